Background: an optimization exercise with open tools, aiming at small area and a short achievable clock period. Do not read the settings as production practice.
Only simulation tests tie the RTL to the original design; equivalence was not proved.
Order is by start time. A run may have started before the one above it ended, and the first run may already hold edits.
Not every run is shown, and edits may drop behaviour that the tests do not exercise.
Power and IR drop assume default switching activity.

<file path="flow/run.sh">
#!/bin/bash
# synth_recipe.tcl (not shown) runs the flow's synth.tcl, then flattens the netlist and writes it again
# the make line also repeats each setting of config.mk as NAME=value (left out here)
make -C /OpenROAD-flow-scripts/flow DESIGN_CONFIG=/design/flow/config.mk WORK_HOME=/design/flow/orfs CLKGATE_MAP_FILE= SYNTH_SCRIPT=/design/flow/synth_recipe.tcl finish
</file>
<file path="flow/config.mk">
export PLATFORM = sky130hd
export DESIGN_NAME = processing_unit
export DESIGN_NICKNAME = processing_unit
export VERILOG_FILES = /design/flow/design.v
export SDC_FILE = /design/flow/constraint.sdc
export NUM_CORES = 4
export LEC_CHECK = 0
export CAP_MARGIN = 20
export CORE_MARGIN = 2
export CORE_UTILIZATION = 40
export SLEW_MARGIN = 20
</file>
<file path="flow/constraint.sdc">
create_clock -name core_clock -period 33.0 [get_ports {clock}]
set_input_delay 6.6000 -clock core_clock [delete_from_list [all_inputs] [get_ports {clock}]]
set_output_delay 6.6000 -clock core_clock [all_outputs]
set_load 0.01 [all_outputs]
</file>
<file path="flow/design.v">
module bin_to_7seg(binary, display);
  input [3:0] binary;
  reg [6:0] aux;
  output wire [6:0] display;
  always @ (*)
  begin
    case(binary)
	   4'B0000:
		  aux = 7'B1000000;
		4'B0001:
		  aux = 7'B1111001;
		4'B0010:
		  aux = 7'B0100100;
		4'B0011:
		  aux = 7'B0110000;
		4'B0100:
		  aux = 7'B0011001;
		4'B0101:
		  aux = 7'B0010010;
		4'B0110:
		  aux = 7'B0000010;
		4'B0111:
		  aux = 7'B1111000;
		4'B1000:
		  aux = 7'B0000000;
		4'B1001:
		  aux = 7'B0010000;
		default:
		  aux = 7'B0111111;
	 endcase
  end
  assign display = aux;
endmodule
module add3(d, q);
  input [3:0] d;
  output reg [3:0] q;
  always @(*) begin
    case (d)
      4'd5: q = 4'd8;
      4'd6: q = 4'd9;
      4'd7: q = 4'd10;
      4'd8: q = 4'd11;
      4'd9: q = 4'd12;
      4'd10: q = 4'd13;
      4'd11: q = 4'd14;
      4'd12: q = 4'd15;
      4'd13: q = 4'd0;
      4'd14: q = 4'd1;
      4'd15: q = 4'd2;
      default: q = d;
    endcase
  end
endmodule
module bin_to_dec(binary, ten_0, ten_1, ten_2);
  input [11:0] binary;
  output [3:0] ten_0, ten_1, ten_2;
  wire [3:0] d0 [0:12];
  wire [3:0] d1 [0:12];
  wire [3:0] d2 [0:12];
  assign d0[0] = 4'd0;
  assign d1[0] = 4'd0;
  assign d2[0] = 4'd0;
  genvar i;
  generate
    for (i = 0; i < 12; i = i + 1) begin : g_step
      wire [3:0] a0, a1, a2;
      add3 u0(.d(d0[i]), .q(a0));
      add3 u1(.d(d1[i]), .q(a1));
      add3 u2(.d(d2[i]), .q(a2));
      assign d2[i+1] = {a2[2:0], a1[3]};
      assign d1[i+1] = {a1[2:0], a0[3]};
      assign d0[i+1] = {a0[2:0], binary[11-i]};
    end
  endgenerate
  assign ten_0 = d0[12];
  assign ten_1 = d1[12];
  assign ten_2 = d2[12];
endmodule
module bin_to_dec2(binary, ten_0, ten_1);
  input [9:0] binary;
  output [3:0] ten_0, ten_1;
  wire [3:0] d0 [0:10];
  wire [3:0] d1 [0:10];
  assign d0[0] = 4'd0;
  assign d1[0] = 4'd0;
  genvar i;
  generate
    for (i = 0; i < 10; i = i + 1) begin : g_step
      wire [3:0] a0, a1;
      add3 u0(.d(d0[i]), .q(a0));
      add3 u1(.d(d1[i]), .q(a1));
      assign d1[i+1] = {a1[2:0], a0[3]};
      assign d0[i+1] = {a0[2:0], binary[9-i]};
    end
  endgenerate
  assign ten_0 = d0[10];
  assign ten_1 = d1[10];
endmodule
module op_display(op, ones, tens);
  input [4:0] op;
  output reg [6:0] ones, tens;
  always @(*) begin
    case (op)
      5'd0, 5'd10, 5'd20, 5'd30: ones = 7'b1000000;
      5'd1, 5'd11, 5'd21, 5'd31: ones = 7'b1111001;
      5'd2, 5'd12, 5'd22: ones = 7'b0100100;
      5'd3, 5'd13, 5'd23: ones = 7'b0110000;
      5'd4, 5'd14, 5'd24: ones = 7'b0011001;
      5'd5, 5'd15, 5'd25: ones = 7'b0010010;
      5'd6, 5'd16, 5'd26: ones = 7'b0000010;
      5'd7, 5'd17, 5'd27: ones = 7'b1111000;
      5'd8, 5'd18, 5'd28: ones = 7'b0000000;
      default: ones = 7'b0010000;
    endcase
    if (op >= 5'd30) tens = 7'b0110000;
    else if (op >= 5'd20) tens = 7'b0100100;
    else if (op >= 5'd10) tens = 7'b1111001;
    else tens = 7'b1000000;
  end
endmodule
module fold125(u, s);
  input [31:0] u;
  output [11:0] s;
  wire w1 = u[3] ^ u[17] ^ ~u[23];
  wire w2 = (u[3] & u[17]) | (u[3] & ~u[23]) | (u[17] & ~u[23]);
  wire w3 = u[4] ^ u[18] ^ ~u[24];
  wire w4 = (u[4] & u[18]) | (u[4] & ~u[24]) | (u[18] & ~u[24]);
  wire w5 = ~u[27] ^ 1'b1;
  wire w6 = ~u[27] & 1'b1;
  wire w7 = u[5] ^ u[12] ^ u[19];
  wire w8 = (u[5] & u[12]) | (u[5] & u[19]) | (u[12] & u[19]);
  wire w9 = ~u[25] ^ ~u[28] ^ ~u[31];
  wire w10 = (~u[25] & ~u[28]) | (~u[25] & ~u[31]) | (~u[28] & ~u[31]);
  wire w11 = u[6] ^ u[12] ^ u[13];
  wire w12 = (u[6] & u[12]) | (u[6] & u[13]) | (u[12] & u[13]);
  wire w13 = u[17] ^ u[20] ^ ~u[29];
  wire w14 = (u[17] & u[20]) | (u[17] & ~u[29]) | (u[20] & ~u[29]);
  wire w15 = u[7] ^ u[13] ^ u[14];
  wire w16 = (u[7] & u[13]) | (u[7] & u[14]) | (u[13] & u[14]);
  wire w17 = u[18] ^ u[21] ^ ~u[23];
  wire w18 = (u[18] & u[21]) | (u[18] & ~u[23]) | (u[21] & ~u[23]);
  wire w19 = ~u[26] ^ ~u[30] ^ 1'b1;
  wire w20 = (~u[26] & ~u[30]) | (~u[26] & 1'b1) | (~u[30] & 1'b1);
  wire w21 = u[8] ^ u[14] ^ u[15];
  wire w22 = (u[8] & u[14]) | (u[8] & u[15]) | (u[14] & u[15]);
  wire w23 = u[19] ^ u[22] ^ ~u[23];
  wire w24 = (u[19] & u[22]) | (u[19] & ~u[23]) | (u[22] & ~u[23]);
  wire w25 = ~u[24] ^ ~u[27] ^ ~u[31];
  wire w26 = (~u[24] & ~u[27]) | (~u[24] & ~u[31]) | (~u[27] & ~u[31]);
  wire w27 = u[9] ^ u[15] ^ u[16];
  wire w28 = (u[9] & u[15]) | (u[9] & u[16]) | (u[15] & u[16]);
  wire w29 = u[20] ^ ~u[24] ^ ~u[25];
  wire w30 = (u[20] & ~u[24]) | (u[20] & ~u[25]) | (~u[24] & ~u[25]);
  wire w31 = ~u[28] ^ 1'b1;
  wire w32 = ~u[28] & 1'b1;
  wire w33 = u[10] ^ u[16] ^ u[21];
  wire w34 = (u[10] & u[16]) | (u[10] & u[21]) | (u[16] & u[21]);
  wire w35 = ~u[25] ^ ~u[29];
  wire w36 = ~u[25] & ~u[29];
  wire w37 = u[11] ^ u[22] ^ ~u[30];
  wire w38 = (u[11] & u[22]) | (u[11] & ~u[30]) | (u[22] & ~u[30]);
  wire w39 = w2 ^ w3 ^ w5;
  wire w40 = (w2 & w3) | (w2 & w5) | (w3 & w5);
  wire w41 = w4 ^ w6 ^ w7;
  wire w42 = (w4 & w6) | (w4 & w7) | (w6 & w7);
  wire w43 = w9 ^ 1'b1;
  wire w44 = w9 & 1'b1;
  wire w45 = w8 ^ w10 ^ w11;
  wire w46 = (w8 & w10) | (w8 & w11) | (w10 & w11);
  wire w47 = w13 ^ ~u[31];
  wire w48 = w13 & ~u[31];
  wire w49 = w12 ^ w14 ^ w15;
  wire w50 = (w12 & w14) | (w12 & w15) | (w14 & w15);
  wire w51 = w17 ^ w19;
  wire w52 = w17 & w19;
  wire w53 = w16 ^ w18 ^ w20;
  wire w54 = (w16 & w18) | (w16 & w20) | (w18 & w20);
  wire w55 = w21 ^ w23 ^ w25;
  wire w56 = (w21 & w23) | (w21 & w25) | (w23 & w25);
  wire w57 = w22 ^ w24 ^ w26;
  wire w58 = (w22 & w24) | (w22 & w26) | (w24 & w26);
  wire w59 = w27 ^ w29 ^ w31;
  wire w60 = (w27 & w29) | (w27 & w31) | (w29 & w31);
  wire w61 = w28 ^ w30 ^ w32;
  wire w62 = (w28 & w30) | (w28 & w32) | (w30 & w32);
  wire w63 = w33 ^ w35;
  wire w64 = w33 & w35;
  wire w65 = w34 ^ w36 ^ w37;
  wire w66 = (w34 & w36) | (w34 & w37) | (w36 & w37);
  wire w67 = w40 ^ w41 ^ w43;
  wire w68 = (w40 & w41) | (w40 & w43) | (w41 & w43);
  wire w69 = w42 ^ w44 ^ w45;
  wire w70 = (w42 & w44) | (w42 & w45) | (w44 & w45);
  wire w71 = w46 ^ w48 ^ w49;
  wire w72 = (w46 & w48) | (w46 & w49) | (w48 & w49);
  wire w73 = w50 ^ w52 ^ w53;
  wire w74 = (w50 & w52) | (w50 & w53) | (w52 & w53);
  wire w75 = w54 ^ w56 ^ w57;
  wire w76 = (w54 & w56) | (w54 & w57) | (w56 & w57);
  wire w77 = w58 ^ w60 ^ w61;
  wire w78 = (w58 & w60) | (w58 & w61) | (w60 & w61);
  wire w79 = w62 ^ w64 ^ w65;
  wire w80 = (w62 & w64) | (w62 & w65) | (w64 & w65);
  wire w81 = w68 ^ w69 ^ w47;
  wire w82 = (w68 & w69) | (w68 & w47) | (w69 & w47);
  wire w83 = w70 ^ w71 ^ w51;
  wire w84 = (w70 & w71) | (w70 & w51) | (w71 & w51);
  wire w85 = w72 ^ w73 ^ w55;
  wire w86 = (w72 & w73) | (w72 & w55) | (w73 & w55);
  wire w87 = w74 ^ w75 ^ w59;
  wire w88 = (w74 & w75) | (w74 & w59) | (w75 & w59);
  wire w89 = w76 ^ w77 ^ w63;
  wire w90 = (w76 & w77) | (w76 & w63) | (w77 & w63);
  wire w91 = w80 ^ w66 ^ w38;
  wire w92 = (w80 & w66) | (w80 & w38) | (w66 & w38);
  wire w93 = w90 ^ w78 ^ w79;
  wire w94 = (w90 & w78) | (w90 & w79) | (w78 & w79);
  wire [11:0] r0 = {1'b0, w92, w94, w93, w88, w86, w84, w82, w81, w67, w39, w1};
  wire [11:0] r1 = {1'b0, 1'b0, w91, 1'b0, w89, w87, w85, w83, 1'b0, 1'b0, 1'b0, ~u[26]};
  assign s = r0 + r1;
endmodule
module fold100(pc, s);
  input [16:0] pc;
  output [9:0] s;
  wire w1 = pc[2] ^ pc[9] ^ ~pc[12];
  wire w2 = (pc[2] & pc[9]) | (pc[2] & ~pc[12]) | (pc[9] & ~pc[12]);
  wire w3 = pc[3] ^ pc[9] ^ pc[10];
  wire w4 = (pc[3] & pc[9]) | (pc[3] & pc[10]) | (pc[9] & pc[10]);
  wire w5 = ~pc[13] ^ 1'b1;
  wire w6 = ~pc[13] & 1'b1;
  wire w7 = pc[4] ^ pc[10] ^ pc[11];
  wire w8 = (pc[4] & pc[10]) | (pc[4] & pc[11]) | (pc[10] & pc[11]);
  wire w9 = pc[5] ^ pc[11] ^ ~pc[15];
  wire w10 = (pc[5] & pc[11]) | (pc[5] & ~pc[15]) | (pc[11] & ~pc[15]);
  wire w11 = pc[6] ^ ~pc[16] ^ 1'b1;
  wire w12 = (pc[6] & ~pc[16]) | (pc[6] & 1'b1) | (~pc[16] & 1'b1);
  wire w13 = w2 ^ w3 ^ w5;
  wire w14 = (w2 & w3) | (w2 & w5) | (w3 & w5);
  wire w15 = w4 ^ w6 ^ w7;
  wire w16 = (w4 & w6) | (w4 & w7) | (w6 & w7);
  wire w17 = w14 ^ w15 ^ ~pc[14];
  wire w18 = (w14 & w15) | (w14 & ~pc[14]) | (w15 & ~pc[14]);
  wire w19 = w16 ^ w8 ^ w9;
  wire w20 = (w16 & w8) | (w16 & w9) | (w8 & w9);
  wire w21 = w20 ^ w10 ^ w11;
  wire w22 = (w20 & w10) | (w20 & w11) | (w10 & w11);
  wire w23 = w22 ^ w12 ^ pc[7];
  wire w24 = (w22 & w12) | (w22 & pc[7]) | (w12 & pc[7]);
  wire [9:0] r0 = {1'b0, w24, w23, w21, w18, w17, w13, w1, pc[1], pc[0]};
  wire [9:0] r1 = {1'b0, pc[8], 1'b0, 1'b0, w19, 1'b0, 1'b0, 1'b1, 1'b0, 1'b0};
  assign s = r0 + r1;
endmodule
module alu(a, b, sub_mode, logic_tt, shamt, sel_srl, sum, carry, zero, logic_out, shl_out, shr_out);
  input [31:0] a, b;
  input sub_mode, sel_srl;
  input [3:0] logic_tt;
  input [4:0] shamt;
  output [31:0] sum, logic_out, shl_out, shr_out;
  output carry, zero;
  wire [31:0] bx = b ^ {32{sub_mode}};
  assign {carry, sum} = {1'b0, a} + {1'b0, bx} + {32'd0, sub_mode};
  assign zero = (sum == 32'd0);
  genvar i;
  generate
    for (i = 0; i < 32; i = i + 1) begin : g_bit
      assign logic_out[i] = logic_tt[{a[i], b[i]}];
    end
  endgenerate
  function [31:0] rev(input [31:0] x);
    integer k;
    for (k = 0; k < 32; k = k + 1) rev[k] = x[31-k];
  endfunction
  wire [31:0] sh_in = sel_srl ? rev(a) : a;
  wire [31:0] sh = sh_in << shamt;
  assign shl_out = sh;
  assign shr_out = rev(sh);
endmodule
module extender(immediate, extended);
  input [16:0] immediate;
  output reg [31:0] extended;
  always @ (*)
  begin
    extended = {14'h0000, immediate};
  end
endmodule
module mux_2(selector, in1, in2, out);
  input selector;
  input [31:0] in1, in2;
  output reg [31:0] out;
  always @ (*) begin
    if(selector == 0)
      out = in1;
    else
      out = in2;
  end
endmodule
module mux_4(selector, in1, in2, in3, in4, out);
  input [31:0] in1, in2, in3, in4;
  input [1:0] selector;
  output reg [31:0] out;
  always @ (*)
  begin
    case(selector[1:0])
      2'b00: out = in1;
      2'b01: out = in2;
      2'b10: out = in3;
      2'b11: out = in4;
    endcase
  end
endmodule
module control_unit(opcode, hold, use_imm, sub_mode, reg_write, dest_rd,
  sel_sum, sel_slt, sel_logic, sel_sll, sel_srl, sel_mem, sel_in,
  mem_write, out_write, is_jump, is_beq, is_bne, halt, logic_tt);
  input [4:0] opcode;
  input hold;
  output reg use_imm, sub_mode, reg_write, dest_rd;
  output reg sel_sum, sel_slt, sel_logic, sel_sll, sel_srl, sel_mem, sel_in;
  output reg mem_write, out_write, is_jump, is_beq, is_bne;
  output halt;
  output reg [3:0] logic_tt;  
  assign halt = hold & ((opcode == 5'd5) | (opcode == 5'd12));
  always @(*) begin
    use_imm = 1'b0; sub_mode = 1'b0; reg_write = 1'b0; dest_rd = 1'b0;
    sel_sum = 1'b0; sel_slt = 1'b0; sel_logic = 1'b0; sel_sll = 1'b0;
    sel_srl = 1'b0; sel_mem = 1'b0; sel_in = 1'b0;
    mem_write = 1'b0; out_write = 1'b0; is_jump = 1'b0; is_beq = 1'b0; is_bne = 1'b0;
    logic_tt = 4'b0000;
    case (opcode)
      5'd0:  begin reg_write = 1'b1; dest_rd = 1'b1; sel_sum = 1'b1; end                        
      5'd1:  begin reg_write = 1'b1; use_imm = 1'b1; sel_sum = 1'b1; end                        
      5'd2:  begin reg_write = 1'b1; dest_rd = 1'b1; sub_mode = 1'b1; sel_sum = 1'b1; end       
      5'd3:  begin reg_write = 1'b1; use_imm = 1'b1; sub_mode = 1'b1; sel_sum = 1'b1; end       
      5'd6:  begin is_jump = 1'b1; end                                                         
      5'd7:  begin sub_mode = 1'b1; is_beq = 1'b1; end                                         
      5'd8:  begin sub_mode = 1'b1; is_bne = 1'b1; end                                         
      5'd9:  begin reg_write = 1'b1; dest_rd = 1'b1; sub_mode = 1'b1; sel_slt = 1'b1; end       
      5'd10: begin reg_write = 1'b1; use_imm = 1'b1; sel_mem = 1'b1; end                        
      5'd11: begin reg_write = 1'b1; use_imm = 1'b1; sel_logic = 1'b1; logic_tt = 4'b1010; end  
      5'd12: begin reg_write = 1'b1; sel_in = 1'b1; end                                         
      5'd13: begin out_write = 1'b1; end                                                       
      5'd14: begin use_imm = 1'b1; mem_write = 1'b1; end                                       
      5'd15: begin reg_write = 1'b1; dest_rd = 1'b1; sel_logic = 1'b1; logic_tt = 4'b1000; end  
      5'd16: begin reg_write = 1'b1; use_imm = 1'b1; sel_logic = 1'b1; logic_tt = 4'b1000; end  
      5'd17: begin reg_write = 1'b1; dest_rd = 1'b1; sel_logic = 1'b1; logic_tt = 4'b1110; end  
      5'd18: begin reg_write = 1'b1; use_imm = 1'b1; sel_logic = 1'b1; logic_tt = 4'b1110; end  
      5'd19: begin reg_write = 1'b1; dest_rd = 1'b1; sel_logic = 1'b1; logic_tt = 4'b0011; end  
      5'd20: begin reg_write = 1'b1; dest_rd = 1'b1; sel_logic = 1'b1; logic_tt = 4'b0110; end  
      5'd21: begin reg_write = 1'b1; use_imm = 1'b1; sel_logic = 1'b1; logic_tt = 4'b0110; end  
      5'd22: begin reg_write = 1'b1; dest_rd = 1'b1; sel_sll = 1'b1; end                        
      5'd23: begin reg_write = 1'b1; dest_rd = 1'b1; sel_srl = 1'b1; end                        
      default: ;                                                                               
    endcase
  end
endmodule
module program_counter(clock, reset, halt, take, target, pc);
  input clock, reset, halt, take;
  input [16:0] target;
  output reg [16:0] pc;
  always @(posedge clock)
    if (reset) pc <= 17'd0;
    else if (!halt) pc <= take ? target : pc + 17'd1;
endmodule
module register_base(clock, rs1, rs2, wa, we, wd, out1, out2);
  input clock, we;
  input [4:0] rs1, rs2, wa;
  input [31:0] wd;
  output [31:0] out1, out2;
  wire [31*32-1:0] regs;
  wire [31:1] sel1, sel2;
  genvar i;
  generate
    for (i = 1; i < 32; i = i + 1) begin : g_reg
      reg [31:0] r;
      always @(posedge clock)
        if (we && wa == i) r <= wd;
      assign regs[(i-1)*32 +: 32] = r;
      assign sel1[i] = (rs1 == i);
      assign sel2[i] = (rs2 == i);
    end
  endgenerate
  register_read md_read1(.sel(sel1), .regs(regs), .out(out1));
  register_read md_read2(.sel(sel2), .regs(regs), .out(out2));
endmodule
module register_read(sel, regs, out);
  input [31:1] sel;
  input [31*32-1:0] regs;
  output [31:0] out;
  wire [32*32-1:0] acc;
  assign acc[31:0] = 32'd0;
  genvar i;
  generate
    for (i = 1; i < 32; i = i + 1) begin : g_or
      assign acc[i*32 +: 32] = acc[(i-1)*32 +: 32] | ({32{sel[i]}} & regs[(i-1)*32 +: 32]);
    end
  endgenerate
  assign out = acc[31*32 +: 32];
endmodule
module memory_data(clock, base, imm, we, wd, rd);
  input clock, we;
  input [31:0] base;
  input [16:0] imm;
  input [31:0] wd;
  output [31:0] rd;
  wire [31:0] b = {15'd0, imm};
  wire [4:0] low = {1'b0, base[3:0]} + {1'b0, b[3:0]};
  wire [31:4] ok;
  assign ok[4] = (base[4] ^ b[4]) == low[4];
  genvar k;
  generate
    for (k = 5; k < 32; k = k + 1) begin : g_ok
      assign ok[k] = (base[k] ^ b[k]) == (base[k-1] | b[k-1]);
    end
  endgenerate
  wire in_range = (&ok) && (low[3:0] < 4'd11);
  wire [12*32-1:0] acc;
  assign acc[31:0] = 32'd0;
  genvar i;
  generate
    for (i = 0; i < 11; i = i + 1) begin : g_word
      reg [31:0] m;
      wire hit = in_range && low[3:0] == i;
      always @(posedge clock)
        if (we && hit) m <= wd;
      assign acc[(i+1)*32 +: 32] = acc[i*32 +: 32] | ({32{hit}} & m);
    end
  endgenerate
  assign rd = acc[11*32 +: 32];
endmodule
module output_data(clock, reset, data_in, write_enabled, display_0, display_1, display_2, display_3);
  input clock, reset, write_enabled;
  input [31:0] data_in;
  output [6:0] display_0, display_1, display_2, display_3;
  wire [11:0] s1;
  fold125 md_fold(.u(data_in), .s(s1));
  wire [7:0] x0 = {1'b0, s1[6:0]};
  wire [7:0] x1 = {3'd0, s1[11:7]};
  wire [7:0] x2 = {2'd0, s1[11:7], 1'b0};
  wire [7:0] cs_s = x0 ^ x1 ^ x2;
  wire [7:0] cs_c = ((x0 & x1) | (x0 & x2) | (x1 & x2)) << 1;
  wire [7:0] s2_in = cs_s + cs_c;
  reg [7:0] s2;
  reg [2:0] lo;
  reg neg;
  always @(posedge clock) begin
    if (reset) begin
      s2 <= 8'd0; lo <= 3'd0; neg <= 1'b0;
    end else if (write_enabled) begin
      s2 <= s2_in; lo <= data_in[2:0]; neg <= data_in[31];
    end
  end
  wire borrow = (lo != 3'd0);
  wire [8:0] v = neg ? 9'd287 - {1'b0, s2} - {8'd0, borrow} : {1'b0, s2};
  wire [2:0] lo_abs = neg ? 3'd0 - lo : lo;
  wire [3:0] ten_0, ten_1, ten_2;
  bin_to_dec md_conversor(.binary({v, lo_abs}), .ten_0(ten_0), .ten_1(ten_1), .ten_2(ten_2));
  bin_to_7seg md_hex_0(.binary(ten_0), .display(display_0));
  bin_to_7seg md_hex_1(.binary(ten_1), .display(display_1));
  bin_to_7seg md_hex_2(.binary(ten_2), .display(display_2));
  assign display_3 = neg ? 7'b0111111 : 7'b1000000;
endmodule
module processing_unit(clock, rst, hold, switches, instr_addr, instr_data,
  display_0, display_1, display_2, display_3, display_4,
  display_5, display_6, display_7, flag_write);
  input clock, rst, hold;
  input [17:0] switches;
  input [31:0] instr_data;
  output wire [16:0] instr_addr;
  output wire [6:0] display_0, display_1, display_2, display_3, display_4, display_5, display_6, display_7;
  output wire flag_write;
  wire [4:0] opcode = instr_data[31:27];
  wire [4:0] rt = instr_data[26:22];
  wire [4:0] rs = instr_data[21:17];
  wire [4:0] rd = instr_data[16:12];
  wire [4:0] shamt = instr_data[11:7];
  wire [31:0] imm = {15'd0, instr_data[16:0]};
  wire use_imm, sub_mode, reg_write, dest_rd;
  wire sel_sum, sel_slt, sel_logic, sel_sll, sel_srl, sel_mem, sel_in;
  wire mem_write, out_write, is_jump, is_beq, is_bne, halt;
  wire [3:0] logic_tt;
  control_unit md_control_unit(
    .opcode(opcode), .hold(hold), .use_imm(use_imm), .sub_mode(sub_mode),
    .reg_write(reg_write), .dest_rd(dest_rd), .sel_sum(sel_sum), .sel_slt(sel_slt),
    .sel_logic(sel_logic), .sel_sll(sel_sll), .sel_srl(sel_srl), .sel_mem(sel_mem),
    .sel_in(sel_in), .mem_write(mem_write), .out_write(out_write), .is_jump(is_jump),
    .is_beq(is_beq), .is_bne(is_bne), .halt(halt), .logic_tt(logic_tt));
  assign flag_write = halt;
  wire [31:0] ra, rb, wd;
  register_base md_register_base(
    .clock(clock), .rs1(rs), .rs2(rt), .wa(dest_rd ? rd : rt), .we(reg_write),
    .wd(wd), .out1(ra), .out2(rb));
  wire [31:0] bop = use_imm ? imm : rb;
  wire [31:0] sum, logic_out, shl_out, shr_out;
  wire carry, zero;
  alu md_alu(
    .a(ra), .b(bop), .sub_mode(sub_mode), .logic_tt(logic_tt), .shamt(shamt),
    .sel_srl(sel_srl), .sum(sum), .carry(carry), .zero(zero), .logic_out(logic_out),
    .shl_out(shl_out), .shr_out(shr_out));
  wire [31:0] mem_out;
  memory_data md_memory_data(
    .clock(clock), .base(ra), .imm(instr_data[16:0]), .we(mem_write), .wd(rb), .rd(mem_out));
  assign wd = ({32{sel_sum}} & sum)
            | ({32{sel_logic}} & logic_out)
            | ({32{sel_sll}} & shl_out)
            | ({32{sel_srl}} & shr_out)
            | ({32{sel_mem}} & mem_out)
            | ({32{sel_in}} & {15'd0, switches[16:0]})
            | {31'd0, sel_slt & ~carry};
  wire take = is_jump | (is_beq & zero) | (is_bne & ~zero);
  wire [16:0] pc;
  program_counter md_pc(
    .clock(clock), .reset(rst), .halt(halt), .take(take), .target(instr_data[16:0]), .pc(pc));
  assign instr_addr = pc;
  output_data md_output_data(
    .clock(clock), .reset(rst), .data_in(rb), .write_enabled(out_write),
    .display_0(display_0), .display_1(display_1), .display_2(display_2), .display_3(display_3));
  op_display md_op_display(.op(opcode), .ones(display_4), .tens(display_5));
  wire [9:0] pc_sum;
  wire [3:0] pc_ones, pc_tens;
  fold100 md_pc_fold(.pc(pc), .s(pc_sum));
  bin_to_dec2 md_pc_converter(.binary(pc_sum), .ten_0(pc_ones), .ten_1(pc_tens));
  bin_to_7seg md_pc_presenter(.binary(pc_ones), .display(display_6));
  bin_to_7seg md_pc_presenter_1(.binary(pc_tens), .display(display_7));
endmodule
</file>
==> results of run 1 <==
-- cell usage in the layout, fill, tap and decap left out, types with 43 or more instances in the layout --
cell and instances:
mux2i_1 222, o21ai_0 183, clkbuf_16 140, nand4_1 108
nor2_4 90, fa_1 56, edfxtp_1 1344, a22oi_1 633
a22o_1 146, a221oi_1 167, ha_1 115, a211oi_1 43
clkdlybuf4s50_1 124, a222oi_1 73, a21oi_1 173, nand3_1 157
nor3_1 88, nand2_1 399, or3_1 43, xnor2_1 61
nor2_1 257, inv_1 194, buf_4 228
-- critical path: cells and delay by family --
family	cells	cell delay [ps]
mux	1	310
buf+inv	4	2350
simple gates	10	4480
xor+xnor	1	160
compound gates	12	3910
fa+ha+maj	1	400
-- flip-flops by register name, summed over array words and instances (netlist names) --
| signal | flops |
|---|---|
| md_register_base.g.r | 992 |
| md_memory_data.g_word.m | 352 |
| md_pc.pc | 17 |
| md_output_data.s2 | 8 |
| md_output_data.lo | 3 |
| md_output_data.neg | 1 |
-- path summary, 6_finish.rpt --
check	startpoint	end	slack [ps]	cells past startpoint
worst min register to register	md_output_data.s2[5]$_SDFFE_PP0P_	md_output_data.s2[5]$_SDFFE_PP0P_	470	2
worst min-delay path	md_output_data.s2[5]$_SDFFE_PP0P_	md_output_data.s2[5]$_SDFFE_PP0P_	470	2
worst max register to register	md_register_base.g_reg[30].r[0]$_DFFE_PP_	md_pc.pc[16]$_SDFFE_PP0N_	23680	25
worst max-delay path	instr_data[23]	md_pc.pc[16]$_SDFFE_PP0N_	15460	29
-- per-layer routing --
layer,vias to the layer above,global-route usage [%],share of wire [%]
li1,23126,-,-
met1,29002,44.9,35
met4,10,21.7,8.4
met2,5693,48.1,40
met3,1595,13.0,16
met5,-,0.349,0.040
-- power by group --
part,switching (mW),internal [mW]
Combinational,1.52,0.988
Sequential,0.0150,2.05
Clock,0.720,0.899
-- logic make-up (layout without fill, tap and decap cells) --
family / Yosys count / after routing
DFF: 1373 / 1373
and+or+nand+nor: 1395 / 1395
adders and majority gates: 178 / 178
AOI/OAI and AO/OA: 1792 / 1792
other: 1 / 14
xor gates and xnor gates: 93 / 93
muxes: 292 / 292
buffers and inverters: 591 / 798
-- area by class of cell --
type / count / area share [%]
sequential: 1373 / 51.1
multi-input combinational: 3751 / 34.9
clock buffer: 165 / 4.49
timing repair buffer: 353 / 3.69
tap: 2325 / 3.63
clock inverter: 76 / 1.18
inverter: 204 / 0.956
antenna: 13 / 0.0406
==> results.tsv, run 1 <==
metric	value	unit
outcome	complete, no violations	
ys.flop_type	edfxtp_1	
seq_area_frac_synth	58.3	%
rsz0062_at_grt	no	
register_area	40900	sq um
nFillCells	15537	
clk_latency	850	ps
synth_seq_cells	1373	
routabilityCongestion	1.02	
numClockSinks	1373	
wire_per_inst	38.6	um
syn_area	70200	sq um
finalClockSkew	55.7	ps
finalCritPeriodShare	53.2	%
worst-path-max-fanout	42	
cap_violations	0	
p_leak	27.1	nW
synthSimpleGateAreaFrac	9.58	%
fin_util	46.0	%
syn_to_final_growth	14.0	%
syn-instance-count	5715	
fin_hold_ws	468	ps
antenna_found_initial	16	
place_area	75500	sq um
dr_total_vias	59426	
synthAdderAreaFrac	3.77	%
fp.dieArea	179000	sq um
ir_drop	0.266	mV
ant_nets	0	
portBuffers	124	
multiInputGateArea	27900	sq um
cts_hold_buffers	0	
firstDrtPassIters	14	
synth_edf_count	1344	
synth.most_common_cell	edfxtp_1	
cts_resized	0	
dpl.hpwl	195	mm
finalHoldViolations	0	
cp_common_cell	o21ai_0	
slew_headroom	16.7	%
synth.distinct_cells	118	
endpoint_kind	flop	
avgSynthCellArea	12.3	sq um
place_ws	15110	ps
grt_pass1_vias	55097	
cp-start-kind	primary input	
synth_mux_area_share	4.83	%
setup_tns	0	ps
initial_core_util	40.3	%
drt-total-wl	318	mm
layout.nets	6048	
grt_max_degree	48	
yosys_warnings	11	
cts-root-buf	clkbuf_16	
htreeDepth	4	
clockBufferDepth	3	
die_w	423	um
drc	0	
cts_buffers	139	
core	174000	sq um
io_pins	127	
synthXorXnorAreaFrac	1.16	%
fin_area	80100	sq um
synth_top_cells_by_count	1344 x edfxtp_1, 633 x a22oi_1, 401 x nand2_1	
drv_slew	0	
async_flop_share	0	%
crit_arrival	18270	ps
cts_setup_buffers	0	
synth.area.top_cells	edfxtp_1 57%, a22oi_1 6.8%, mux2i_1 3.2%	
cpPeakStageDelay	1070	ps
grt_pass1_wl	435	mm
die_y	423	um
synth_area_leader_cell	edfxtp_1	
clkTransAtPathRegs	60	ps
synth_compound_area_share	19.0	%
power	6.19	mW
finalWorstSetupSlack	15460	ps
tritoncts	built	
finalSetupViolations	0	
powerDensity	77.3	nW/um^2
via_per_inst	7.19	
synth_top_family_by_area	compound AO/OA/AOI/OAI gates	
worstSetupPathType	primary input to flop	
finalNonFillerCells	8260	
rows	153	
grt_usage	34.5	%
cp_slowest_cell	clkdlybuf4s50_1	
drive_gt1_share	11.8	%
worst_slew_pin_slew	1250	ps
first_iter_violations	11984	
max_freq	57.0	MHz
netlist.area_leader.share	57.5	%
dp_cells	8005	
hp-class	flop to flop	
min_period	17540	ps
gr-total-overflow	0	
synth_nets	5941	
required	33730	ps
==> run 2: changes to the inputs <==
--- a/flow/design.v
+++ b/flow/design.v
@@ -114,6 +114,8 @@
     endcase
-    if (op >= 5'd30) tens = 7'b0110000;
-    else if (op >= 5'd20) tens = 7'b0100100;
-    else if (op >= 5'd10) tens = 7'b1111001;
-    else tens = 7'b1000000;
+    case (op)
+      5'd30, 5'd31: tens = 7'b0110000;
+      5'd20, 5'd21, 5'd22, 5'd23, 5'd24, 5'd25, 5'd26, 5'd27, 5'd28, 5'd29: tens = 7'b0100100;
+      5'd10, 5'd11, 5'd12, 5'd13, 5'd14, 5'd15, 5'd16, 5'd17, 5'd18, 5'd19: tens = 7'b1111001;
+      default: tens = 7'b1000000;
+    endcase
   end
@@ -252,3 +254,3 @@
 endmodule
-module alu(a, b, sub_mode, logic_tt, shamt, sel_srl, sum, carry, zero, logic_out, shl_out, shr_out);
+module alu(a, b, sub_mode, logic_tt, shamt, sel_srl, sum, carry, logic_out, shl_out, shr_out);
   input [31:0] a, b;
@@ -258,6 +260,5 @@
   output [31:0] sum, logic_out, shl_out, shr_out;
-  output carry, zero;
+  output carry;
   wire [31:0] bx = b ^ {32{sub_mode}};
-  assign {carry, sum} = {1'b0, a} + {1'b0, bx} + {32'd0, sub_mode};
-  assign zero = (sum == 32'd0);
+  prefix_add md_add(.a(a), .b(bx), .cin(sub_mode), .sum(sum), .cout(carry));
   genvar i;
@@ -277,2 +278,32 @@
 endmodule
+module prefix_add(a, b, cin, sum, cout);
+  input [31:0] a, b;
+  input cin;
+  output [31:0] sum;
+  output cout;
+  wire [31:0] p = a ^ b;
+  wire [31:0] g0 = a & b;
+  wire [31:0] gl [0:5];
+  wire [31:0] pl [0:5];
+  assign gl[0] = {g0[31:1], g0[0] | (p[0] & cin)};
+  assign pl[0] = p;
+  genvar l, i;
+  generate
+    for (l = 0; l < 5; l = l + 1) begin : g_lvl
+      for (i = 0; i < 32; i = i + 1) begin : g_bit
+        if ((i >> l) & 1) begin : g_op
+          localparam integer j = ((i >> l) << l) - 1;
+          assign gl[l+1][i] = gl[l][i] | (pl[l][i] & gl[l][j]);
+          assign pl[l+1][i] = pl[l][i] & pl[l][j];
+        end else begin : g_pass
+          assign gl[l+1][i] = gl[l][i];
+          assign pl[l+1][i] = pl[l][i];
+        end
+      end
+    end
+  endgenerate
+  wire [32:0] c = {gl[5], cin};
+  assign sum = p ^ c[31:0];
+  assign cout = c[32];
+endmodule
 module extender(immediate, extended);
@@ -387,11 +418,20 @@
   output [31:0] out;
-  wire [32*32-1:0] acc;
-  assign acc[31:0] = 32'd0;
+  wire [31:0] r [0:31];
+  wire [31:0] s;
+  assign r[0] = 32'd0;
+  assign s = {sel, 1'b0};
   genvar i;
   generate
-    for (i = 1; i < 32; i = i + 1) begin : g_or
-      assign acc[i*32 +: 32] = acc[(i-1)*32 +: 32] | ({32{sel[i]}} & regs[(i-1)*32 +: 32]);
+    for (i = 1; i < 32; i = i + 1) begin : g_r
+      assign r[i] = regs[(i-1)*32 +: 32];
+    end
+  endgenerate
+  wire [31:0] t [0:10];
+  generate
+    for (i = 0; i < 10; i = i + 1) begin : g_t
+      assign t[i] = ({32{s[3*i+1]}} & r[3*i+1]) | ({32{s[3*i+2]}} & r[3*i+2]) | ({32{s[3*i+3]}} & r[3*i+3]);
     end
   endgenerate
-  assign out = acc[31*32 +: 32];
+  assign t[10] = {32{s[31]}} & r[31];
+  assign out = (((t[0] | t[1]) | (t[2] | t[3])) | ((t[4] | t[5]) | (t[6] | t[7]))) | ((t[8] | t[9]) | t[10]);
 endmodule
@@ -413,5 +453,4 @@
   endgenerate
-  wire in_range = (&ok) && (low[3:0] < 4'd11);
-  wire [12*32-1:0] acc;
-  assign acc[31:0] = 32'd0;
+  wire in_range = (&ok) && !(low[3] && (low[2] || (low[1] && low[0])));   
+  wire [31:0] t [0:10];
   genvar i;
@@ -423,6 +462,6 @@
         if (we && hit) m <= wd;
-      assign acc[(i+1)*32 +: 32] = acc[i*32 +: 32] | ({32{hit}} & m);
+      assign t[i] = {32{hit}} & m;
     end
   endgenerate
-  assign rd = acc[11*32 +: 32];
+  assign rd = (((t[0] | t[1]) | (t[2] | t[3])) | ((t[4] | t[5]) | (t[6] | t[7]))) | ((t[8] | t[9]) | t[10]);
 endmodule
@@ -492,6 +531,6 @@
   wire [31:0] sum, logic_out, shl_out, shr_out;
-  wire carry, zero;
+  wire carry;
   alu md_alu(
     .a(ra), .b(bop), .sub_mode(sub_mode), .logic_tt(logic_tt), .shamt(shamt),
-    .sel_srl(sel_srl), .sum(sum), .carry(carry), .zero(zero), .logic_out(logic_out),
+    .sel_srl(sel_srl), .sum(sum), .carry(carry), .logic_out(logic_out),
     .shl_out(shl_out), .shr_out(shr_out));
@@ -507,3 +546,4 @@
             | {31'd0, sel_slt & ~carry};
-  wire take = is_jump | (is_beq & zero) | (is_bne & ~zero);
+  wire equal = (ra == rb);
+  wire take = is_jump | (is_beq & equal) | (is_bne & ~equal);
   wire [16:0] pc;
==> flow/flow/run.sh (new file) <==
#!/bin/bash
# Standard ORFS layout (standard.sh), with two changes:
#  - synthesis maps logic with flow/abc_map.script (ABC's &nf mapper with
#    area recovery) in place of ORFS's abc_speed.script; everything else in
#    synthesis (registers, flattening, renaming) is the standard flow's own synth_recipe.tcl;
#  - port buffers are sky130_fd_sc_hd__buf_4 cells.
set -euo pipefail
W=$(pwd)
F=$W/flow
cat > "$W/my_synth.tcl" <<EOF
proc abc {args} {
  set i [lsearch -exact \$args -script]
  if {\$i >= 0} { lset args [expr {\$i + 1}] $F/abc_map.script }
  yosys abc {*}\$args
}
source $W/synth_recipe.tcl
EOF
export BUFFER_PORTS_ARGS="-buffer_cell sky130_fd_sc_hd__buf_4"
bash "$W/standard.sh" "SYNTH_SCRIPT=$W/my_synth.tcl" "BUFFER_PORTS_ARGS=$BUFFER_PORTS_ARGS" finish > "$W/flow_make.log" 2>&1
==> flow/flow/abc_map.script (new file) <==
strash
&get -n
&st
&dch
&nf -R 20
&put
topo
buffer -c
upsize -c
dnsize -c
==> flow/standard.sh (new file) <==
#!/bin/bash
# synth_recipe.tcl (not shown) runs the flow's synth.tcl, then flattens the netlist and writes it again
# the make line also repeats each setting of config.mk as NAME=value (left out here)
make -C /OpenROAD-flow-scripts/flow DESIGN_CONFIG=/design/flow/config.mk WORK_HOME=/design/flow/orfs CLKGATE_MAP_FILE= SYNTH_SCRIPT=/design/flow/synth_recipe.tcl "${@:-finish}"
--- a/flow/config.mk
+++ b/flow/config.mk
@@ -10,2 +10,3 @@
 export CORE_UTILIZATION = 40
+export CTS_BUF_LIST = sky130_fd_sc_hd__clkbuf_8
 export SLEW_MARGIN = 20
removed: flow/run.sh
==> results.tsv, run 2 <==
metric	value	unit
outcome	complete, no violations	
fp.dieArea	166000	sq um
regMostFlops	md_register_base.g.r	
grt_max_degree	51	
p_leak	24.6	nW
powerDensity	91.5	nW/um^2
seq_area_frac_synth	62.9	%
die_y	407	um
finalClockSkew	99.8	ps
numClockSinks	1373	
initial_core_util	40.4	%
slew_headroom	25.1	%
drt-total-wl	236	mm
portBuffers	124	
r2r_cells	34	
layout.nets	5268	
cpPeakStageDelay	550	ps
finalHoldViolations	0	
routabilityCongestion	0.973	
ir_drop	0.454	mV
clkTransAtPathRegs	60	ps
clockBufferDepth	3	
firstDrtPassIters	14	
yosys_warnings	13	
p_sw_share	41.3	%
finalSetupViolations	0	
first_iter_violations	10238	
setup_tns	0	ps
netlist.area_leader.share	62.1	%
largest_reg_flops	992	
r2r_end	md_register_base.g_reg[5].r[28]$_DFFE_PP_	
min_period	15830	ps
gr-total-overflow	0	
ys.flop_type	edfxtp_1	
cts_hold_buffers	0	
cp_common_cell	fa_1	
p_seq_share	30.6	%
max_freq	63.2	MHz
required	26400	ps
cp-startpoint	md_pc.pc[10]$_SDFFE_PP0N_	
synth.distinct_cells	88	
async_flop_share	0	%
grt_pass1_vias	47007	
cts_buffers	211	
syn-instance-count	4846	
cts-root-buf	clkbuf_8	
dr_total_vias	49456	
wire_per_inst	32.0	um
r2r_start	md_register_base.g_reg[5].r[3]$_DFFE_PP_	
synth_top_cells_by_count	1344 x edfxtp_1, 671 x a222oi_1, 319 x nand2_1	
ant_nets	0	
synth.area.top_cells	edfxtp_1 62%, a222oi_1 10%, nand4_1 2.3%	
reg_top3	md_register_base.g.r: 992 flops, md_memory_data.g_word.m: 352 flops, md_pc.pc: 17 flops	
die_w	407	um
clk_latency	1000	ps
grt_usage	27.3	%
cp-start-kind	flop	
cts_resized	0	
layout_commonest_cell	edfxtp_1	
fin_hold_ws	496	ps
htreeDepth	4	
hp-class	flop to flop	
drive_gt1_share	14.0	%
core	161000	sq um
finalCritPeriodShare	48.0	%
cp_slowest_cell	dfxtp_1	
p_sw	2.77	mW
clkPwrFrac	19.9	%
syn_area	65000	sq um
synth_nets	5075	
synth_edf_count	1344	
tritoncts	built	
drv_slew	0	
io_pins	127	
worst-path-max-fanout	8	
synth_seq_cells	1373	
internal-power	3.95	mW
synth_area_leader_cell	edfxtp_1	
drc	0	
avgSynthCellArea	13.4	sq um
crit_arrival	9230	ps
p_comb_share	49.5	%
dpl.hpwl	141	mm
synth.most_common_cell	edfxtp_1	
syn_to_final_growth	13.0	%
via_per_inst	6.70	
rsz0062_at_grt	no	
endpoint_kind	output port	
worstSetupPathType	flop to output port	
cap_violations	0	
crit_end	display_6[4]	
rows	147	
grt_pass1_wl	331	mm
cts_setup_buffers	0	
mostFrequentLayoutCells	1344 x edfxtp_1, 671 x a222oi_1, 329 x buf_4	
worst_slew_pin_slew	1120	ps
r2r_slack	24310	ps
antenna_found_initial	5	
run 2: cell types whose count changed in the layout (fill, tap and decap cells not counted), moves of 128 or more:
cell	change
nand4_1	+135
clkbuf_16	-140
a222oi_1	+598
a221oi_1	-128
clkbuf_8	+212
a22oi_1	-562
run 2: per-layer routing:
layer | GRT usage [%] | share of wire, % | vias up
li1 | - | - | 20716
met3 | 6.75 | 13 | 604
met4 | 14.2 | 5.6 | 4
met2 | 42.2 | 45 | 3661
met5 | 0 | 0.0093 | -
met1 | 35.6 | 37 | 24471
run 2: worst min path at each step:
stage                                            from                                 to  depth (start not counted)
CTS                 md_output_data.lo[2]$_SDFFE_PP0P_  md_output_data.lo[2]$_SDFFE_PP0P_                          2
global placement    md_output_data.lo[2]$_SDFFE_PP0P_  md_output_data.lo[2]$_SDFFE_PP0P_                          2
floorplan           md_output_data.s2[5]$_SDFFE_PP0P_  md_output_data.s2[5]$_SDFFE_PP0P_                          2
global route        md_output_data.lo[2]$_SDFFE_PP0P_  md_output_data.lo[2]$_SDFFE_PP0P_                          2
detailed placement  md_output_data.lo[2]$_SDFFE_PP0P_  md_output_data.lo[2]$_SDFFE_PP0P_                          2
finish              md_output_data.lo[2]$_SDFFE_PP0P_  md_output_data.lo[2]$_SDFFE_PP0P_                          2
run 2: kinds of logic (layout without fill, tap and decap cells):
group	Yosys count	count (layout)	synth area share [%]
buffers and inverters	522	885	3.07
multiplexers	150	150	2.34
XOR/XNOR	143	143	1.94
flip-flops	1373	1373	62.9
other	1	11	0.00577
adder cells (fa/ha/maj)	176	176	4.09
AND/OR/NAND/NOR	1172	1172	8.73
AO/OA/AOI/OAI	1309	1309	16.9
run 2: area by class of cell:
type	instances	area, sq um
clock inverter	171	1020
sequential	1373	40900
timing repair buffer	329	2470
multi-input combinational	2951	22700
clock buffer	212	2920
tap	2160	2700
antenna	10	25.0
inverter	173	649
fill	14280	87500
run 2: worst max-delay path: cells and delay by family (launching register included):
family | cells | cell delay [ps]
xor+xnor | 5 | 1420
simple gates | 8 | 1520
buf+inv | 5 | 420
fa+ha+maj | 6 | 1990
compound gates | 8 | 1740
mux | 2 | 590
flops | 1 | 550
run 2: power by group through the flow:
stage / combinational (mW) / clock, mW / sequential [mW]
6_report: 3.33 / 1.34 / 2.05
5_1_grt: 3.61 / 1.43 / 2.06
4_1_cts: 3.30 / 1.36 / 2.05
3_5_place_dp: 3.28 / 0 / 2.09
3_3_place_gp: 3.23 / 0 / 2.09
2_1_floorplan: 2.03 / 0 / 2.09
run 2: per-stage QoR:
step	cell area, sq um	std cells	total power [mW]	util, %	worst slack (ps)
floorplan	65000	4846	4.12	-	18080
global placement	69500	6986	5.32	43.2	17320
detailed placement	69500	6986	5.37	43.2	17230
CTS	73400	7369	6.71	45.6	17060
global route	73400	7371	7.09	45.6	16390
finish	73500	7379	6.72	45.6	17170
==> run 3: changes to the inputs <==
--- a/flow/design.v
+++ b/flow/design.v
@@ -351,3 +351,3 @@
   output reg [3:0] logic_tt;  
-  assign halt = hold & ((opcode == 5'd5) | (opcode == 5'd12));
+  stall_flag md_stall(.opcode(opcode), .hold(hold), .halt(halt));
   always @(*) begin
@@ -385,2 +385,8 @@
 endmodule
+module stall_flag(opcode, hold, halt);
+  input [4:0] opcode;
+  input hold;
+  output halt;
+  assign halt = hold & ((opcode == 5'd5) | (opcode == 5'd12));
+endmodule
 module program_counter(clock, reset, halt, take, target, pc);
@@ -389,5 +395,19 @@
   output reg [16:0] pc;
+  wire enable = reset | !halt;
   always @(posedge clock)
-    if (reset) pc <= 17'd0;
-    else if (!halt) pc <= take ? target : pc + 17'd1;
+    if (enable) pc <= reset ? 17'd0 : take ? target : pc + 17'd1;
+endmodule
+module pc_decimal(clock, reset, halt, take, wrap, target_ones, target_tens, ones, tens);
+  input clock, reset, halt, take, wrap;
+  input [3:0] target_ones, target_tens;
+  output reg [3:0] ones, tens;
+  wire ones9 = (ones == 4'd9);
+  wire [3:0] inc_ones = ones9 ? 4'd0 : ones + 4'd1;
+  wire [3:0] inc_tens = ones9 ? ((tens == 4'd9) ? 4'd0 : tens + 4'd1) : tens;
+  wire enable = reset | !halt;
+  always @(posedge clock)
+    if (enable) begin
+      ones <= reset ? 4'd0 : take ? target_ones : wrap ? 4'd0 : inc_ones;
+      tens <= reset ? 4'd0 : take ? target_tens : wrap ? 4'd0 : inc_tens;
+    end
 endmodule
@@ -556,6 +576,10 @@
   op_display md_op_display(.op(opcode), .ones(display_4), .tens(display_5));
-  wire [9:0] pc_sum;
+  wire [9:0] target_sum;
+  wire [3:0] target_ones, target_tens;
+  fold100 md_target_fold(.pc(instr_data[16:0]), .s(target_sum));
+  bin_to_dec2 md_target_converter(.binary(target_sum), .ten_0(target_ones), .ten_1(target_tens));
   wire [3:0] pc_ones, pc_tens;
-  fold100 md_pc_fold(.pc(pc), .s(pc_sum));
-  bin_to_dec2 md_pc_converter(.binary(pc_sum), .ten_0(pc_ones), .ten_1(pc_tens));
+  pc_decimal md_pc_decimal(
+    .clock(clock), .reset(rst), .halt(halt), .take(take), .wrap(&pc),
+    .target_ones(target_ones), .target_tens(target_tens), .ones(pc_ones), .tens(pc_tens));
   bin_to_7seg md_pc_presenter(.binary(pc_ones), .display(display_6));
==> flow/flow/run.sh (replaced) <==
#!/bin/bash
# Standard ORFS layout (standard.sh), with these changes:
#  - synthesis maps logic with flow/abc_map.script (ABC's &nf mapper with
#    area recovery) in place of ORFS's abc_speed.script, except for the
#    adder (prefix_add), the opcode display (op_display) and the stall flag
#    (stall_flag), which keep their hierarchy until mapping and are mapped
#    with ORFS's own speed script, apart from the logic around them; yosys's half/full adder extraction
#    is skipped so that ABC maps that logic too. Everything else in synthesis
#    (registers, flattening, renaming) is the standard flow's own synth_recipe.tcl;
#  - port buffers are sky130_fd_sc_hd__buf_4 cells.
set -euo pipefail
W=$(pwd)
F=$W/flow
grep -q '^proc synth ' "$W/synth_recipe.tcl"
{
  cat <<EOF
proc synth {args} {
  if {![info exists ::keep_set]} {
    set ::keep_set 1
    yosys setattr -mod -set keep_hierarchy 1 prefix_add op_display stall_flag
  }
  yosys synth -nofsm -noshare {*}\$args
}
proc extract_fa {args} {}
proc abc {args} {
  set i [lsearch -exact \$args -script]
  yosys abc {*}\$args prefix_add op_display stall_flag
  lset args [expr {\$i + 1}] $F/abc_map.script
  yosys abc {*}\$args processing_unit
}
EOF
  grep -v '^proc synth ' "$W/synth_recipe.tcl"
} > "$W/my_synth.tcl"
export BUFFER_PORTS_ARGS="-buffer_cell sky130_fd_sc_hd__buf_4"
bash "$W/standard.sh" "SYNTH_SCRIPT=$W/my_synth.tcl" "BUFFER_PORTS_ARGS=$BUFFER_PORTS_ARGS" finish > "$W/flow_make.log" 2>&1
==> results.tsv, run 3 <==
metric	value	unit
firstDrtPassIters	12	
p_leak	24.1	nW
numClockSinks	1395	
synth_seq_cells	1395	
max_freq	66.2	MHz
async_flop_share	0	%
p_sw_share	36.4	%
synth_nets	4944	
layout.nets	5098	
first_iter_violations	10553	
cp_slowest_cell	a211oi_1	
io_pins	127	
cts_buffers	217	
cts_setup_buffers	0	
synth.area.top_cells	edfxtp_1 62%, a222oi_1 9.4%, xnor2_1 3.0%	
ant_nets	0	
drc	0	
synth.distinct_cells	104	
grt_usage	28.2	%
dr_total_vias	50207	
drt-total-wl	246	mm
netlist.area_leader.share	62.4	%
mostFrequentLayoutCells	1369 x edfxtp_1, 621 x a222oi_1, 319 x buf_4	
grt_max_degree	65	
finalSetupViolations	0	
grt_pass1_wl	342	mm
largest_reg_flops	992	
ir_drop	0.272	mV
grt_pass1_vias	47403	
clkTransAtPathRegs	50	ps
cts-root-buf	clkbuf_8	
die_y	410	um
htreeDepth	4	
endpoint_kind	output port	
ys.flop_type	edfxtp_1	
nFillCells	14607	
drv_slew	0	
worst_slew_pin_slew	1210	ps
regMostFlops	md_register_base.g.r	
synth_area_leader_cell	edfxtp_1	
synth_top_cells_by_count	1369 x edfxtp_1, 621 x a222oi_1, 310 x nand2_1	
worstSetupPathType	flop to output port	
yosys_warnings	14	
finalNonFillerCells	7403	
p_sw	2.13	mW
cp-start-kind	flop	
syn-instance-count	4891	
fp.dieArea	168000	sq um
finalCritPeriodShare	45.8	%
powerDensity	78.7	nW/um^2
antenna_found_initial	19	
finalClockSkew	118	ps
finalHoldViolations	0	
reg_top3	md_register_base.g.r: 992 flops, md_memory_data.g_word.m: 352 flops, md_pc.pc: 17 flops	
outcome	complete, no violations	
p_seq_share	36.0	%
internal-power	3.72	mW
min_period	15110	ps
drive_gt1_share	15.2	%
slew_headroom	19.6	%
initial_core_util	40.4	%
tritoncts	built	
clockBufferDepth	3	
rows	148	
seq_area_frac_synth	63.2	%
cts_hold_buffers	0	
synth.most_common_cell	edfxtp_1	
synth_edf_count	1369	
avgSynthCellArea	13.5	sq um
core	163000	sq um
syn_to_final_growth	12.8	%
worst-path-max-fanout	11	
cp_top_family	compound AO/OA/AOI/OAI gates	
hp-class	flop to flop	
via_per_inst	6.78	
cap_violations	0	
portBuffers	124	
cts_resized	0	
syn_area	65900	sq um
crit_arrival	8510	ps
gr-total-overflow	0	
dp_cells	7000	
p_comb_share	40.3	%
dpl.hpwl	144	mm
layout_commonest_cell	edfxtp_1	
clk_latency	1000	ps
wire_per_inst	33.2	um
rsz0062_at_grt	no	
cp.buffers_inverters	1	
clkPwrFrac	23.8	%
cpPeakStageDelay	510	ps
die_w	410	um
required	26400	ps
setup_tns	0	ps
routabilityCongestion	0.942	
==> run 3: cell count changes after synthesis, sizes merged, moves of 61 or more <==
cell	before	now
ha	115	0
xnor2	83	226
maj3	0	63
o21ai	142	70
inv	170	28
fa	61	0
==> run 3: final timing paths <==
kind | start | end | slack (ps) | depth (start not counted)
worst max register to register | md_register_base.g_reg[7].r[29]$_DFFE_PP_ | display_7[3]$_DFF_P_ | 25260 | 21
worst max-delay path | md_output_data.lo[0]$_SDFFE_PP0P_ | display_0[3] | 17890 | 27
worst min register to register | md_output_data.s2[6]$_SDFFE_PP0P_ | md_output_data.s2[6]$_SDFFE_PP0P_ | 530 | 2
worst min-delay path | md_output_data.s2[6]$_SDFFE_PP0P_ | md_output_data.s2[6]$_SDFFE_PP0P_ | 530 | 2
==> run 3: power groups by stage <==
stage,clock network [mW],registers [mW],logic [mW]
3_3_place_gp,0,2.14,2.32
3_5_place_dp,0,2.14,2.34
6_report,1.39,2.10,2.35
5_1_grt,1.48,2.11,2.57
4_1_cts,1.41,2.10,2.34
2_1_floorplan,0,2.14,1.71
==> run 3: per-module statistics from Yosys (local to each module, per instance) <==
module | cells | flops+latches | area (sq um) | copies in the design
prefix_add | 164 | 0 | 1280 | 1
processing_unit | 4663 | 1395 | 64200 | 1
op_display | 61 | 0 | 387 | 1
stall_flag | 3 | 0 | 25.0 | 1
==> run 3: layer usage <==
metal | global-route usage [%] | part of all wire, %
met5 | 0 | 0.041
met4 | 16.1 | 5.8
met3 | 8.54 | 14
met2 | 42.4 | 44
met1 | 36.2 | 37
==> run 3: layout make-up <==
| type | count | area [sq um] | share of cell area [%] |
|---|---|---|---|
| multi-input combinational | 3076 | 23300 | 31.3 |
| sequential | 1395 | 41600 | 56.0 |
| antenna | 9 | 22.5 | 0.0303 |
| clock buffer | 217 | 2990 | 4.02 |
| inverter | 35 | 131 | 0.177 |
| timing repair buffer | 320 | 2400 | 3.23 |
| clock inverter | 176 | 1110 | 1.49 |
| tap | 2175 | 2720 | 3.66 |
==> run 3: metrics by stage <==
stage          area, sq um  util (%)  total power [mW]  setup slack [ps]  hold WS (ps)
2_1_floorplan        65900         -              3.85             19010           496
3_3_place_gp         70100      43.0              4.45             17790           518
3_5_place_dp         70100      43.0              4.48             17720           526
4_1_cts              74200      45.5              5.86             17850           534
5_1_grt              74300      45.5              6.16             17270           569
6_report             74300      45.5              5.85             17890           532
==> run 3: worst register-to-register path, delay by kind of cell (launching register included) <==
family / cells / cell delay, ps
mux: 1 / 210
simple gates: 9 / 3690
xor+xnor: 1 / 390
flops: 1 / 390
buf+inv: 3 / 1570
compound gates: 7 / 1450
==> run 3: logic make-up after synthesis <==
kind of cell	share of synthesized area, %
mux	2.67
buf+inv	2.58
simple gates	9.28
xor+xnor	4.73
fa+ha+maj	0.978
flops	63.2
other cells	0.00569
compound gates	16.6
==> run 4: changes to the inputs <==
--- a/flow/design.v
+++ b/flow/design.v
@@ -499,4 +499,9 @@
   wire [7:0] s2_in = cs_s + cs_c;
-  reg [7:0] s2;
-  reg [2:0] lo;
+  wire neg_in = data_in[31];
+  wire [2:0] lo_in = data_in[2:0];
+  wire borrow = (lo_in != 3'd0);
+  wire [8:0] v_in = neg_in ? 9'd287 - {1'b0, s2_in} - {8'd0, borrow} : {1'b0, s2_in};
+  wire [2:0] lo_abs_in = neg_in ? 3'd0 - lo_in : lo_in;
+  reg [8:0] v;
+  reg [2:0] lo_abs;
   reg neg;
@@ -504,10 +509,7 @@
     if (reset) begin
-      s2 <= 8'd0; lo <= 3'd0; neg <= 1'b0;
+      v <= 9'd0; lo_abs <= 3'd0; neg <= 1'b0;
     end else if (write_enabled) begin
-      s2 <= s2_in; lo <= data_in[2:0]; neg <= data_in[31];
+      v <= v_in; lo_abs <= lo_abs_in; neg <= neg_in;
     end
   end
-  wire borrow = (lo != 3'd0);
-  wire [8:0] v = neg ? 9'd287 - {1'b0, s2} - {8'd0, borrow} : {1'b0, s2};
-  wire [2:0] lo_abs = neg ? 3'd0 - lo : lo;
   wire [3:0] ten_0, ten_1, ten_2;
==> flow/flow/abc_map.script (replaced) <==
strash
&get -n
&st
&dch
&nf -R 1000 -p
&put
topo
buffer -c
upsize -c
dnsize -c
--- a/flow/config.mk
+++ b/flow/config.mk
@@ -11,2 +11,4 @@
 export CTS_BUF_LIST = sky130_fd_sc_hd__clkbuf_8
+export CTS_CLUSTER_DIAMETER = 100
+export CTS_CLUSTER_SIZE = 15
 export SLEW_MARGIN = 20
==> results.tsv, run 4 <==
metric	value	unit
synth.area.top_cells	edfxtp_1 63%, a222oi_1 9.3%, xnor2_1 3.0%	
htreeDepth	3	
gr-total-overflow	0	
largest_reg_flops	992	
synth.most_common_cell	edfxtp_1	
powerDensity	88.5	nW/um^2
portBuffers	124	
drive_gt1_share	13.5	%
worstPathCellList	buf_4, nand2b_1, nor2_1, nand2_1, a21oi_1, buf_4	
worst_slew_pin_slew	1160	ps
cp-startpoint	instr_data[29]	
dpl.hpwl	140	mm
avgSynthCellArea	13.4	sq um
synth_top_cells_by_count	1369 x edfxtp_1, 608 x a222oi_1, 356 x nand2_1	
outcome	complete, no violations	
synth_top_family_by_area	compound AO/OA/AOI/OAI gates	
grt_pass1_wl	326	mm
die_y	409	um
grt_usage	26.9	%
slew_headroom	22.9	%
worst-path-max-fanout	26	
syn_area	65500	sq um
finalClockSkew	93.1	ps
wire_per_inst	32.3	um
drt-total-wl	233	mm
cap_violations	0	
endpoint_kind	output port	
r2r_end	md_register_base.g_reg[21].r[1]$_DFFE_PP_	
mostFrequentLayoutCells	1369 x edfxtp_1, 608 x a222oi_1, 356 x nand2_1	
cp_common_cell	buf_4	
synthXorXnorAreaFrac	4.25	%
seq_area_frac_synth	63.6	%
synth_area_leader_cell	edfxtp_1	
rows	148	
finalSetupViolations	0	
worstSetupPathType	primary input to output port	
io_pins	127	
cpPeakStageDelay	290	ps
drv_slew	0	
tritoncts	built	
r2r_start	md_register_base.g_reg[2].r[17]$_DFFE_PP_	
synth_compound_area_share	16.9	%
reg_top3	md_register_base.g.r: 992 flops, md_memory_data.g_word.m: 352 flops, md_pc.pc: 17 flops	
rsz0062_at_grt	no	
cts-root-buf	clkbuf_8	
ys.flop_type	edfxtp_1	
synthSimpleGateAreaFrac	9.51	%
syn_to_final_growth	9.52	%
via_per_inst	6.76	
layout.nets	5035	
ir_drop	0.488	mV
synthAdderAreaFrac	0.791	%
cts_buffers	106	
grt_max_degree	65	
required	26400	ps
synth_seq_cells	1396	
fp.dieArea	167000	sq um
netlist.area_leader.share	62.8	%
p_leak	22.5	nW
async_flop_share	0	%
layout_commonest_cell	edfxtp_1	
syn-instance-count	4891	
finalNonFillerCells	7192	
r2r_cells	19	
max_freq	69.0	MHz
numClockSinks	1396	
synth_mux_area_share	2.58	%
cts_setup_buffers	0	
synth_edf_count	1369	
min_period	14500	ps
clkTransAtPathRegs	100	ps
routabilityCongestion	0.962	
hp-class	flop to flop	
drc	0	
yosys_warnings	14	
core	163000	sq um
die_w	409	um
crit_arrival	7900	ps
synth.distinct_cells	97	
regMostFlops	md_register_base.g.r	
cts_resized	0	
dp_cells	7049	
initial_core_util	40.3	%
dr_total_vias	48616	
clk_latency	900	ps
clockBufferDepth	3	
cp_slowest_cell	buf_4	
cts_hold_buffers	0	
setup_tns	0	ps
cp-start-kind	primary input	
crit_end	display_4[2]	
finalCritPeriodShare	43.9	%
first_iter_violations	9516	
finalHoldViolations	0	
grt_pass1_vias	45860	
antenna_found_initial	9	
holdPathStages	2	
ant_nets	0	
r2r_slack	25250	ps
synth_nets	4944	
firstDrtPassIters	14	
[run 4: area by class of cell]
class | count | area (sq um)
Timing Repair Buffer | 325 | 2440
Antenna cell | 7 | 17.5
Tap cell | 2175 | 2720
Clock inverter | 29 | 226
Fill cell | 14629 | 90900
Clock buffer | 107 | 1470
Inverter | 36 | 135
Sequential cell | 1396 | 41600
Multi-Input combinational cell | 3117 | 23100
[run 4: how the worst min path moves through the flow]
stage               slack (ps)                             startpoint                               endpoint
floorplan                  510       md_output_data.v[3]$_SDFFE_PP0P_       md_output_data.v[3]$_SDFFE_PP0P_
global placement           530  md_output_data.lo_abs[2]$_SDFFE_PP0P_  md_output_data.lo_abs[2]$_SDFFE_PP0P_
detailed placement         530  md_output_data.lo_abs[2]$_SDFFE_PP0P_  md_output_data.lo_abs[2]$_SDFFE_PP0P_
CTS                        550       md_output_data.v[3]$_SDFFE_PP0P_       md_output_data.v[3]$_SDFFE_PP0P_
global route               580       md_output_data.v[7]$_SDFFE_PP0P_       md_output_data.v[7]$_SDFFE_PP0P_
finish                     540       md_output_data.v[3]$_SDFFE_PP0P_       md_output_data.v[3]$_SDFFE_PP0P_
[run 4: stage by stage]
step	setup WS [ps]	power [mW]	hold slack [ps]	utilization [%]	instance area, sq um
2_1_floorplan	19010	4.60	509	-	65500
3_3_place_gp	18150	5.49	529	43.1	70000
3_5_place_dp	17980	5.53	532	43.1	70000
4_1_cts	18440	6.38	550	44.1	71700
5_1_grt	17680	6.77	584	44.1	71700
6_report	18500	6.34	545	44.1	71700
[run 4: per-layer routing]
metal | vias up | wire (um) | track usage (%)
met5 | - | 76 | 0
met4 | 10 | 12900 | 13.7
met3 | 502 | 31500 | 7.12
met2 | 3538 | 102000 | 40.8
met1 | 24065 | 85900 | 35.4
li1 | 20501 | - | -
[run 4: critical path, delay by kind of cell]
family	cells	cell delay (ps)
buf+inv	2	450
simple gates	3	660
compound gates	1	180
[run 4: cells by family after synthesis]
kind of cell,count (synthesis)
xor gates and xnor gates,309
buffers and inverters,378
and+or+nand+nor,1259
AOI/OAI and AO/OA,1331
DFF,1396
other,1
adders and majority gates,50
muxes,167
[run 4: Yosys stat by module (local to each module, per instance)]
| module | flip-flops and latches | copies in the design |
|---|---|---|
| prefix_add | 0 | 1 |
| stall_flag | 0 | 1 |
| processing_unit | 1396 | 1 |
| op_display | 0 | 1 |
[run 4: power by group]
part	internal [mW]	switching [mW]
Clock	0.308	0.559
Combinational	1.39	1.98
Sequential	2.08	0.0152
Total	3.79	2.56
==> run 5: changes to the inputs <==
--- a/flow/design.v
+++ b/flow/design.v
@@ -2,32 +2,14 @@
   input [3:0] binary;
-  reg [6:0] aux;
   output wire [6:0] display;
-  always @ (*)
-  begin
-    case(binary)
-	   4'B0000:
-		  aux = 7'B1000000;
-		4'B0001:
-		  aux = 7'B1111001;
-		4'B0010:
-		  aux = 7'B0100100;
-		4'B0011:
-		  aux = 7'B0110000;
-		4'B0100:
-		  aux = 7'B0011001;
-		4'B0101:
-		  aux = 7'B0010010;
-		4'B0110:
-		  aux = 7'B0000010;
-		4'B0111:
-		  aux = 7'B1111000;
-		4'B1000:
-		  aux = 7'B0000000;
-		4'B1001:
-		  aux = 7'B0010000;
-		default:
-		  aux = 7'B0111111;
-	 endcase
-  end
-  assign display = aux;
+  assign display = (binary == 4'd0) ? 7'b1000000 :
+                   (binary == 4'd1) ? 7'b1111001 :
+                   (binary == 4'd2) ? 7'b0100100 :
+                   (binary == 4'd3) ? 7'b0110000 :
+                   (binary == 4'd4) ? 7'b0011001 :
+                   (binary == 4'd5) ? 7'b0010010 :
+                   (binary == 4'd6) ? 7'b0000010 :
+                   (binary == 4'd7) ? 7'b1111000 :
+                   (binary == 4'd8) ? 7'b0000000 :
+                   (binary == 4'd9) ? 7'b0010000 :
+                                      7'b0111111;
 endmodule
==> results.tsv, run 5 <==
metric	value	unit
numClockSinks	1382	
cts_resized	0	
cts-root-buf	clkbuf_8	
syn_area	65500	sq um
powerDensity	89.2	nW/um^2
layout_commonest_cell	edfxtp_1	
dpl.hpwl	142	mm
max_freq	66.3	MHz
rows	148	
cp_top_family	simple AND/OR/NAND/NOR gates	
fp.dieArea	167000	sq um
clk_latency	890	ps
yosys_warnings	13	
r2r_start	md_register_base.g_reg[10].r[1]$_DFFE_PP_	
grt_use_met1	34.1	%
outcome	complete, no violations	
clockBufferDepth	3	
die_w	409	um
syn_to_final_growth	9.38	%
r2r_slack	24680	ps
io_pins	127	
htreeDepth	3	
p_sw_share	41.7	%
ys.flop_type	edfxtp_1	
drive_gt1_share	13.8	%
fin_area	71600	sq um
ant_nets	0	
r2r_end	md_register_base.g_reg[20].r[16]$_DFFE_PP_	
crit_arrival	15600	ps
p_sw	2.66	mW
grt_pass1_vias	45645	
cp.buffers_inverters	4	
place_area	70000	sq um
grt_pass1_wl	328	mm
synth_nets	4964	
required	33520	ps
clkPwrFrac	13.3	%
netlist.area_leader.share	62.8	%
firstDrtPassIters	14	
tritoncts	built	
cp_common_cell	buf_4	
setup_tns	0	ps
nFillCells	14792	
cp_slowest_cell	nand2b_1	
synth.distinct_cells	95	
routabilityCongestion	0.920	
grt_usage	27.1	%
endpoint_kind	flop	
internal-power	3.73	mW
cts_hold_buffers	0	
dr_total_vias	48162	
p_comb_share	54.4	%
slew_headroom	24.7	%
portBuffers	124	
first_iter_violations	8611	
grt_max_degree	66	
largest_reg_flops	992	
synth.area.top_cells	edfxtp_1 63%, a222oi_1 9.2%, xnor2_1 2.9%	
synth_top_cells_by_count	1369 x edfxtp_1, 604 x a222oi_1, 355 x nand2_1	
cts_setup_buffers	0	
synth_edf_count	1369	
p_leak	22.6	nW
clkTransAtPathRegs	100	ps
grt_use_met3	7.23	%
drv_slew	0	
min-delay-start	md_output_data.lo_abs[2]$_SDFFE_PP0P_	
busiest_layer	met2	
cp-start-kind	primary input	
p_seq_share	32.3	%
hp-class	flop to flop	
holdPathEnd	md_output_data.lo_abs[2]$_SDFFE_PP0P_	
finalHoldViolations	0	
finalCritPeriodShare	45.7	%
synth.most_common_cell	edfxtp_1	
min_period	15090	ps
grtUsageMet2	41.6	%
initial_core_util	40.3	%
finalSetupViolations	0	
synth_area_leader_cell	edfxtp_1	
ir_drop	0.567	mV
r2r_cells	23	
cts_buffers	104	
rsz0062_at_grt	no	
worst_slew_pin_slew	1130	ps
holdPathStages	2	
cap_violations	0	
die_y	409	um
mostFrequentLayoutCells	1369 x edfxtp_1, 604 x a222oi_1, 353 x nand2_1	
async_flop_share	0	%
worst-path-max-fanout	32	
finalClockSkew	60.6	ps
reg_top3	md_register_base.g.r: 992 flops, md_memory_data.g_word.m: 352 flops, md_pc.pc: 17 flops	
gr-total-overflow	0	
layout.nets	5047	
wire_per_inst	32.7	um
seq_area_frac_synth	63.2	%
core	163000	sq um
worstSetupPathType	primary input to flop	
avgSynthCellArea	13.3	sq um
syn-instance-count	4911	
drc	0	
via_per_inst	6.70	
drt-total-wl	235	mm
cpPeakStageDelay	860	ps
regMostFlops	md_register_base.g.r	
synth_seq_cells	1382	
antenna_found_initial	5	
-- run 5: changes by cell type after synthesis, moves of 12 or more --
cell | before | now
a311oi_1 | 28 | 2
dfxtp_1 | 27 | 13
mux2_2 | 5 | 23
o21ai_0 | 82 | 112
o21ai_1 | 34 | 22
xor2_1 | 73 | 95
-- run 5: worst max path at each step --
stage,start,end,slack [ps],cells after the start
3_5_place_dp,instr_data[18],md_register_base.g_reg[19].r[4]$_DFFE_PP_,16600,27
5_1_grt,md_output_data.v[7]$_SDFFE_PP0P_,display_1[5],17210,32
6_report,instr_data[18],md_register_base.g_reg[20].r[16]$_DFFE_PP_,17910,27
2_1_floorplan,instr_data[29],display_4[6],19080,4
3_3_place_gp,instr_data[18],md_register_base.g_reg[19].r[4]$_DFFE_PP_,16700,27
4_1_cts,instr_data[18],md_register_base.g_reg[27].r[4]$_DFFE_PP_,17500,27
-- run 5: through the flow --
stage	total power [mW]	setup slack, ps	utilization (%)	cells	hold WS, ps
floorplan	4.57	19080	-	4911	501
global placement	5.49	16700	43.0	7062	538
detailed placement	5.54	16600	43.0	7062	544
CTS	6.38	17500	44.0	7180	555
global route	6.80	17210	44.0	7182	584
finish	6.39	17910	44.0	7183	557
-- run 5: worst reg2reg max path, stage by stage, from the launching register on --
cell	delay (ps)
edfxtp_1	400
a222oi_1	360
nand4_1	540
nor2_1	500
nand4_1	150
buf_4	220
xor2_1	400
a32oi_1	210
nor2_1	130
nor2_1	70
o21ai_0	490
xnor2_1	190
nand2_1	80
nor4_1	360
o2111ai_1	320
nor4_2	630
o21ai_0	230
or3_1	560
nor2_2	620
buf_4	460
a22oi_1	130
nand4_1	120
nand2_1	70
nand2_2	690
-- run 5: cells by family (layout without fill, tap and decap cells) --
group | count (synthesis) | in the layout | synth area share [%]
AND/OR/NAND/NOR | 1271 | 1271 | 9.75
adder cells (fa/ha/maj) | 53 | 53 | 0.845
XOR/XNOR | 320 | 320 | 4.39
flip-flops | 1382 | 1382 | 63.2
multiplexers | 189 | 189 | 2.94
buffers and inverters | 384 | 479 | 2.45
AO/OA/AOI/OAI | 1311 | 1311 | 16.4
other | 1 | 3 | 0.00573
-- run 5: cell type report --
class                   count  area [sq um]  share of cell area [%]
diodes                      2          5.00                 0.00699
clock buffers             106          1460                    2.04
clock inverters            12           128                   0.178
inverters                  30           113                   0.157
multi-input cells        3145         23300                    32.6
flip-flops and latches   1382         41400                    57.8
well taps                2175          2720                    3.80
repair buffers            331          2490                    3.48
-- run 5: modules after synthesis, one instance, submodules excluded --
module           copies in the design  flops+latches  cells  area, sq um
processing_unit                     1           1382   4692        63800
prefix_add                          1              0    164         1280
op_display                          1              0     52          360
stall_flag                          1              0      3         25.0
-- run 5: metal layers --
layer | part of all wire, % | vias up
li1 | - | 20492
met1 | 36 | 23899
met4 | 7.1 | 2
met2 | 44 | 3203
met3 | 12 | 566
met5 | 0.0060 | -
-- run 5: power by group through the flow --
stage / clock [mW] / sequential (mW) / combinational, mW
2_1_floorplan: 0 / 2.10 / 2.47
5_1_grt: 0.915 / 2.07 / 3.82
3_5_place_dp: 0 / 2.11 / 3.43
6_report: 0.849 / 2.07 / 3.47
4_1_cts: 0.859 / 2.07 / 3.46
3_3_place_gp: 0 / 2.10 / 3.38
==> run 6: changes to the inputs <==
==> flow/flow/abc_map.script (replaced) <==
strash
&get -n
&st
&dch
&nf -R 1000 -p
&put
topo
==> results.tsv, run 6 <==
metric	value	unit
outcome	complete, no violations	
worstSetupPathType	flop to output port	
worst-path-max-fanout	8	
ys.flop_type	edfxtp_1	
grt_pass1_vias	46000	
min_period	15340	ps
max_freq	65.2	MHz
die_y	403	um
fin_util	45.0	%
power	6.10	mW
clockBufferDepth	3	
synth.most_common_cell	edfxtp_1	
reg_top3	md_register_base.g.r: 992 flops, md_memory_data.g_word.m: 352 flops, md_pc.pc: 17 flops	
cp_common_cell	a21oi_1	
routabilityCongestion	0.963	
portBuffers	124	
clkTransAtPathRegs	100	ps
layout_commonest_cell	edfxtp_1	
worst_slew_pin_slew	1200	ps
syn_area	63700	sq um
cp-startpoint	md_output_data.v[7]$_SDFFE_PP0P_	
required	26400	ps
place_ws	17090	ps
finalCritPeriodShare	46.5	%
antenna_found_initial	19	
cp.depth	31	
drc	0	
synth_top_cells_by_count	1369 x edfxtp_1, 604 x a222oi_1, 356 x nand2_1	
synth.distinct_cells	74	
rsz0062_at_grt	no	
powerDensity	85.7	nW/um^2
mostFrequentLayoutCells	1369 x edfxtp_1, 604 x a222oi_1, 353 x nand2_1	
synth_area_leader_cell	edfxtp_1	
synth_edf_count	1369	
cp_top_family	compound AO/OA/AOI/OAI gates	
die_w	403	um
layout.nets	5051	
syn-instance-count	4571	
io_pins	127	
tritoncts	built	
drive_gt1_share	12.0	%
clk_latency	930	ps
regMostFlops	md_register_base.g.r	
synth_nets	4624	
r2r_slack	24540	ps
drv_slew	0	
cts_resized	0	
core	158000	sq um
cts_setup_buffers	0	
ir_drop	0.492	mV
r2r_end	md_output_data.v[7]$_SDFFE_PP0P_	
hp-class	flop to flop	
setup_tns	0	ps
fp.dieArea	162000	sq um
cpPeakStageDelay	680	ps
via_per_inst	6.81	
drt-total-wl	233	mm
synth.area.top_cells	edfxtp_1 65%, a222oi_1 9.5%, xnor2_1 3.1%	
cap_violations	0	
holdPathStages	2	
first_iter_violations	9125	
avgSynthCellArea	13.9	sq um
cp-start-kind	flop	
crit_arrival	8740	ps
cts_buffers	103	
largest_reg_flops	992	
numClockSinks	1382	
dr_total_vias	48328	
cp_slowest_cell	o21ai_0	
min-delay-start	md_output_data.v[4]$_SDFFE_PP0P_	
slew_headroom	19.4	%
netlist.area_leader.share	64.5	%
ant_nets	0	
async_flop_share	0	%
synth_seq_cells	1382	
finalClockSkew	88.8	ps
grt_max_degree	57	
r2r_cells	28	
p_leak	22.4	nW
wire_per_inst	32.9	um
finalHoldViolations	0	
cts_hold_buffers	0	
firstDrtPassIters	14	
crit_end	display_1[5]	
endpoint_kind	output port	
seq_area_frac_synth	65.0	%
syn_to_final_growth	11.7	%
initial_core_util	40.3	%
finalSetupViolations	0	
htreeDepth	3	
cts-root-buf	clkbuf_8	
gr-total-overflow	0	
cp.buffers_inverters	2	
rows	146	
yosys_warnings	13	
dpl.hpwl	140	mm
grt_pass1_wl	327	mm
r2r_start	md_register_base.g_reg[6].r[3]$_DFFE_PP_	
finalWorstSetupSlack	17660	ps
grt_usage	27.8	%
## run 6: cell types whose count changed after synthesis, sizes merged
cell,delta
dlygate4sd1,-3
clkinv,+26
buf,-77
and2b,-1
inv,-26
nor2b,+1
clkbuf,-260
## run 6: per-module statistics from Yosys, one instance, submodules excluded
module	cells	flops+latches
processing_unit	4352	1382
prefix_add	164	0
op_display	52	0
stall_flag	3	0
## run 6: kinds of logic after synthesis
| kind of cell | count (synthesis) | share of synthesized area, % |
|---|---|---|
| adders and majority gates | 53 | 0.845 |
| and+or+nand+nor | 1271 | 9.62 |
| AOI/OAI and AO/OA | 1311 | 16.8 |
| other | 1 | 0.00589 |
| xor gates and xnor gates | 320 | 4.40 |
| muxes | 189 | 3.02 |
| buffers and inverters | 44 | 0.342 |
| DFF | 1382 | 65.0 |
## run 6: per-stage QoR
stage	hold WS, ps	cells	area [sq um]
2_1_floorplan	498	4571	63700
3_3_place_gp	533	6963	69500
3_5_place_dp	533	6964	69500
4_1_cts	547	7087	71100
5_1_grt	571	7094	71100
6_report	545	7099	71100
## run 6: final cells by class
type                       instances  area, sq um
sequential                      1382        41400
clock buffer                     104         1430
antenna                           11         27.5
timing repair buffer             336         2550
clock inverter                    19          153
fill                           14165        87100
tap                             2072         2590
multi-input combinational       3145        22900
inverter                          30          113
## run 6: where the power goes
part / leakage, nW / switching [mW] / total [mW] / internal (mW)
Sequential: 12.7 / 0.0177 / 2.07 / 2.05
Clock: 0.841 / 0.549 / 0.839 / 0.290
Combinational: 8.90 / 1.91 / 3.19 / 1.29
Total: 22.4 / 2.47 / 6.10 / 3.62
## run 6: worst min-delay path by stage
stage,endpoint,slack (ps)
3_3_place_gp,md_output_data.v[8]$_SDFFE_PP0P_,530
6_report,md_output_data.v[4]$_SDFFE_PP0P_,550
3_5_place_dp,md_output_data.v[4]$_SDFFE_PP0P_,530
4_1_cts,md_output_data.v[4]$_SDFFE_PP0P_,550
2_1_floorplan,md_output_data.v[8]$_SDFFE_PP0P_,500
5_1_grt,md_output_data.v[4]$_SDFFE_PP0P_,570
## run 6: worst register-to-register path, delay by kind of cell (launching register included)
family | cells | cell delay, ps
AO/OA/AOI/OAI | 8 | 1770
XOR/XNOR | 7 | 1310
adder cells (fa/ha/maj) | 4 | 1730
flip-flops | 1 | 420
AND/OR/NAND/NOR | 9 | 3080
## run 6: metal layers
metal	part of all wire, %	wire length, um	track usage, %
met1	37	85500	35.5
met2	45	104000	42.8
met3	13	29200	7.53
met4	6.2	14400	15.4
met5	0.034	79	0

## re-timing with driven ports
The flow's constraints put no driver on any port. The routed layouts listed below were extracted and timed again, unchanged, in two steps. Step 1 assumes that a clkbuf_16 drives the clock port and a buf_2 every other input. Step 2 also shifts input and output timing later by t, the mid clock arrival at the registers, as if the neighbouring blocks saw the same clock. a / b / c = ideal / step 1 / step 2; a / b = the first two.
run	t, ns	slack for setup (ns)	hold slack, ns	latest minus earliest clock arrival (ns)	worst register clock-pin slew, ns
run 1	0.895	15.455 / 15.505 / 14.610	0.468 / 0.468 / 0.468	0.056 / 0.056	0.08 / 0.08
run 2	1.028	17.167 / 17.090 / 17.021	0.496 / 0.496 / 0.496	0.100 / 0.100	0.07 / 0.07
run 3	1.020	17.891 / 17.809 / 17.841	0.532 / 0.532 / 0.532	0.118 / 0.118	0.08 / 0.08
run 4	0.936	18.503 / 18.434 / 17.811	0.545 / 0.545 / 0.545	0.093 / 0.093	0.12 / 0.12
run 5	0.932	17.914 / 17.918 / 16.985	0.557 / 0.557 / 0.557	0.060 / 0.061	0.11 / 0.11
run 6	0.956	17.662 / 17.591 / 16.953	0.545 / 0.545 / 0.545	0.088 / 0.089	0.11 / 0.11
After both steps setup and hold are still met in every run listed. For run 5, which loses most, drivers alone change the setup slack by +0.004 ns; drivers and shift together by -0.929 ns.
